Background: an optimization exercise with open tools, aiming at small area and a short achievable clock period. Do not read the settings as production practice.
In this exercise RTL edits were held to simulation tests only and were not proved equivalent to the original.
Order is by start time. A run may have started before the one above it ended, and the first run may already hold edits.
Not every run is shown, and edits may drop behaviour that the tests do not exercise.
No activity file was given, so power comes from the tool's default toggle rates.

==> flow/design.v <==
module proc(DIN, Resetn, Clock, Run, Done, BusWires);
	input [15:0] DIN;
	input Resetn, Clock, Run;
	output Done;
	output [15:0] BusWires;
	parameter T0 = 2'b00, T1 = 2'b01, T2 = 2'b10, T3 = 2'b11;
	reg [15:0] BusWires;
	reg [0:7] Rin, Rout;
	reg [15:0] Sum;
	reg IRin, Done, DINout, Ain, Gin, Gout, AddSub, ADDRin,incr_pc,W_D;
	reg [1:0] Tstep_Q, Tstep_D;
	wire [2:0] I;
	wire [0:7] Xreg, Yreg;
	wire [15:0] R0, R1, R2, R3, R4, R5, R6, R7, A, G;
	wire [1:9] IR;
	wire [1:10] Sel; 
	assign I = IR[1:3];
	dec3to8 decX (IR[4:6], 1'b1, Xreg);
	dec3to8 decY (IR[7:9], 1'b1, Yreg);
	always @(Tstep_Q, Run, Done)
	begin
		case (Tstep_Q)
			T0:
				if (~Run) Tstep_D = T0;
				else Tstep_D = T1;
	 		T1:
				if (Done) Tstep_D = T0;
				else Tstep_D = T2;
			T2: 
 				Tstep_D = T3;
			T3: 
 				Tstep_D = T0;
		endcase
	end
  	parameter mv = 4'b0000, mvi = 4'b0001, add = 4'b0010, sub = 4'b0011, storex=4'b0100,loadex=4'b0101,mvnzex=4'b0110,shftex=4'b0111,orex=4'b1000,andex=4'b1001;
	always @(*)
	begin
		Done = 1'b0; Ain = 1'b0; Gin = 1'b0; Gout = 1'b0; AddSub = 1'b0;
		IRin = 1'b0; DINout = 1'b0; Rin = 8'b0; Rout = 8'b0;ADDRin = 1'b0;
		incr_pc = 1'b0;W_D = 1'b0;
		case (Tstep_Q)
			T0: 
				begin
					IRin = 1'b1;
				end
			T1:   
				case (I)
					mv: 
					begin
						Rout = Yreg;
						Rin = Xreg;
						Done = 1'b1;
					end
					mvi: 
					begin
						DINout = 1'b1;
						Rin = Xreg; 
						Done = 1'b1;
					end
					add, sub: 
					begin
						Rout = Xreg;
						Ain = 1'b1;
					end
					loadex:  
					begin
						Rout = Yreg;
						ADDRin = 1'b1;
					end
					storex:  
					begin
						Rout = Xreg;
					end
					mvnzex:  
					begin
						if (G != 0) begin
						Rout = Yreg;
						Rin = Xreg;
					end
					Done = 1'b1;
					end		
				endcase
			T2:   
				case (I)
					add: 
					begin
						Rout = Yreg;
						Gin = 1'b1;
					end
					sub: 
					begin
						Rout = Yreg;
						AddSub = 1'b1;
						Gin = 1'b1;
					end
					loadex:  
					begin
						DINout = 1'b1;
						Rin = Xreg;
						Done = 1'b1;
					end
					storex:  
					begin
						Rout = Yreg;
						ADDRin = 1'b1;
						W_D = 1'b1;
					end
					andex:
					begin
						Rout = Yreg;
						AddSub = 1'b1;
						Gin = 1'b1;
					end
					orex:
					begin
						Rout = Yreg;
						Gin = 1'b1;
					end
					shftex:
					begin
						Rout = Yreg;
						Rin = Xreg;
						Done = 1'b1;
					end
				endcase
			T3:  
				case (I)
					add, sub: 
					begin
						Gout = 1'b1;
						Rin = Xreg;
						Done = 1'b1;
					end
				endcase
		endcase
	end	
	always @(posedge Clock, negedge Resetn)
		if (!Resetn)
			Tstep_Q <= T0;
		else
			Tstep_Q <= Tstep_D;
	regn reg_0 (BusWires, Rin[0], Clock, R0);
	regn reg_1 (BusWires, Rin[1], Clock, R1);
	regn reg_2 (BusWires, Rin[2], Clock, R2);
	regn reg_3 (BusWires, Rin[3], Clock, R3);
	regn reg_4 (BusWires, Rin[4], Clock, R4);
	regn reg_5 (BusWires, Rin[5], Clock, R5);
	regn reg_6 (BusWires, Rin[6], Clock, R6);
	regn reg_7 (BusWires, Rin[7], Clock, R7);
	regn reg_A (BusWires, Ain, Clock, A);
	regn #(.n(9)) reg_IR (DIN[15:7], IRin, Clock, IR);
	always @(AddSub or A or BusWires)
		begin
		if (!AddSub)
			Sum = A + BusWires;
	    else
			Sum = A - BusWires;
		end
	regn reg_G (Sum, Gin, Clock, G);
	assign Sel = {Rout, Gout, DINout};
	always @(*)
	begin
		if (Sel == 10'b1000000000)
			BusWires = R0;
   	else if (Sel == 10'b0100000000)
			BusWires = R1;
		else if (Sel == 10'b0010000000)
			BusWires = R2;
		else if (Sel == 10'b0001000000)
			BusWires = R3;
		else if (Sel == 10'b0000100000)
			BusWires = R4;
		else if (Sel == 10'b0000010000)
			BusWires = R5;
		else if (Sel == 10'b0000001000)
			BusWires = R6;
		else if (Sel == 10'b0000000100)
			BusWires = R7;
		else if (Sel == 10'b0000000010)
			BusWires = G;
   	else BusWires = DIN;
	end	
endmodule
module dec3to8(W, En, Y);
	input [2:0] W;
	input En;
	output [0:7] Y;
	reg [0:7] Y;
	always @(W or En)
	begin
		if (En == 1)
			case (W)
				3'b000: Y = 8'b10000000;
	   	   3'b001: Y = 8'b01000000;
				3'b010: Y = 8'b00100000;
				3'b011: Y = 8'b00010000;
				3'b100: Y = 8'b00001000;
				3'b101: Y = 8'b00000100;
				3'b110: Y = 8'b00000010;
				3'b111: Y = 8'b00000001;
			endcase
		else 
			Y = 8'b00000000;
	end
endmodule
module regn(R, Rin, Clock, Q);
	parameter n = 16;
	input [n-1:0] R;
	input Rin, Clock;
	output [n-1:0] Q;
	reg [n-1:0] Q;
	always @(posedge Clock)
	 	if (Rin)
			Q <= R;
endmodule
==> flow/run.sh <==
#!/bin/bash
# synth_recipe.tcl (not shown) runs the flow's synth.tcl, then flattens the netlist and writes it again
# the make line also repeats each setting of config.mk as NAME=value (left out here)
make -C /OpenROAD-flow-scripts/flow DESIGN_CONFIG=/design/flow/config.mk WORK_HOME=/design/flow/orfs CLKGATE_MAP_FILE= SYNTH_SCRIPT=/design/flow/synth_recipe.tcl finish
==> flow/config.mk <==
export PLATFORM = sky130hd
export DESIGN_NAME = proc
export DESIGN_NICKNAME = proc
export VERILOG_FILES = /design/flow/design.v
export SDC_FILE = /design/flow/constraint.sdc
export NUM_CORES = 4
export LEC_CHECK = 0
export CAP_MARGIN = 20
export CORE_MARGIN = 2
export CORE_UTILIZATION = 40
export PLACE_DENSITY = 0.6
export SLEW_MARGIN = 20
==> flow/constraint.sdc <==
create_clock -name core_clock -period 8.0 [get_ports {Clock}]
set_input_delay 1.6000 -clock core_clock [delete_from_list [all_inputs] [get_ports {Clock}]]
set_output_delay 1.6000 -clock core_clock [all_outputs]
set_load 0.01 [all_outputs]
==> run_results.csv, run 1 <==
group,metric,value,unit
sta,fmax,138,MHz
sta,finClkSkew,0.0178,ns
detailed_routing,first_pass_iters,5,
critical_path,crit_required,8.19,ns
logic_synthesis,synth_seq_area_share,59.6,%
clock_network,cts_resized,0,
clock_network,clockRootBuffer,"clkbuf_16",
global_routing,grt_pass1_wl,37500,µm
clock_network,clock_path_buffers,2,
critical_path,cpPeakStageDelay,0.78,ns
logic_synthesis,synth_area_leaders,"edfxtp_1, dfxtp_1, nor2_1, ha_1, a21oi_1",
min_path,min_path_type,"flop to flop",
clock_network,numCtsBuffers,17,
detailed_routing,post-route-drc-count,0,
critical_path,critPathSlowestCell,"nor3_2",
floorplan,io_pins,36,
floorplan,start_util,40.6,%
logic_synthesis,synth-edff-count,169,
layout,area_growth,15.7,%
logic_synthesis,synth_top_area_share,55.5,%
sta,fin_tns_setup,0,ns
floorplan,dieWidth,155,µm
floorplan,coreArea,0.0225,mm²
logic_synthesis,async_reset_ff_share,1.07,%
clock_network,worstSkewPairLatency,0.44,ns
logic_synthesis,synth-seq-cells,187,
critical_path,cp-start-kind,"flop",
sta,min_period,7.26,ns
detailed_routing,vias_per_cell,6.00,
sta,setup_viol,0,
floorplan,rows,55,
place,hpwl,17400,µm
critical_path,path_cells,"nor4_2 -> nand4_2 -> a211o_2 -> a32o_1 -> nor3_2 -> a221o_1 -> o211ai_1 -> nand3_1 -> inv_1 -> ha_1 -> mux2i_1 -> ha_1 -> nor2b_1 -> o21ai_0 -> a21boi_0 -> o211ai_1 -> a21oi_1 -> a2111oi_0 -> o41ai_1 -> a31o_2 -> or3_1 -> o311ai_0 -> nor3_1",
layout,fin_cells,1065,
sta,hold_viol,0,
floorplan,die_h,155,µm
sta,fin_crit_sh,90.7,%
logic_synthesis,synth_cell_types,96,
layout,diodes,0,
global_routing,grt_pass1_vias,6285,
logic_synthesis,postSynthAreaPerCell,13.0,µm²
place,portBuffers,35,
global_routing,grt_max_degree,30,
floorplan,die_area,0.0241,mm²
layout,fillers,1966,
detailed_routing,drt-wirelength-per-cell,23.0,µm
detailed_routing,num_vias,6391,
detailed_routing,drt_wl_total,24500,µm
logic_synthesis,syn-num-nets,738,
layout,nNetsFinal,803,
critical_path,path_max_fanout,16,
layout,drive_above_1_share,15.0,%
pwr,p_leak,3.62,nW
clock_network,cts.sinks,187,
sta,worst_slack,0.744,ns
run_status,status,"finished clean",
flow_run,cap_violations,0,
place,place_worst_setup_slack,0.730,ns
sta,rsz0062_at_grt,"false",
sta,slew_viol_final,0,
critical_path,cp.arrival,7.45,ns
detailed_routing,first_iter_violations,577,
critical_path,critPathKind,"flop to flop",
clock_network,htree_levels,4,
logic_synthesis,synth_area,0.00914,mm²
place,globalplace.congestion,0.880,
logic_synthesis,synth_top_flop_cell,"edfxtp_1",
sta,worst_pin_slew,0.974,ns
global_routing,track_usage,20.8,%
place,dp_cells,1033,
detailed_routing,ant_nets,0,
clock_network,cts_setup_buffers,0,
sta,max_slew_margin,34.6,%
global_routing,antenna_found_initial,0,
pwr,power_density,499,mW/mm²
pwr,peakVddDrop,0.262,mV
logic_synthesis,synthesis.instances,702,
critical_path,end_kind,"flop",
logic_synthesis,synth_warnings,4,
clock_network,cts_tree,"done",
logic_synthesis,synth_top_cell_by_area,"edfxtp_1",
global_routing,grt_overflow,0,
clock_network,clk_pin_slew,0.08,ns
layout,stdcell_area,0.0106,mm²
clock_network,ctsHoldBuffers,0,
place,placed_area,0.00997,mm²
## final timing paths
path | slack [ns] | startpoint | depth (start not counted) | end
max | 0.74 | reg_G.Q[3]$_DFFE_PP_ | 23 | reg_G.Q[15]$_DFFE_PP_
min | 0.61 | reg_IR.Q[3]$_DFFE_PP_ | 2 | Xreg[5]$_SDFF_PN0_
max reg2reg | 0.74 | reg_G.Q[3]$_DFFE_PP_ | 23 | reg_G.Q[15]$_DFFE_PP_
min reg2reg | 0.61 | reg_IR.Q[3]$_DFFE_PP_ | 2 | Xreg[5]$_SDFF_PN0_
max in group asynchronous | 6.56 | Resetn | 1 | asynchronous set/reset pin
min in group asynchronous | 1.32 | Resetn | 1 | Tstep_Q[0]$_DFF_PN0_
## synthesized netlist by cell type (5+ instances only)
| library cell | number |
|---|---|
| buf_2 | 5 |
| dfxtp_1 | 16 |
| edfxtp_1 | 169 |
| ha_1 | 16 |
| clkbuf_1 | 8 |
| nor3b_1 | 5 |
| o22ai_1 | 13 |
| mux2_2 | 12 |
| a222oi_1 | 8 |
| inv_1 | 17 |
| a31oi_1 | 13 |
| o22a_1 | 5 |
| nor3_1 | 15 |
| nor2_1 | 63 |
| o21ai_0 | 17 |
| nor4_2 | 7 |
| mux2i_1 | 11 |
| nor2b_1 | 13 |
| nand2_1 | 30 |
| nand2b_1 | 6 |
| a22oi_1 | 5 |
| xor2_1 | 12 |
| o311a_1 | 5 |
| nor4_1 | 7 |
| o211ai_1 | 7 |
| a21oi_1 | 27 |
| xnor2_1 | 14 |
| a21o_1 | 7 |
| a32o_1 | 5 |
| o21bai_1 | 5 |
| a211oi_1 | 10 |
| nand3_1 | 15 |
| o21ai_1 | 11 |
| nand4_1 | 7 |
| and3_1 | 5 |
| or3_1 | 12 |
## logic make-up (layout without fill, tap and decap cells)
logic type	count (synthesis)	count (layout)	share of synthesized area, %
and+or+nand+nor	213	213	13.4
xor gates and xnor gates	27	27	2.67
AOI/OAI and AO/OA	196	196	17.1
adders and majority gates	17	17	2.41
buffers and inverters	38	116	2.04
muxes	24	24	2.85
DFF	187	187	59.6
## layout make-up
cell class | count | area, µm² | area share (%)
timing repair buffer | 67 | 591 | 5.59
inverter | 17 | 63.8 | 0.604
clock buffer | 17 | 425 | 4.02
clock inverter | 15 | 164 | 1.55
tap | 285 | 357 | 3.37
multi-input combinational | 477 | 3520 | 33.3
sequential | 187 | 5450 | 51.5
## cells in the final DEF (no fill, tap or decap), drive strengths merged, types with 9 or more instances in the layout
master         count
mux2i             11
xnor2             15
nand4              9
nand2             30
a31oi             13
mux2              13
nor4              15
nor3              19
or3               12
edfxtp           169
clkdlybuf4s50     35
clkbuf            17
ha                16
a211oi            11
dfxtp             16
xor2              12
o22ai             13
inv               26
nor2              64
buf               32
nor2b             13
a21oi             28
o21ai             28
nand3             17
## stage by stage
step | hold WS, ns | utilization [%] | total power, mW
after floorplan | 0.550 | - | 3.45
after global placement | 0.586 | 44.3 | 4.41
after detailed placement | 0.600 | 44.3 | 4.44
after CTS | 0.613 | 46.9 | 5.29
after global routing | 0.657 | 47.0 | 5.61
final | 0.606 | 47.0 | 5.28
## per-layer routing
layer / global-route usage [%] / up-vias / share of wire, %
met4: 7.19 / 0 / 2.4
met1: 27.2 / 3199 / 43
met2: 35.3 / 201 / 50
met5: 0 / - / 0
li1: - / 2950 / -
met3: 3.15 / 41 / 5.1
## power by group
| group | internal [mW] | switching [mW] | total [mW] |
|---|---|---|---|
| clock | 0.421 | 0.418 | 0.840 |
| sequential | 1.58 | 0.140 | 1.72 |
| combinational | 1.06 | 1.67 | 2.72 |
| total | 3.06 | 2.22 | 5.28 |
## sequential cells by signal, indices dropped and copies added (netlist names), 9 cells and up, named ones only
| name | flops |
|---|---|
| reg_G.Q | 16 |
| reg_7.Q | 16 |
| reg_2.Q | 16 |
| reg_A.Q | 16 |
| reg_1.Q | 16 |
| reg_IR.Q | 9 |
| reg_4.Q | 16 |
| reg_5.Q | 16 |
| reg_0.Q | 16 |
| reg_3.Q | 16 |
| reg_6.Q | 16 |
## critical path: cells and delay by family (launching register included)
kind                     cells  cell delay (ns)
AND/OR/NAND/NOR              7             2.20
adder cells (fa/ha/maj)      2             0.56
multiplexers                 1             0.25
AO/OA/AOI/OAI               12             3.51
buffers and inverters        1             0.05
flip-flops                   1             0.42
==> run 2, diff against run 1 <==
==> flow/design.v (replaced) <==
module proc(DIN, Resetn, Clock, Run, Done, BusWires);
	input [15:0] DIN;
	input Resetn, Clock, Run;
	output Done;
	output [15:0] BusWires;
	reg [1:0] T;
	reg [8:0] IR;
	reg [15:0] acc;
	reg accg, gnz;
	reg [7:0] rs;
	reg racc, rdin;
	reg [15:0] R0, R1, R2, R3, R4, R5, R6, R7;
	wire [2:0] I = IR[8:6];
	wire [2:0] X = IR[5:3];
	wire [2:0] Y = IR[2:0];
	wire t0 = (T == 2'd0);
	wire t1 = (T == 2'd1);
	wire t2 = (T == 2'd2);
	wire t3 = (T == 2'd3);
	wire op_mv   = (I == 3'b000);
	wire op_mvi  = (I == 3'b001);
	wire op_as   = (I[2:1] == 2'b01);
	wire op_sub  = (I == 3'b011);
	wire op_st   = (I == 3'b100);
	wire op_ld   = (I == 3'b101);
	wire op_mvnz = (I == 3'b110);
	wire op_sh   = (I == 3'b111);
	wire gnz_now = accg ? (|acc) : gnz;
	wire wr = (t1 & (op_mv | op_mvi | (op_mvnz & gnz_now))) | (t2 & (op_ld | op_sh)) | (t3 & op_as);
	assign Done = (t1 & (op_mv | op_mvi | op_mvnz)) | (t2 & (op_ld | op_sh)) | (t3 & op_as);
	wire [15:0] rsel = ({16{rs[0]}} & R0) | ({16{rs[1]}} & R1) | ({16{rs[2]}} & R2) | ({16{rs[3]}} & R3)
	                 | ({16{rs[4]}} & R4) | ({16{rs[5]}} & R5) | ({16{rs[6]}} & R6) | ({16{rs[7]}} & R7);
	assign BusWires = ({16{rdin}} & DIN) | ({16{racc}} & acc) | rsel;
	wire [2:0] dop = DIN[15:13];
	wire d_rdx = (dop == 3'b010) | (dop == 3'b011) | (dop == 3'b100);
	wire d_rdy = (dop == 3'b000) | (dop == 3'b101) | ((dop == 3'b110) & gnz_now);
	reg [7:0] rs_n;
	reg racc_n;
	always @(*) begin
		rs_n = 8'd0; racc_n = 1'b0;
		case (T)
			2'd0: rs_n = ({8{Run & d_rdx}} & (8'd1 << DIN[12:10])) | ({8{Run & d_rdy}} & (8'd1 << DIN[9:7]));
			2'd1: rs_n = {8{op_as | op_st | op_sh}} & (8'd1 << Y);
			2'd2: racc_n = op_as;
			default: ;
		endcase
	end
	wire [15:0] opa = t2 ? acc : 16'd0;
	wire sub = t2 & op_sub;
	wire [15:0] sum = opa + (rsel ^ {16{sub}}) + {15'd0, sub};
	always @(posedge Clock, negedge Resetn)
		if (!Resetn) begin
			T <= 2'd0;
			rs <= 8'd0;
			racc <= 1'b0;
			rdin <= 1'b1;
		end else begin
			case (T)
				2'd0: T <= Run ? 2'd1 : 2'd0;
				2'd1: T <= Done ? 2'd0 : 2'd2;
				2'd2: T <= 2'd3;
				2'd3: T <= 2'd0;
			endcase
			rs <= rs_n;
			racc <= racc_n;
			rdin <= ~(|rs_n | racc_n);
		end
	always @(posedge Clock)
		if (t0)
			IR <= DIN[15:7];
	always @(posedge Clock)
		if ((t1 | t2) & op_as)
			acc <= sum;
	always @(posedge Clock)
		if (t2 & op_as)
			accg <= 1'b1;
		else if (t1 & op_as)
			accg <= 1'b0;
	always @(posedge Clock)
		if (accg)
			gnz <= |acc;
	wire [7:0] we = {8{wr}} & (8'd1 << X);
	always @(posedge Clock) begin
		if (we[0]) R0 <= BusWires;
		if (we[1]) R1 <= BusWires;
		if (we[2]) R2 <= BusWires;
		if (we[3]) R3 <= BusWires;
		if (we[4]) R4 <= BusWires;
		if (we[5]) R5 <= BusWires;
		if (we[6]) R6 <= BusWires;
		if (we[7]) R7 <= BusWires;
	end
endmodule
==> flow/flow/run.sh (new file) <==
#!/bin/bash
# Standard layout, with plain buf_2 cells as the port buffers and the resizer
# free to pick any cell footprint. Output of the ORFS run goes to flow_make.log;
# each ORFS step also keeps its own log under orfs/logs/.
set -euo pipefail
bash standard.sh MATCH_CELL_FOOTPRINT=0 "BUFFER_PORTS_ARGS=-buffer_cell sky130_fd_sc_hd__buf_2" finish > flow_make.log 2>&1
==> flow/standard.sh (new file) <==
#!/bin/bash
# synth_recipe.tcl (not shown) runs the flow's synth.tcl, then flattens the netlist and writes it again
# the make line also repeats each setting of config.mk as NAME=value (left out here)
make -C /OpenROAD-flow-scripts/flow DESIGN_CONFIG=/design/flow/config.mk WORK_HOME=/design/flow/orfs CLKGATE_MAP_FILE= SYNTH_SCRIPT=/design/flow/synth_recipe.tcl "${@:-finish}"
--- a/flow/config.mk
+++ b/flow/config.mk
@@ -8,5 +8,7 @@
 export CAP_MARGIN = 20
 export CORE_MARGIN = 2
 export CORE_UTILIZATION = 40
+export CTS_BUF_LIST = sky130_fd_sc_hd__clkbuf_4 sky130_fd_sc_hd__clkbuf_8
 export PLACE_DENSITY = 0.6
+export SETUP_SLACK_MARGIN = 4.2
 export SLEW_MARGIN = 20
removed: flow/run.sh
==> run 2 against run 1 <==
Still clean. Total power shrank 43%. Sequential share of layout area up 5.1 points. Design area is 17% lower. Global-route usage fell by 1.2 points. Via count decreased by 25%. Clock power decreased by 21%. Final cell count is 23% lower. Clock-buffer cell count rose by 1. Critical path type is now primary input to primary output. Largest cell class unchanged. Largest power group is now sequential cells.
==> run_results.csv, run 2 <==
group,metric,value,unit
clock_network,numCtsBuffers,17,
logic_synthesis,synth-seq-cells,167,
sta,slew_viol_final,0,
clock_network,clock_path_buffers,2,
clock_network,clockRootBuffer,"clkbuf_8",
critical_path,crit_family,"compound AO/OA/AOI/OAI gates",
sta,fin_crit_sh,48.2,%
layout,drive_above_1_share,25.1,%
global_routing,antenna_found_initial,0,
detailed_routing,num_vias,4776,
layout,fillers,1514,
min_path,hp-start,"accg$_SDFFE_PP1P_",
min_path,hold_end,"accg$_SDFFE_PP1P_",
critical_path,crit_required,6.40,ns
detailed_routing,drt_wl_total,18800,µm
layout,area_growth,18.5,%
layout,stdcell_area,0.00877,mm²
sta,setup_viol,0,
pwr,p_leak,3.10,nW
critical_path,reg2reg_from,"T[0]$_DFF_PN0_",
clock_network,htree_levels,4,
flow_run,cap_violations,0,
logic_synthesis,synth_top_area_share,62.0,%
floorplan,io_pins,36,
sta,max_slew_margin,38.9,%
floorplan,rows,49,
logic_synthesis,synth_area_leaders,"edfxtp_1, a22oi_1, dfrtp_1, ha_1, xnor2_1",
logic_synthesis,synth_top_flop_cell,"edfxtp_1",
critical_path,cpPeakStageDelay,0.42,ns
critical_path,path_buf_inv,2,
floorplan,coreArea,0.0181,mm²
pwr,power_density,342,mW/mm²
detailed_routing,ant_nets,0,
sta,min_period,3.86,ns
pwr,peakVddDrop,0.121,mV
critical_path,critPathSlowestCell,"a221o_2",
logic_synthesis,synth-edff-count,153,
critical_path,path_max_fanout,7,
global_routing,grt_pass1_vias,4688,
clock_network,ctsHoldBuffers,0,
detailed_routing,drt-wirelength-per-cell,23.0,µm
logic_synthesis,syn-num-nets,543,
floorplan,dieWidth,140,µm
logic_synthesis,postSynthAreaPerCell,14.7,µm²
critical_path,r2r-end,"acc[12]$_DFFE_PP_",
sta,hold_viol,0,
critical_path,critPathKind,"primary input to primary output",
layout,fin_cells,815,
place,hpwl,12000,µm
global_routing,grt_pass1_wl,28100,µm
run_status,status,"finished clean",
floorplan,die_h,140,µm
critical_path,reg2reg_depth,12,
clock_network,cts_tree,"done",
detailed_routing,first_iter_violations,543,
critical_path,r2r_slack,4.51,ns
logic_synthesis,synth.most_common_cell,"edfxtp_1",
global_routing,grt_max_degree,22,
clock_network,worstSkewPairLatency,0.47,ns
place,globalplace.congestion,0.885,
sta,rsz0062_at_grt,"true",
logic_synthesis,synth_area,0.00740,mm²
clock_network,cts.sinks,167,
place,placed_area,0.00780,mm²
detailed_routing,first_pass_iters,18,
global_routing,track_usage,19.5,%
clock_network,clk_pin_slew,0.09,ns
layout,diodes,0,
critical_path,cp-start-kind,"primary input",
layout,final_cell_mix,"edfxtp_1, a22oi_1, buf_4",
sta,finClkSkew,0.0147,ns
logic_synthesis,synth_seq_area_share,66.7,%
global_routing,grt_overflow,0,
critical_path,cpMostUsedCell,"buf_6",
floorplan,die_area,0.0196,mm²
min_path,min_path_type,"flop to flop",
logic_synthesis,synthesis.instances,504,
min_path,hold_depth,2,
logic_synthesis,synth_warnings,1,
sta,fin_tns_setup,0,ns
critical_path,end_kind,"primary output",
layout,final_common_cell,"edfxtp_1",
place,portBuffers,35,
sta,worst_pin_slew,0.913,ns
detailed_routing,vias_per_cell,5.86,
sta,fmax,259,MHz
logic_synthesis,async_reset_ff_share,7.19,%
logic_synthesis,synth.top_cells.by_count,"edfxtp_1, a22oi_1, xnor2_1",
floorplan,start_util,40.9,%
critical_path,path_cells,"buf_6 -> a221o_2 -> buf_6",
logic_synthesis,synth_cell_types,62,
place,dp_cells,753,
pwr,report.power.total,3.00,mW
layout,post-route-util,48.5,%
logic_synthesis,synth_top_cell_by_area,"edfxtp_1",
critical_path,cp.arrival,2.26,ns
detailed_routing,post-route-drc-count,0,
layout,nNetsFinal,613,
[run 2: cell types whose count changed after synthesis, sizes merged, moves of 13 or more]
cell / change
a21oi: -16
dfxtp: -14
nand3: -13
a22oi: +60
edfxtp: -16
o21ai: -21
a221o: +15
nor2: -45
mux2: -13
[run 2: worst max-delay path by stage]
| stage | from | end | slack, ns | depth (start not counted) |
|---|---|---|---|---|
| finish | DIN[6] | BusWires[6] | 4.14 | 3 |
| global route | DIN[6] | BusWires[6] | 4.11 | 3 |
| CTS | DIN[8] | BusWires[8] | 4.01 | 3 |
| detailed placement | DIN[14] | BusWires[14] | 3.97 | 3 |
| global placement | DIN[14] | BusWires[14] | 4.00 | 3 |
| floorplan | DIN[10] | BusWires[10] | 4.40 | 1 |
[run 2: timing repair]
| action | 4_1_cts | 5_1_grt |
|---|---|---|
| buffers inserted | 23 | 8 |
| endpoints found under the setup margin | 22 | 20 |
| pin swaps | 14 | 20 |
| resized for setup | 75 | 16 |
| hold endpoints to repair | 0 | 0 |
[run 2: final cells by class]
class	instances	area (µm²)	share of cell area, %
tap	229	287	3.27
clock buffer	18	241	2.75
timing repair buffer	74	699	7.97
clock inverter	13	194	2.21
multi-input combinational	301	2340	26.7
inverter	13	48.8	0.556
sequential	167	4960	56.6
[run 2: tightest hold or removal path, cell delays in order (launching register included)]
cell and delay (ns):
dfxtp_1 0.36, nand2_1 0.07, nand2_1 0.04
[run 2: stage by stage]
step / hold slack [ns] / setup WS (ns)
3_5_place_dp: 0.487 / 3.97
2_1_floorplan: 0.458 / 4.40
4_1_cts: 0.502 / 4.01
3_3_place_gp: 0.480 / 4.00
5_1_grt: 0.539 / 4.11
6_report: 0.509 / 4.14
[run 2: power breakdown]
part | internal (mW) | switching, mW | leakage (nW)
Combinational | 0.432 | 0.567 | 1.33
Clock | 0.347 | 0.317 | 0.212
Sequential | 1.22 | 0.122 | 1.56
Total | 1.99 | 1.01 | 3.10
[run 2: kinds of logic (layout without fill, tap and decap cells)]
group	after synthesis	in the layout	synth area share (%)
adder cells (fa/ha/maj)	20	20	3.48
AND/OR/NAND/NOR	116	116	8.87
buffers and inverters	36	118	2.43
multiplexers	1	1	0.304
flip-flops	167	167	66.7
XOR/XNOR	32	32	3.79
AO/OA/AOI/OAI	132	132	14.5
[run 2: metal layers]
metal | GRT usage, % | up-vias | share of wire [%]
met3 | 3.59 | 35 | 5.4
met1 | 24.8 | 2409 | 42
met2 | 33.9 | 186 | 50
li1 | - | 2146 | -
met4 | 6.70 | 0 | 2.5
met5 | 0 | - | 0
==> run 3, diff against run 2 <==
==> flow/design.v (replaced) <==
module proc(DIN, Resetn, Clock, Run, Done, BusWires);
	input [15:0] DIN;
	input Resetn, Clock, Run;
	output Done;
	output [15:0] BusWires;
	reg [1:0] T;
	reg [8:0] IR;
	reg [15:0] acc;
	reg accg, gnz;
	reg [7:0] rs;
	reg racc, rdin;
	reg acc_en, add_en, sub_en;
	reg [15:0] R0, R1, R2, R3, R4, R5, R6, R7;
	wire [2:0] I = IR[8:6];
	wire [2:0] X = IR[5:3];
	wire [2:0] Y = IR[2:0];
	wire t0 = (T == 2'd0);
	wire t1 = (T == 2'd1);
	wire t2 = (T == 2'd2);
	wire t3 = (T == 2'd3);
	wire op_mv   = (I == 3'b000);
	wire op_mvi  = (I == 3'b001);
	wire op_as   = (I[2:1] == 2'b01);
	wire op_sub  = (I == 3'b011);
	wire op_st   = (I == 3'b100);
	wire op_ld   = (I == 3'b101);
	wire op_mvnz = (I == 3'b110);
	wire op_sh   = (I == 3'b111);
	wire gnz_now = accg ? (|acc) : gnz;
	wire wr = (t1 & (op_mv | op_mvi | (op_mvnz & gnz_now))) | (t2 & (op_ld | op_sh)) | (t3 & op_as);
	assign Done = (t1 & (op_mv | op_mvi | op_mvnz)) | (t2 & (op_ld | op_sh)) | (t3 & op_as);
	wire [15:0] rbus, wbus;
	genvar i;
	generate for (i = 0; i < 16; i = i + 1) begin : bus
		wire x0, x1, x2, u, v;
		g_aoi222 m0(.a1(R0[i]), .a2(rs[0]), .b1(R1[i]), .b2(rs[1]), .c1(R2[i]), .c2(rs[2]), .y(x0));
		g_aoi222 m1(.a1(R3[i]), .a2(rs[3]), .b1(R4[i]), .b2(rs[4]), .c1(R5[i]), .c2(rs[5]), .y(x1));
		g_aoi222 m2(.a1(R6[i]), .a2(rs[6]), .b1(R7[i]), .b2(rs[7]), .c1(acc[i]), .c2(racc), .y(x2));
		g_nand3 m3(.a(x0), .b(x1), .c(x2), .y(rbus[i]));
		g_and3 m4(.a(x0), .b(x1), .c(x2), .y(v));
		g_nand2 m5(.a(DIN[i]), .b(rdin), .y(u));
		g_nand2 m6(.a(u), .b(v), .y(BusWires[i]));
		g_nand2 m7(.a(u), .b(v), .y(wbus[i]));
	end endgenerate
	wire [2:0] dop = DIN[15:13];
	wire d_as  = (dop[2:1] == 2'b01);
	wire d_rdx = d_as | (dop == 3'b100);
	wire d_rdy = (dop == 3'b000) | (dop == 3'b101) | ((dop == 3'b110) & gnz_now);
	reg [7:0] rs_n;
	reg racc_n, acc_en_n, add_en_n, sub_en_n;
	always @(*) begin
		rs_n = 8'd0; racc_n = 1'b0; acc_en_n = 1'b0; add_en_n = 1'b0; sub_en_n = 1'b0;
		case (T)
			2'd0: begin
				rs_n = ({8{Run & d_rdx}} & (8'd1 << DIN[12:10])) | ({8{Run & d_rdy}} & (8'd1 << DIN[9:7]));
				acc_en_n = Run & d_as;
				sub_en_n = (dop == 3'b011);
			end
			2'd1: begin
				rs_n = {8{op_as | op_st | op_sh}} & (8'd1 << Y);
				acc_en_n = op_as;
				add_en_n = op_as;
				sub_en_n = op_sub;
			end
			2'd2: racc_n = op_as;
			default: ;
		endcase
	end
	wire [15:0] opa = acc & {16{add_en}};
	wire [15:0] sum = (opa + rbus) ^ {16{sub_en}};
	always @(posedge Clock, negedge Resetn)
		if (!Resetn) begin
			T <= 2'd0;
			rs <= 8'd0;
			racc <= 1'b0;
			rdin <= 1'b1;
			acc_en <= 1'b0;
		end else begin
			case (T)
				2'd0: T <= Run ? 2'd1 : 2'd0;
				2'd1: T <= Done ? 2'd0 : 2'd2;
				2'd2: T <= 2'd3;
				2'd3: T <= 2'd0;
			endcase
			rs <= rs_n;
			racc <= racc_n;
			rdin <= ~(|rs_n | racc_n);
			acc_en <= acc_en_n;
		end
	always @(posedge Clock) begin
		add_en <= add_en_n;
		sub_en <= sub_en_n;
	end
	always @(posedge Clock)
		if (t0)
			IR <= DIN[15:7];
	always @(posedge Clock)
		if (acc_en)
			acc <= sum;
	always @(posedge Clock)
		if (t2 & op_as)
			accg <= 1'b1;
		else if (t1 & op_as)
			accg <= 1'b0;
	always @(posedge Clock)
		if (accg)
			gnz <= |acc;
	wire [7:0] we = {8{wr}} & (8'd1 << X);
	always @(posedge Clock) begin
		if (we[0]) R0 <= wbus;
		if (we[1]) R1 <= wbus;
		if (we[2]) R2 <= wbus;
		if (we[3]) R3 <= wbus;
		if (we[4]) R4 <= wbus;
		if (we[5]) R5 <= wbus;
		if (we[6]) R6 <= wbus;
		if (we[7]) R7 <= wbus;
	end
endmodule
module g_aoi222(a1, a2, b1, b2, c1, c2, y);
	input a1, a2, b1, b2, c1, c2;
	output y;
	assign y = ~((a1 & a2) | (b1 & b2) | (c1 & c2));
endmodule
module g_nand2(a, b, y);
	input a, b;
	output y;
	assign y = ~(a & b);
endmodule
module g_nand3(a, b, c, y);
	input a, b, c;
	output y;
	assign y = ~(a & b & c);
endmodule
module g_and3(a, b, c, y);
	input a, b, c;
	output y;
	assign y = a & b & c;
endmodule
--- a/flow/config.mk
+++ b/flow/config.mk
@@ -12,3 +12,4 @@
 export PLACE_DENSITY = 0.6
 export SETUP_SLACK_MARGIN = 4.2
 export SLEW_MARGIN = 20
+export SYNTH_HIERARCHICAL = 1
==> run 3 against run 2 <==
Clock-buffer cell count rose by 2. Flip-flop and latch count grew 3. Sequential power is essentially flat. Critical path depth grew 1. Clock skew about the same. Synthesized cell count up 6.3%. Register-to-register slack got worse by 0.17 ns. Clock power fell by 18%. Core utilization down 2.6 points. Design area down 5.1%. Global-route usage rose by 0.22 points. Non-clock buffer count down 30. Critical path type unchanged.
==> run_results.csv, run 3 <==
group,metric,value,unit
run_status,status,"finished clean",
logic_synthesis,synth-edff-count,153,
sta,fin_tns_setup,0,ns
layout,nNetsFinal,625,
global_routing,grt_max_degree,17,
layout,diodes,0,
critical_path,end_kind,"primary output",
clock_network,worstSkewPairLatency,0.47,ns
detailed_routing,vias_per_cell,5.95,
floorplan,dieWidth,141,µm
layout,area_growth,11.4,%
critical_path,cp-start-kind,"primary input",
clock_network,cts_tree,"done",
critical_path,r2r_slack,4.34,ns
clock_network,clockRootBuffer,"clkbuf_8",
min_path,hold_end,"gnz$_DFF_P_",
logic_synthesis,synth_cell_types,57,
logic_synthesis,synth-seq-cells,170,
critical_path,cp.arrival,2.15,ns
layout,drive_above_1_share,16.3,%
logic_synthesis,synth.most_common_cell,"edfxtp_1",
floorplan,io_pins,36,
global_routing,grt_overflow,0,
logic_synthesis,synthesis.instances,536,
detailed_routing,drt_wl_total,19100,µm
floorplan,die_area,0.0198,mm²
layout,seq_area,0.00501,mm²
min_path,hold_depth,2,
layout,final_cell_mix,"edfxtp_1, nand2_1, a222oi_1",
detailed_routing,first_iter_violations,629,
min_path,hp-start,"gnz$_DFF_P_",
clock_network,clock_path_buffers,2,
global_routing,antenna_found_initial,0,
layout,fillers,1599,
critical_path,reg2reg_depth,9,
logic_synthesis,synth_warnings,7,
sta,slew_viol_final,0,
detailed_routing,ant_nets,0,
clock_network,numCtsBuffers,17,
place,globalplace.congestion,0.839,
clock_network,clk_pin_slew,0.08,ns
critical_path,r2r-end,"acc[14]$_DFFE_PP_",
floorplan,start_util,41.2,%
critical_path,path_max_fanout,7,
sta,max_slew_margin,31.9,%
global_routing,grt_pass1_vias,4848,
sta,finClkSkew,0.0142,ns
detailed_routing,drt-wirelength-per-cell,23.0,µm
clock_network,ctsHoldBuffers,0,
place,portBuffers,35,
global_routing,track_usage,19.8,%
logic_synthesis,synth_top_flop_cell,"edfxtp_1",
logic_synthesis,synth_area,0.00747,mm²
sta,worst_pin_slew,1.02,ns
layout,post-route-util,45.9,%
sta,fin_crit_sh,46.9,%
logic_synthesis,synth.top_cells.by_count,"edfxtp_1, nand2_1, a222oi_1",
flow_run,cap_violations,0,
layout,multi_input_area,0.00241,mm²
logic_synthesis,synth_top_area_share,61.5,%
critical_path,critPathKind,"primary input to primary output",
detailed_routing,post-route-drc-count,0,
critical_path,reg2reg_from,"racc$_DFF_PN0_",
logic_synthesis,synth_top_cell_by_area,"edfxtp_1",
sta,min_period,3.75,ns
sta,hold_viol,0,
pwr,power_density,313,mW/mm²
clock_network,cts.sinks,170,
layout,final_common_cell,"edfxtp_1",
sta,fmax,266,MHz
floorplan,die_h,141,µm
critical_path,crit_required,6.40,ns
sta,rsz0062_at_grt,"true",
floorplan,rows,49,
logic_synthesis,synth_area_leaders,"edfxtp_1, a222oi_1, dfrtp_1, nand2_1, xnor2_1",
detailed_routing,num_vias,4945,
pwr,p_leak,3.11,nW
sta,setup_viol,0,
logic_synthesis,synth_seq_area_share,66.9,%
pwr,peakVddDrop,0.142,mV
min_path,min_path_type,"flop to flop",
logic_synthesis,async_reset_ff_share,7.65,%
detailed_routing,first_pass_iters,6,
place,hpwl,12200,µm
clock_network,htree_levels,4,
logic_synthesis,syn-num-nets,571,
floorplan,coreArea,0.0181,mm²
global_routing,grt_pass1_wl,28500,µm
logic_synthesis,postSynthAreaPerCell,13.9,µm²
[run 3: changes by cell type in the layout (fill, tap and decap cells not counted), sizes merged, moves of 7 or more]
cell / previous run / this run
and3: 1 / 16
inv: 18 / 9
nand3: 4 / 22
a22oi: 65 / 2
o21ai: 7 / 17
nor2: 19 / 31
a222oi: 0 / 48
buf: 74 / 43
nand2: 24 / 59
nand4: 17 / 5
clkinv: 1 / 8
a221o: 16 / 0
[run 3: per-module statistics from Yosys (local to each module, per instance)]
module,cells inside,copies in the design
g_nand3,1,16
g_nand2,1,48
proc,408,1
g_aoi222,1,48
g_and3,1,16
[run 3: worst max-delay path by stage]
stage | start | to | cells after the start
after floorplan | DIN[0] | BusWires[0] | 2
after detailed placement | DIN[7] | BusWires[7] | 4
after global placement | DIN[7] | BusWires[7] | 4
after CTS | rs[2]$_DFF_PN0_ | BusWires[12] | 4
after global routing | racc$_DFF_PN0_ | acc[14]$_DFFE_PP_ | 9
final | DIN[7] | BusWires[7] | 4
[run 3: metrics by stage]
stage	area (µm²)	std cells	power [mW]	worst slack (ns)	hold WS (ns)
2_1_floorplan	7470	536	1.80	4.64	0.479
3_3_place_gp	7960	799	2.05	4.20	0.504
3_5_place_dp	7960	799	2.07	4.20	0.506
4_1_cts	8310	830	2.61	4.20	0.526
5_1_grt	8320	831	2.74	4.16	0.571
6_report	8320	831	2.60	4.25	0.533
[run 3: cells by family (layout without fill, tap and decap cells)]
group,Yosys count,in the layout,share of synthesized area [%]
buffers and inverters,18,84,0.971
xor gates and xnor gates,33,33,3.87
adders and majority gates,16,16,2.78
AOI/OAI and AO/OA,119,119,13.5
DFF,170,170,66.9
and+or+nand+nor,180,180,11.9
[run 3: per-layer routing]
layer  track usage (%)  vias to the layer above  wire (µm)
li1                  -                     2270          -
met1              25.8                     2411       7800
met2              32.6                      235       9320
met3              3.09                       29       1440
met4              9.26                        0        554
met5                 0                        -          0
[run 3: critical path, stage by stage]
cell and delay, ns:
clkbuf_4 0.18, nand2_1 0.12, nand2_1 0.12, buf_2 0.13
[run 3: power by group]
group	switching, mW	internal [mW]
combinational	0.453	0.260
clock	0.295	0.248
sequential	0.143	1.20
total	0.891	1.71
[run 3: final cells by class]
cell class              instances  share of cell area [%]
clock buffers                  20                    3.08
clock inverters                11                   0.977
repair buffers                 44                    2.95
inverters                       9                   0.406
well taps                     229                    3.44
flip-flops and latches        170                    60.2
multi-input cells             348                    29.0
[run 3: what timing repair did]
item,CTS,global route
setup buffers,0,1
endpoints found under the setup margin,3,14
resized for setup,3,6
pin swaps,0,1
==> run 4, diff against run 3 <==
==> flow/design.v (replaced) <==
module proc(DIN, Resetn, Clock, Run, Done, BusWires);
	input [15:0] DIN;
	input Resetn, Clock, Run;
	output Done;
	output [15:0] BusWires;
	reg [1:0] T;
	reg [8:0] IR;
	reg [15:0] acc;
	reg accg, gnz;
	reg [7:0] rs;
	reg racc, rdin;
	reg acc_en, add_en, sub_en;
	reg [15:0] R0, R1, R2, R3, R4, R5, R6, R7;
	wire [2:0] I = IR[8:6];
	wire [2:0] X = IR[5:3];
	wire [2:0] Y = IR[2:0];
	wire t0 = (T == 2'd0);
	wire t1 = (T == 2'd1);
	wire t2 = (T == 2'd2);
	wire t3 = (T == 2'd3);
	wire op_mv   = (I == 3'b000);
	wire op_mvi  = (I == 3'b001);
	wire op_as   = (I[2:1] == 2'b01);
	wire op_sub  = (I == 3'b011);
	wire op_st   = (I == 3'b100);
	wire op_ld   = (I == 3'b101);
	wire op_mvnz = (I == 3'b110);
	wire op_sh   = (I == 3'b111);
	wire gnz_now = accg ? (|acc) : gnz;
	wire wr = (t1 & (op_mv | op_mvi | (op_mvnz & gnz_now))) | (t2 & (op_ld | op_sh)) | (t3 & op_as);
	assign Done = (t1 & (op_mv | op_mvi | op_mvnz)) | (t2 & (op_ld | op_sh)) | (t3 & op_as);
	wire [15:0] nrbus, wbus;
	genvar i;
	generate for (i = 0; i < 16; i = i + 1) begin : bus
		wire x0, x1, x2, u, v;
		g_aoi222 m0(.a1(R0[i]), .a2(rs[0]), .b1(R1[i]), .b2(rs[1]), .c1(R2[i]), .c2(rs[2]), .y(x0));
		g_aoi222 m1(.a1(R3[i]), .a2(rs[3]), .b1(R4[i]), .b2(rs[4]), .c1(R5[i]), .c2(rs[5]), .y(x1));
		g_aoi222 m2(.a1(R6[i]), .a2(rs[6]), .b1(R7[i]), .b2(rs[7]), .c1(acc[i]), .c2(racc), .y(x2));
		g_and3 m4(.a(x0), .b(x1), .c(x2), .y(v));
		assign nrbus[i] = v;
		g_nand2 m5(.a(DIN[i]), .b(rdin), .y(u));
		g_nand2 m6(.a(u), .b(v), .y(BusWires[i]));
		g_nand2 m7(.a(u), .b(v), .y(wbus[i]));
	end endgenerate
	wire [2:0] dop = DIN[15:13];
	wire d_as  = (dop[2:1] == 2'b01);
	wire d_rdx = d_as | (dop == 3'b100);
	wire d_rdy = (dop == 3'b000) | (dop == 3'b101) | ((dop == 3'b110) & gnz_now);
	wire [2:0] sidx_n = t0 ? (d_rdx ? DIN[12:10] : DIN[9:7]) : Y;
	wire rd_n = t0 ? (Run & (d_rdx | d_rdy)) : (t1 & (op_as | op_st | op_sh));
	wire [7:0] rs_n = {8{rd_n}} & (8'd1 << sidx_n);
	wire racc_n = t2 & op_as;
	wire acc_en_n = (t0 & Run & d_as) | (t1 & op_as);
	wire add_en_n = t1 & op_as;
	wire sub_en_n = t0 ? (dop == 3'b011) : op_sub;
	wire [15:0] sum;
	g_addsub alu(.a(acc), .nb(nrbus), .en(add_en), .inv(sub_en), .y(sum));
	always @(posedge Clock, negedge Resetn)
		if (!Resetn) begin
			T <= 2'd0;
			rs <= 8'd0;
			racc <= 1'b0;
			rdin <= 1'b1;
			acc_en <= 1'b0;
		end else begin
			case (T)
				2'd0: T <= Run ? 2'd1 : 2'd0;
				2'd1: T <= Done ? 2'd0 : 2'd2;
				2'd2: T <= 2'd3;
				2'd3: T <= 2'd0;
			endcase
			rs <= rs_n;
			racc <= racc_n;
			rdin <= ~(|rs_n | racc_n);
			acc_en <= acc_en_n;
		end
	always @(posedge Clock) begin
		add_en <= add_en_n;
		sub_en <= sub_en_n;
	end
	wire [8:0] IR_n;
	wire [15:0] acc_n;
	g_hold9 hir(.en(t0), .d(DIN[15:7]), .q(IR), .y(IR_n));
	g_hold16 hacc(.en(acc_en), .d(sum), .q(acc), .y(acc_n));
	always @(posedge Clock) begin
		IR <= IR_n;
		acc <= acc_n;
	end
	always @(posedge Clock)
		if (t2 & op_as)
			accg <= 1'b1;
		else if (t1 & op_as)
			accg <= 1'b0;
	always @(posedge Clock)
		if (accg)
			gnz <= |acc;
	wire [7:0] we = {8{wr}} & (8'd1 << X);
	wire [15:0] R0_n, R1_n, R2_n, R3_n, R4_n, R5_n, R6_n, R7_n;
	g_hold16 h0(.en(we[0]), .d(wbus), .q(R0), .y(R0_n));
	g_hold16 h1(.en(we[1]), .d(wbus), .q(R1), .y(R1_n));
	g_hold16 h2(.en(we[2]), .d(wbus), .q(R2), .y(R2_n));
	g_hold16 h3(.en(we[3]), .d(wbus), .q(R3), .y(R3_n));
	g_hold16 h4(.en(we[4]), .d(wbus), .q(R4), .y(R4_n));
	g_hold16 h5(.en(we[5]), .d(wbus), .q(R5), .y(R5_n));
	g_hold16 h6(.en(we[6]), .d(wbus), .q(R6), .y(R6_n));
	g_hold16 h7(.en(we[7]), .d(wbus), .q(R7), .y(R7_n));
	always @(posedge Clock) begin
		R0 <= R0_n;
		R1 <= R1_n;
		R2 <= R2_n;
		R3 <= R3_n;
		R4 <= R4_n;
		R5 <= R5_n;
		R6 <= R6_n;
		R7 <= R7_n;
	end
endmodule
module g_aoi222(a1, a2, b1, b2, c1, c2, y);
	input a1, a2, b1, b2, c1, c2;
	output y;
	assign y = ~((a1 & a2) | (b1 & b2) | (c1 & c2));
endmodule
module g_nand2(a, b, y);
	input a, b;
	output y;
	assign y = ~(a & b);
endmodule
module g_and3(a, b, c, y);
	input a, b, c;
	output y;
	assign y = a & b & c;
endmodule
module g_hold16(en, d, q, y);
	input en;
	input [15:0] d, q;
	output [15:0] y;
	wire nen = ~en;
	genvar i;
	generate for (i = 0; i < 16; i = i + 1) begin : b
		g_ao22 m(.a1(en), .a2(d[i]), .b1(nen), .b2(q[i]), .y(y[i]));
	end endgenerate
endmodule
module g_hold9(en, d, q, y);
	input en;
	input [8:0] d, q;
	output [8:0] y;
	wire nen = ~en;
	genvar i;
	generate for (i = 0; i < 9; i = i + 1) begin : b
		g_ao22 m(.a1(en), .a2(d[i]), .b1(nen), .b2(q[i]), .y(y[i]));
	end endgenerate
endmodule
module g_ao22(a1, a2, b1, b2, y);
	input a1, a2, b1, b2;
	output y;
	assign y = (a1 & a2) | (b1 & b2);
endmodule
module g_addsub(a, nb, en, inv, y);
	input [15:0] a, nb;
	wire [15:0] b = ~nb;
	input en, inv;
	output [15:0] y;
	wire [15:0] aa = a & {16{en}};
	wire [15:0] p = aa ^ b;
	wire [15:0] g = aa & b;
	wire gg0 = g[1] | (p[1] & g[0]);
	wire gg1 = g[3] | (p[3] & g[2]);
	wire pp1 = p[3] & p[2];
	wire gg2 = g[5] | (p[5] & g[4]);
	wire pp2 = p[5] & p[4];
	wire gg3 = g[7] | (p[7] & g[6]);
	wire pp3 = p[7] & p[6];
	wire gg4 = g[9] | (p[9] & g[8]);
	wire pp4 = p[9] & p[8];
	wire gg5 = g[11] | (p[11] & g[10]);
	wire pp5 = p[11] & p[10];
	wire gg6 = g[13] | (p[13] & g[12]);
	wire pp6 = p[13] & p[12];
	wire gg7 = g[15] | (p[15] & g[14]);
	wire pp7 = p[15] & p[14];
	wire gg8 = gg1 | (pp1 & gg0);
	wire gg9 = gg3 | (pp3 & gg2);
	wire pp9 = pp3 & pp2;
	wire gg10 = gg5 | (pp5 & gg4);
	wire pp10 = pp5 & pp4;
	wire gg11 = gg7 | (pp7 & gg6);
	wire pp11 = pp7 & pp6;
	wire gg12 = gg9 | (pp9 & gg8);
	wire gg13 = gg11 | (pp11 & gg10);
	wire pp13 = pp11 & pp10;
	wire gg14 = gg13 | (pp13 & gg12);
	wire gg15 = gg10 | (pp10 & gg12);
	wire gg16 = gg2 | (pp2 & gg8);
	wire gg17 = gg4 | (pp4 & gg12);
	wire gg18 = gg6 | (pp6 & gg15);
	wire gg19 = g[2] | (p[2] & gg0);
	wire gg20 = g[4] | (p[4] & gg8);
	wire gg21 = g[6] | (p[6] & gg16);
	wire gg22 = g[8] | (p[8] & gg12);
	wire gg23 = g[10] | (p[10] & gg17);
	wire gg24 = g[12] | (p[12] & gg15);
	wire gg25 = g[14] | (p[14] & gg18);
	wire [15:0] c = {gg25, gg18, gg24, gg15, gg23, gg17, gg22, gg12, gg21, gg16, gg20, gg8, gg19, gg0, g[0], 1'b0};
	assign y = p ^ c ^ {16{inv}};
endmodule
==> flow/flow/run.sh (replaced) <==
#!/bin/bash
# Standard layout (standard.sh) with these changes:
#  - plain buf_2 cells as the port buffers, and the resizer free to pick any
#    cell footprint;
#  - clock tree synthesis without dummy load cells.
# The ORFS run's output goes to flow_make.log; each ORFS step also keeps its
# own log under orfs/logs/.
set -euo pipefail
bash standard.sh \
  MATCH_CELL_FOOTPRINT=0 \
  "BUFFER_PORTS_ARGS=-buffer_cell sky130_fd_sc_hd__buf_2" \
  "CTS_ARGS=-sink_clustering_enable -repair_clock_nets -dont_use_dummy_load -buf_list {sky130_fd_sc_hd__clkbuf_4 sky130_fd_sc_hd__clkbuf_8}" \
  finish > flow_make.log 2>&1
==> run 4 against run 3 <==
Global-route usage rose by 1.8 points. Synthesized area down 5.2%. Flip-flop and latch count unchanged. Sequential share of layout area decreased by 16 points. Design area down 4.3%. Total power grew 24%. Highest routed layer unchanged.
==> run_results.csv, run 4 <==
group,metric,value,unit
logic_synthesis,postSynthAreaPerCell,11.2,µm²
clock_network,cts.sinks,170,
logic_synthesis,synth-seq-cells,170,
clock_network,numCtsBuffers,17,
pwr,seqPwrFrac,48.8,%
detailed_routing,drt-wirelength-per-cell,21.2,µm
sta,hold_viol,0,
detailed_routing,first_pass_iters,8,
logic_synthesis,synth-edff-count,0,
pwr,p_switching,1.25,mW
clock_network,worstSkewPairLatency,0.45,ns
floorplan,io_pins,36,
logic_synthesis,synthesis.instances,634,
critical_path,cp.arrival,4.12,ns
logic_synthesis,syn-num-nets,674,
floorplan,die_h,137,µm
pwr,clkPwrFrac,14.0,%
clock_network,htree_levels,4,
logic_synthesis,synth_seq_area_share,49.0,%
critical_path,cp-start-kind,"flop",
layout,seq_area,0.00348,mm²
layout,diodes,0,
sta,max_slew_margin,35.8,%
logic_synthesis,synth_top_area_share,44.4,%
flow_run,cap_violations,0,
critical_path,r2r_slack,4.21,ns
detailed_routing,num_vias,5715,
critical_path,crit_required,8.33,ns
global_routing,grt_pass1_wl,31300,µm
pwr,p_sw_share,38.7,%
sta,fin_tns_setup,0,ns
pwr,report.power.total,3.23,mW
floorplan,rows,48,
place,portBuffers,35,
sta,worst_slack,4.21,ns
critical_path,critPathKind,"flop to flop",
pwr,power_density,406,mW/mm²
layout,nNetsFinal,744,
detailed_routing,post-route-drc-count,0,
logic_synthesis,synth_area_leaders,"dfxtp_1, a22o_1, a222oi_1, dfrtp_1, nand2_1",
logic_synthesis,async_reset_ff_share,7.65,%
sta,finClkSkew,0.0246,ns
detailed_routing,ant_nets,0,
clock_network,clockRootBuffer,"clkbuf_8",
layout,multi_input_area,0.00353,mm²
layout,final_cell_mix,"dfxtp_1, a22o_1, nand2_1",
floorplan,die_area,0.0188,mm²
clock_network,ctsHoldBuffers,0,
layout,drive_above_1_share,16.0,%
place,hpwl,13500,µm
pwr,peakVddDrop,0.206,mV
layout,fin_cells,927,
floorplan,start_util,40.9,%
critical_path,end_kind,"flop",
pwr,p_int,1.98,mW
logic_synthesis,synth_cell_types,58,
sta,timing.hold.ws,0.472,ns
global_routing,track_usage,21.6,%
detailed_routing,first_iter_violations,716,
logic_synthesis,synth_warnings,7,
place,placed_area,0.00760,mm²
clock_network,clk_pin_slew,0.07,ns
layout,post-route-util,46.1,%
sta,fin_crit_sh,47.3,%
min_path,min_path_type,"flop to flop",
run_status,status,"finished clean",
sta,min_period,3.79,ns
logic_synthesis,synth.top_cells.by_count,"dfxtp_1, a22o_1, nand2_1",
layout,stdcell_area,0.00797,mm²
pwr,p_comb_share,37.3,%
floorplan,coreArea,0.0173,mm²
clock_network,clock_path_buffers,2,
global_routing,grt_pass1_vias,5735,
global_routing,grt_max_degree,18,
sta,slew_viol_final,0,
layout,fillers,1616,
logic_synthesis,synth_top_cell_by_area,"dfxtp_1",
global_routing,antenna_found_initial,0,
sta,rsz0062_at_grt,"true",
place,place_worst_setup_slack,4.19,ns
pwr,p_leak,3.57,nW
layout,area_growth,12.6,%
critical_path,path_max_fanout,14,
place,dp_cells,897,
logic_synthesis,synth.most_common_cell,"dfxtp_1",
layout,final_common_cell,"dfxtp_1",
detailed_routing,drt_wl_total,19600,µm
sta,worst_pin_slew,0.961,ns
floorplan,dieWidth,137,µm
global_routing,grt_overflow,0,
logic_synthesis,synth_top_flop_cell,"dfxtp_1",
detailed_routing,vias_per_cell,6.17,
sta,fmax,264,MHz
clock_network,cts_tree,"done",
sta,setup_viol,0,
logic_synthesis,synth_area,0.00708,mm²
place,globalplace.congestion,0.851,
run 4: layer usage:
layer,track usage [%],vias up,share of wire (%)
met5,0,-,0
met4,7.33,0,2.6
met3,4.26,33,6.5
met2,34.3,245,47
met1,29.4,2798,44
li1,-,2639,-
run 4: final timing paths:
path                               endpoint  cells after the start            start
max                         acc[14]$_DFF_P_                     12  rs[2]$_DFF_PN0_
min                           R2[8]$_DFF_P_                      1    R2[8]$_DFF_P_
max reg2reg                 acc[14]$_DFF_P_                     12  rs[2]$_DFF_PN0_
min reg2reg                   R2[8]$_DFF_P_                      1    R2[8]$_DFF_P_
max in group asynchronous    rdin$_DFF_PN1_                      1           Resetn
min in group asynchronous  acc_en$_DFF_PN0_                      1           Resetn
run 4: area by class of cell:
class | count | area share (%)
Clock buffer | 17 | 2.94
Tap cell | 225 | 3.53
Sequential cell | 170 | 43.7
Multi-Input combinational cell | 430 | 44.3
Inverter | 29 | 1.37
Timing Repair Buffer | 56 | 4.22
run 4: Yosys stat by module, one instance, submodules excluded:
module    cells  flops+latches  times used
proc        257            170           1
g_addsub    102              0           1
g_aoi222      1              0          48
g_ao22        1              0         153
g_and3        1              0          16
g_hold16      1              0           9
g_hold9       1              0           1
g_nand2       1              0          48
run 4: critical path, cell delays in order (launching register included):
cell and delay (ns):
dfrtp_2 0.52, buf_4 0.18, a222oi_1 0.50, and3_1 0.32, inv_1 0.10, ha_1 0.33, a211oi_2 0.33, o21ai_4 0.12
o2111ai_2 0.22, a32oi_1 0.14, fa_1 0.47, xor2_1 0.18, a22o_1 0.25
run 4: cell families after synthesis:
group / count (synthesis) / share of synthesized area (%)
compound gates: 233 / 29.8
simple gates: 146 / 10.8
buf+inv: 34 / 2.00
fa+ha+maj: 21 / 4.56
xor+xnor: 25 / 3.09
mux: 5 / 0.742
flops: 170 / 49.0
run 4: timing repair:
item / CTS / global route
endpoints found under the setup margin: 2 / 13
hold endpoints to repair: 0 / 0
resized for setup: 3 / 15
pin swaps: 0 / 5
setup buffers: 0 / 13
run 4: power groups by stage:
stage | registers (mW) | clock network [mW] | logic, mW
after floorplan | 1.46 | 0 | 0.883
after global placement | 1.57 | 0 | 1.13
after detailed placement | 1.58 | 0 | 1.16
after CTS | 1.57 | 0.458 | 1.17
after global routing | 1.63 | 0.495 | 1.32
final | 1.58 | 0.452 | 1.20
==> run 5, diff against run 4 <==
--- a/flow/design.v
+++ b/flow/design.v
@@ -32,21 +32,23 @@
 	wire [15:0] nrbus, wbus;
 	genvar i;
 	generate for (i = 0; i < 16; i = i + 1) begin : bus
-		wire x0, x1, x2, u, v;
-		g_aoi222 m0(.a1(R0[i]), .a2(rs[0]), .b1(R1[i]), .b2(rs[1]), .c1(R2[i]), .c2(rs[2]), .y(x0));
-		g_aoi222 m1(.a1(R3[i]), .a2(rs[3]), .b1(R4[i]), .b2(rs[4]), .c1(R5[i]), .c2(rs[5]), .y(x1));
-		g_aoi222 m2(.a1(R6[i]), .a2(rs[6]), .b1(R7[i]), .b2(rs[7]), .c1(acc[i]), .c2(racc), .y(x2));
-		g_and3 m4(.a(x0), .b(x1), .c(x2), .y(v));
+		wire x0, x1, x2, x3, v, ya, u;
+		g_aoi22 m0(.a1(R0[i]), .a2(rs[0]), .b1(R1[i]), .b2(rs[1]), .y(x0));
+		g_aoi22 m1(.a1(R2[i]), .a2(rs[2]), .b1(R3[i]), .b2(rs[3]), .y(x1));
+		g_aoi22 m2(.a1(R4[i]), .a2(rs[4]), .b1(R5[i]), .b2(rs[5]), .y(x2));
+		g_aoi22 m3(.a1(R6[i]), .a2(rs[6]), .b1(R7[i]), .b2(rs[7]), .y(x3));
+		g_and4 m4(.a(x0), .b(x1), .c(x2), .d(x3), .y(v));
+		g_nand2 m5(.a(acc[i]), .b(racc), .y(ya));
+		g_nand2 m6(.a(DIN[i]), .b(rdin), .y(u));
+		g_nand3 m7(.a(v), .b(ya), .c(u), .y(BusWires[i]));
+		g_nand3 m8(.a(v), .b(ya), .c(u), .y(wbus[i]));
 		assign nrbus[i] = v;
-		g_nand2 m5(.a(DIN[i]), .b(rdin), .y(u));
-		g_nand2 m6(.a(u), .b(v), .y(BusWires[i]));
-		g_nand2 m7(.a(u), .b(v), .y(wbus[i]));
 	end endgenerate
-	wire [2:0] dop = DIN[15:13];
+	wire [2:0] dop = wbus[15:13];
 	wire d_as  = (dop[2:1] == 2'b01);
 	wire d_rdx = d_as | (dop == 3'b100);
 	wire d_rdy = (dop == 3'b000) | (dop == 3'b101) | ((dop == 3'b110) & gnz_now);
-	wire [2:0] sidx_n = t0 ? (d_rdx ? DIN[12:10] : DIN[9:7]) : Y;
+	wire [2:0] sidx_n = t0 ? (d_rdx ? wbus[12:10] : wbus[9:7]) : Y;
 	wire rd_n = t0 ? (Run & (d_rdx | d_rdy)) : (t1 & (op_as | op_st | op_sh));
 	wire [7:0] rs_n = {8{rd_n}} & (8'd1 << sidx_n);
 	wire racc_n = t2 & op_as;
@@ -80,7 +82,7 @@
 	end
 	wire [8:0] IR_n;
 	wire [15:0] acc_n;
-	g_hold9 hir(.en(t0), .d(DIN[15:7]), .q(IR), .y(IR_n));
+	g_hold9 hir(.en(t0), .d(wbus[15:7]), .q(IR), .y(IR_n));
 	g_hold16 hacc(.en(acc_en), .d(sum), .q(acc), .y(acc_n));
 	always @(posedge Clock) begin
 		IR <= IR_n;
@@ -115,20 +117,25 @@
 		R7 <= R7_n;
 	end
 endmodule
-module g_aoi222(a1, a2, b1, b2, c1, c2, y);
-	input a1, a2, b1, b2, c1, c2;
-	output y;
-	assign y = ~((a1 & a2) | (b1 & b2) | (c1 & c2));
+module g_aoi22(a1, a2, b1, b2, y);
+	input a1, a2, b1, b2;
+	output y;
+	assign y = ~((a1 & a2) | (b1 & b2));
 endmodule
 module g_nand2(a, b, y);
 	input a, b;
 	output y;
 	assign y = ~(a & b);
 endmodule
-module g_and3(a, b, c, y);
+module g_nand3(a, b, c, y);
 	input a, b, c;
 	output y;
-	assign y = a & b & c;
+	assign y = ~(a & b & c);
+endmodule
+module g_and4(a, b, c, d, y);
+	input a, b, c, d;
+	output y;
+	assign y = a & b & c & d;
 endmodule
 module g_hold16(en, d, q, y);
 	input en;
--- a/flow/flow/run.sh
+++ b/flow/flow/run.sh
@@ -1,5 +1,7 @@
 #!/bin/bash
 # Standard layout (standard.sh) with these changes:
+#  - ABC maps for a 3 fF load per gate instead of 5 fF, which keeps the
+#    one-gate modules of the bus multiplexer at their smallest size;
 #  - plain buf_2 cells as the port buffers, and the resizer free to pick any
 #    cell footprint;
 #  - clock tree synthesis without dummy load cells.
@@ -7,6 +9,7 @@
 # own log under orfs/logs/.
 set -euo pipefail
 bash standard.sh \
+  ABC_LOAD_IN_FF=3 \
   MATCH_CELL_FOOTPRINT=0 \
   "BUFFER_PORTS_ARGS=-buffer_cell sky130_fd_sc_hd__buf_2" \
   "CTS_ARGS=-sink_clustering_enable -repair_clock_nets -dont_use_dummy_load -buf_list {sky130_fd_sc_hd__clkbuf_4 sky130_fd_sc_hd__clkbuf_8}" \
==> run 5 against run 4 <==
Synthesized area increased by 2.1%. Still clean on timing, DRC and antenna. Combinational power grew 8%. Flip-flop and latch count did not move. Die area increased by 2.1%. Final cell count rose by 2.7%.
==> run_results.csv, run 5 <==
group,metric,value,unit
run_status,status,"finished clean",
critical_path,crit_family,"buffers and inverters",
sta,min_period,3.68,ns
logic_synthesis,async_reset_ff_share,7.65,%
floorplan,io_pins,36,
floorplan,dieWidth,138,µm
sta,max_slew_margin,33.4,%
layout,nNetsFinal,765,
sta,setup_viol,0,
global_routing,grt_overflow,0,
global_routing,grt_max_degree,18,
clock_network,numCtsBuffers,17,
min_path,min_path_type,"flop to flop",
layout,fillers,1686,
logic_synthesis,synth.most_common_cell,"dfxtp_1",
global_routing,grt_pass1_vias,5836,
detailed_routing,first_iter_violations,474,
logic_synthesis,synth-edff-count,0,
critical_path,cpMostUsedCell,"buf_2",
critical_path,path_cells,"buf_2 -> nand2_1 -> nand3_1 -> buf_2",
critical_path,crit_required,6.40,ns
pwr,power_density,406,mW/mm²
layout,diodes,0,
layout,final_cell_mix,"dfxtp_1, a22o_1, a22oi_1",
pwr,p_leak,3.48,nW
detailed_routing,drt_wl_total,21800,µm
critical_path,cp-start-kind,"primary input",
sta,fmax,272,MHz
detailed_routing,drt-wirelength-per-cell,22.9,µm
logic_synthesis,synth_area,0.00723,mm²
place,globalplace.congestion,0.825,
sta,rsz0062_at_grt,"false",
logic_synthesis,synth_warnings,7,
clock_network,cts_tree,"done",
logic_synthesis,synth.top_cells.by_count,"dfxtp_1, a22o_1, a22oi_1",
detailed_routing,first_pass_iters,5,
clock_network,worstSkewPairLatency,0.45,ns
critical_path,path_max_fanout,2,
clock_network,htree_levels,4,
logic_synthesis,syn-num-nets,706,
clock_network,clk_pin_slew,0.06,ns
critical_path,critPathKind,"primary input to primary output",
logic_synthesis,synth_cell_types,58,
clock_network,clock_path_buffers,2,
floorplan,coreArea,0.0178,mm²
place,portBuffers,35,
critical_path,path_buf_inv,2,
sta,timing.hold.ws,0.472,ns
global_routing,antenna_found_initial,0,
logic_synthesis,synth_area_leaders,"dfxtp_1, a22o_1, a22oi_1, dfrtp_1, nand3_1",
global_routing,track_usage,22.8,%
detailed_routing,vias_per_cell,6.16,
floorplan,die_h,138,µm
flow_run,cap_violations,0,
detailed_routing,post-route-drc-count,0,
global_routing,grt_pass1_wl,33900,µm
sta,worst_pin_slew,0.997,ns
layout,drive_above_1_share,13.0,%
sta,hold_viol,0,
layout,multi_input_area,0.00366,mm²
floorplan,start_util,40.5,%
detailed_routing,ant_nets,0,
clock_network,clockRootBuffer,"clkbuf_8",
place,hpwl,13800,µm
sta,fin_crit_sh,46.0,%
logic_synthesis,synth-seq-cells,170,
clock_network,cts.sinks,170,
sta,finClkSkew,0.0206,ns
logic_synthesis,synth_seq_area_share,48.0,%
layout,area_growth,10.9,%
sta,fin_tns_setup,0,ns
floorplan,rows,49,
clock_network,cts_setup_buffers,0,
critical_path,critPathSlowestCell,"buf_2",
layout,final_common_cell,"dfxtp_1",
sta,slew_viol_final,0,
logic_synthesis,synth_top_flop_cell,"dfxtp_1",
critical_path,cp.arrival,2.08,ns
critical_path,end_kind,"primary output",
logic_synthesis,postSynthAreaPerCell,10.9,µm²
logic_synthesis,synthesis.instances,666,
pwr,peakVddDrop,0.153,mV
critical_path,cpPeakStageDelay,0.16,ns
layout,seq_area,0.00348,mm²
logic_synthesis,synth_top_cell_by_area,"dfxtp_1",
detailed_routing,num_vias,5865,
floorplan,die_area,0.0192,mm²
logic_synthesis,synth_top_area_share,43.5,%
-- run 5: cell count changes after synthesis, sizes merged --
cell,previous run,this run
and4,0,16
a22oi,0,64
a222oi,48,0
nand2,58,42
and3,17,1
nand3,3,35
inv,28,29
clkinv,1,0
-- run 5: path summary, 6_finish.rpt --
path	from	endpoint	slack (ns)	cells after the start
setup / recovery	DIN[0]	BusWires[0]	4.32	4
hold / removal	R3[14]$_DFF_P_	R3[14]$_DFF_P_	0.47	1
setup reg to reg	rs[6]$_DFF_PN0_	acc[14]$_DFF_P_	4.40	12
hold reg to reg	R3[14]$_DFF_P_	R3[14]$_DFF_P_	0.47	1
max in group asynchronous	Resetn	rdin$_DFF_PN1_	6.69	1
min in group asynchronous	Resetn	T[0]$_DFF_PN0_	1.02	1
-- run 5: timing repair --
| item | in CTS | in global routing |
|---|---|---|
| gates resized for setup | 0 | 7 |
| hold buffers | 0 | 0 |
| setup endpoints to repair | 0 | 10 |
-- run 5: cells by family after synthesis --
logic type | share of synthesized area [%]
AND/OR/NAND/NOR | 12.6
multiplexers | 0.727
XOR/XNOR | 3.03
adder cells (fa/ha/maj) | 4.46
buffers and inverters | 1.99
flip-flops | 48.0
AO/OA/AOI/OAI | 29.2
-- run 5: stage by stage --
step / util, % / area [µm²] / power, mW / std cells / setup WS, ns
after floorplan: - / 7230 / 2.35 / 666 / 4.43
after global placement: 43.6 / 7780 / 2.75 / 935 / 4.31
after detailed placement: 43.6 / 7780 / 2.79 / 935 / 4.28
after CTS: 44.9 / 8010 / 3.25 / 952 / 4.28
after global routing: 45.0 / 8020 / 3.45 / 952 / 4.21
final: 45.0 / 8020 / 3.25 / 952 / 4.32
-- run 5: report_power, final --
group          total [mW]  leakage, nW  switching [mW]  internal [mW]
clock network       0.455        0.122           0.267          0.188
logic                1.29         1.90           0.725          0.565
registers            1.51         1.46           0.328           1.18
-- run 5: per-layer routing --
metal,vias up,global-route usage (%),wire [µm]
met2,190,35.7,10100
met1,2926,30.6,9780
met5,-,0,0
met4,0,9.56,753
met3,46,5.20,1220
li1,2703,-,-
-- run 5: Yosys stat by module (local to each module, per instance) --
| module | cells inside | cell area [µm²] | flops+latches |
|---|---|---|---|
| proc | 257 | 4100 | 170 |
| g_nand3 | 1 | 5.00 | 0 |
| g_hold16 | 1 | 3.75 | 0 |
| g_and4 | 1 | 8.76 | 0 |
| g_nand2 | 1 | 3.75 | 0 |
| g_aoi22 | 1 | 7.51 | 0 |
| g_hold9 | 1 | 3.75 | 0 |
| g_addsub | 102 | 857 | 0 |
| g_ao22 | 1 | 8.76 | 0 |
-- run 5: area by class of cell --
class | count | area share, %
multi-input combinational | 462 | 45.7
sequential | 170 | 43.4
tap | 229 | 3.57
timing repair buffer | 45 | 3.12
clock buffer | 17 | 2.92
inverter | 29 | 1.36
-- run 5: worst reg2reg max path, delay by kind of cell, from the launching register on --
family	cells	cell delay, ns
buf+inv	1	0.07
simple gates	1	0.31
compound gates	6	1.24
flops	1	0.60
fa+ha+maj	3	1.10
xor+xnor	1	0.17
==> run 6, diff against run 5 <==
--- a/flow/design.v
+++ b/flow/design.v
@@ -9,7 +9,7 @@
 	reg accg, gnz;
 	reg [7:0] rs;
 	reg racc, rdin;
-	reg acc_en, add_en, sub_en;
+	reg acc_en, sub_en;
 	reg [15:0] R0, R1, R2, R3, R4, R5, R6, R7;
 	wire [2:0] I = IR[8:6];
 	wire [2:0] X = IR[5:3];
@@ -53,10 +53,9 @@
 	wire [7:0] rs_n = {8{rd_n}} & (8'd1 << sidx_n);
 	wire racc_n = t2 & op_as;
 	wire acc_en_n = (t0 & Run & d_as) | (t1 & op_as);
-	wire add_en_n = t1 & op_as;
 	wire sub_en_n = t0 ? (dop == 3'b011) : op_sub;
 	wire [15:0] sum;
-	g_addsub alu(.a(acc), .nb(nrbus), .en(add_en), .inv(sub_en), .y(sum));
+	g_addsub alu(.a(acc), .nb(nrbus), .inv(sub_en), .y(sum));
 	always @(posedge Clock, negedge Resetn)
 		if (!Resetn) begin
 			T <= 2'd0;
@@ -76,23 +75,15 @@
 			rdin <= ~(|rs_n | racc_n);
 			acc_en <= acc_en_n;
 		end
-	always @(posedge Clock) begin
-		add_en <= add_en_n;
+	always @(posedge Clock)
 		sub_en <= sub_en_n;
-	end
 	wire [8:0] IR_n;
-	wire [15:0] acc_n;
 	g_hold9 hir(.en(t0), .d(wbus[15:7]), .q(IR), .y(IR_n));
-	g_hold16 hacc(.en(acc_en), .d(sum), .q(acc), .y(acc_n));
 	always @(posedge Clock) begin
 		IR <= IR_n;
-		acc <= acc_n;
+		acc <= {16{acc_en}} & sum;
+		accg <= t2 & op_as;
 	end
-	always @(posedge Clock)
-		if (t2 & op_as)
-			accg <= 1'b1;
-		else if (t1 & op_as)
-			accg <= 1'b0;
 	always @(posedge Clock)
 		if (accg)
 			gnz <= |acc;
@@ -162,12 +153,12 @@
 	output y;
 	assign y = (a1 & a2) | (b1 & b2);
 endmodule
-module g_addsub(a, nb, en, inv, y);
+module g_addsub(a, nb, inv, y);
 	input [15:0] a, nb;
 	wire [15:0] b = ~nb;
-	input en, inv;
+	input inv;
 	output [15:0] y;
-	wire [15:0] aa = a & {16{en}};
+	wire [15:0] aa = a;
 	wire [15:0] p = aa ^ b;
 	wire [15:0] g = aa & b;
 	wire gg0 = g[1] | (p[1] & g[0]);
==> run 6 against run 5 <==
Clock skew rose by 0.013 ns. Design area fell by 1.9%. Flip-flop and latch count fell by 1. Global-route usage rose by 0.56 points. Clock-buffer cell count did not move. Sequential power fell by 5%. Via count fell by 2.6%. Synthesized cell count fell by 2.9%. Combinational power barely moved. Largest cell class unchanged.
==> run_results.csv, run 6 <==
group,metric,value,unit
pwr,clkPwrFrac,14.4,%
clock_network,worstSkewPairLatency,0.47,ns
detailed_routing,post-route-drc-count,0,
critical_path,crit_required,6.40,ns
logic_synthesis,synth_top_cell_by_area,"dfxtp_1",
clock_network,clockRootBuffer,"clkbuf_8",
logic_synthesis,async_reset_ff_share,7.69,%
detailed_routing,ant_nets,0,
logic_synthesis,postSynthAreaPerCell,10.9,µm²
sta,timing.hold.ws,0.469,ns
detailed_routing,drt-wirelength-per-cell,22.5,µm
logic_synthesis,synth-edff-count,0,
logic_synthesis,synth.top_cells.by_count,"dfxtp_1, a22o_1, a22oi_1",
clock_network,clk_pin_slew,0.06,ns
clock_network,numCtsBuffers,17,
min_path,min_path_type,"flop to flop",
logic_synthesis,synth.most_common_cell,"dfxtp_1",
logic_synthesis,synth_seq_area_share,48.9,%
global_routing,gr-usage-met2,36.3,%
floorplan,rows,48,
sta,hold_viol,0,
clock_network,cts_tree,"done",
sta,rsz0062_at_grt,"false",
floorplan,io_pins,36,
min_path,hp-start,"R1[10]$_DFF_P_",
pwr,p_comb_share,39.9,%
detailed_routing,first_pass_iters,5,
clock_network,clock_path_buffers,2,
floorplan,die_h,137,µm
sta,min_period,3.64,ns
layout,fin_cells,933,
global_routing,grt_pass1_vias,5740,
floorplan,dieWidth,137,µm
logic_synthesis,synth_area,0.00705,mm²
detailed_routing,vias_per_cell,6.13,
run_status,status,"finished clean",
detailed_routing,drt_wl_total,21000,µm
global_routing,grt_use_met3,6.04,%
layout,diodes,0,
layout,final_cell_mix,"dfxtp_1, a22o_1, a22oi_1",
pwr,p_int,1.92,mW
critical_path,crit_start,"DIN[7]",
pwr,report.power.total,3.16,mW
layout,nNetsFinal,750,
sta,worst_pin_slew,0.826,ns
layout,area_growth,11.6,%
place,globalplace.congestion,0.794,
sta,fin_crit_sh,45.5,%
critical_path,path_max_fanout,2,
logic_synthesis,synth_top_area_share,44.3,%
place,dp_cells,916,
layout,fillers,1601,
sta,slew_viol_final,0,
pwr,power_density,401,mW/mm²
pwr,p_sw_share,39.2,%
pwr,p_leak,3.42,nW
pwr,p_switching,1.24,mW
global_routing,antenna_found_initial,0,
detailed_routing,first_iter_violations,516,
critical_path,critPathKind,"primary input to primary output",
layout,stdcell_area,0.00787,mm²
sta,fin_tns_setup,0,ns
critical_path,reg2reg_from,"rs[4]$_DFF_PN0_",
layout,drive_above_1_share,13.4,%
logic_synthesis,synthesis.instances,647,
floorplan,coreArea,0.0172,mm²
detailed_routing,num_vias,5715,
place,hpwl,13200,µm
clock_network,cts.sinks,169,
place,portBuffers,35,
clock_network,htree_levels,4,
sta,finClkSkew,0.0336,ns
logic_synthesis,synth_top_flop_cell,"dfxtp_1",
sta,max_slew_margin,44.9,%
floorplan,start_util,40.9,%
global_routing,grt_pass1_wl,32500,µm
critical_path,cp.arrival,2.04,ns
logic_synthesis,synth_area_leaders,"dfxtp_1, a22o_1, a22oi_1, dfrtp_1, nand3_1",
pwr,seqPwrFrac,45.7,%
global_routing,track_usage,23.4,%
floorplan,die_area,0.0187,mm²
critical_path,r2r_slack,4.50,ns
global_routing,grt.busiest_layer,"met2",
sta,fmax,275,MHz
critical_path,end_kind,"primary output",
global_routing,use_met1,30.5,%
layout,final_common_cell,"dfxtp_1",
flow_run,cap_violations,0,
critical_path,cp-start-kind,"primary input",
logic_synthesis,synth_cell_types,57,
sta,setup_viol,0,
pwr,peakVddDrop,0.142,mV
global_routing,grt_max_degree,18,
logic_synthesis,syn-num-nets,687,
logic_synthesis,synth_warnings,7,
place,placed_area,0.00762,mm²
logic_synthesis,synth-seq-cells,169,
global_routing,grt_overflow,0,
run 6: per-layer routing:
layer / part of all wire (%) / vias to the layer above / routed length [µm]
li1: - / 2637 / -
met1: 44 / 2803 / 9150
met2: 46 / 231 / 9710
met3: 7.3 / 44 / 1530
met4: 2.9 / 0 / 602
met5: 0 / - / 0
run 6: kinds of logic after synthesis:
group,Yosys count,share of synthesized area [%]
xor+xnor,25,3.11
fa+ha+maj,21,4.58
compound gates,232,27.5
buf+inv,32,2.13
simple gates,163,13.0
mux,5,0.799
flops,169,48.9
run 6: area by class of cell:
| cell class | count | area (µm²) | area share, % |
|---|---|---|---|
| Clock buffer | 17 | 234 | 2.97 |
| Inverter | 26 | 103 | 1.30 |
| Multi-Input combinational cell | 446 | 3510 | 44.6 |
| Sequential cell | 169 | 3450 | 43.9 |
| Tap cell | 225 | 282 | 3.58 |
| Timing Repair Buffer | 50 | 288 | 3.66 |
run 6: final timing paths:
check / endpoint / cells past startpoint
worst min register to register: R1[10]$_DFF_P_ / 1
worst min-delay path: R1[10]$_DFF_P_ / 1
worst max register to register: acc[15]$_DFF_P_ / 13
max in group asynchronous: rdin$_DFF_PN1_ / 1
min in group asynchronous: asynchronous set/reset pin / 1
worst max-delay path: BusWires[7] / 4
run 6: power by group through the flow:
| stage | combinational, mW | clock (mW) | sequential (mW) |
|---|---|---|---|
| floorplan | 0.901 | 0 | 1.38 |
| global placement | 1.21 | 0 | 1.44 |
| detailed placement | 1.24 | 0 | 1.45 |
| CTS | 1.25 | 0.458 | 1.44 |
| global route | 1.37 | 0.496 | 1.49 |
| finish | 1.26 | 0.454 | 1.44 |
run 6: worst max-delay path: stages:
cell	delay (ns)
buf_2	0.09
nand2_1	0.09
nand3_1	0.10
buf_2	0.15
run 6: Yosys stat by module (local to each module, per instance):
module / area, µm² / times used / cells inside
g_hold16: 3.75 / 8 / 1
g_hold9: 3.75 / 1 / 1
proc: 4180 / 1 / 272
g_addsub: 738 / 1 / 85
g_aoi22: 7.51 / 64 / 1
g_nand3: 5.00 / 32 / 1
g_and4: 8.76 / 16 / 1
g_nand2: 3.75 / 32 / 1
g_ao22: 8.76 / 137 / 1
run 6: per-stage QoR:
step,setup WS (ns),utilization [%]
2_1_floorplan,4.44,-
6_report,4.36,45.6
3_5_place_dp,4.25,44.2
4_1_cts,4.26,45.6
5_1_grt,4.26,45.6
3_3_place_gp,4.32,44.2
run 6: repair_timing:
item,in CTS,in global routing
hold buffers,0,0
buffers inserted,0,0
resized for setup,0,5
endpoints found under the setup margin,0,3
==> run 7, diff against run 6 <==
--- a/flow/design.v
+++ b/flow/design.v
@@ -50,7 +50,8 @@
 	wire d_rdy = (dop == 3'b000) | (dop == 3'b101) | ((dop == 3'b110) & gnz_now);
 	wire [2:0] sidx_n = t0 ? (d_rdx ? wbus[12:10] : wbus[9:7]) : Y;
 	wire rd_n = t0 ? (Run & (d_rdx | d_rdy)) : (t1 & (op_as | op_st | op_sh));
-	wire [7:0] rs_n = {8{rd_n}} & (8'd1 << sidx_n);
+	wire [7:0] rs_n;
+	g_dec8 drs(.en(rd_n), .s(sidx_n), .y(rs_n));
 	wire racc_n = t2 & op_as;
 	wire acc_en_n = (t0 & Run & d_as) | (t1 & op_as);
 	wire sub_en_n = t0 ? (dop == 3'b011) : op_sub;
@@ -72,7 +73,7 @@
 			endcase
 			rs <= rs_n;
 			racc <= racc_n;
-			rdin <= ~(|rs_n | racc_n);
+			rdin <= ~(rd_n | racc_n);
 			acc_en <= acc_en_n;
 		end
 	always @(posedge Clock)
@@ -87,7 +88,8 @@
 	always @(posedge Clock)
 		if (accg)
 			gnz <= |acc;
-	wire [7:0] we = {8{wr}} & (8'd1 << X);
+	wire [7:0] we;
+	g_dec8 dwe(.en(wr), .s(X), .y(we));
 	wire [15:0] R0_n, R1_n, R2_n, R3_n, R4_n, R5_n, R6_n, R7_n;
 	g_hold16 h0(.en(we[0]), .d(wbus), .q(R0), .y(R0_n));
 	g_hold16 h1(.en(we[1]), .d(wbus), .q(R1), .y(R1_n));
@@ -201,3 +203,19 @@
 	wire [15:0] c = {gg25, gg18, gg24, gg15, gg23, gg17, gg22, gg12, gg21, gg16, gg20, gg8, gg19, gg0, g[0], 1'b0};
 	assign y = p ^ c ^ {16{inv}};
 endmodule
+module g_dec8(en, s, y);
+	input en;
+	input [2:0] s;
+	output [7:0] y;
+	wire nen = ~en;
+	wire [2:0] ns = ~s;
+	genvar k;
+	generate for (k = 0; k < 8; k = k + 1) begin : d
+		g_nor4 m(.a(nen), .b(k[2] ? ns[2] : s[2]), .c(k[1] ? ns[1] : s[1]), .d(k[0] ? ns[0] : s[0]), .y(y[k]));
+	end endgenerate
+endmodule
+module g_nor4(a, b, c, d, y);
+	input a, b, c, d;
+	output y;
+	assign y = ~(a | b | c | d);
+endmodule
==> run 7 against run 6 <==
Still clean on timing, DRC and antenna. Fmax is 1.2% lower. Flip-flop and latch count unchanged. Synthesized cell count down 0.15%. Clock-buffer cell count is the same. Sequential power is essentially flat. Synthesized area down 1.8%. First-iteration DRC count fell by 2.1%. Routed wire length is 0.21% higher.
==> run_results.csv, run 7 <==
group,metric,value,unit
critical_path,end_kind,"primary output",
place,portBuffers,35,
clock_network,cts_setup_buffers,0,
global_routing,grt_pass1_wl,32800,µm
pwr,peakVddDrop,0.174,mV
global_routing,grt_pass1_vias,5803,
place,hpwl,13300,µm
min_path,hold_end,"R7[10]$_DFF_P_",
run_status,status,"finished clean",
global_routing,grt_max_degree,19,
flow_run,cap_violations,0,
clock_network,clockRootBuffer,"clkbuf_8",
logic_synthesis,synth_cell_types,43,
clock_network,clock_path_buffers,2,
sta,fmax,271,MHz
clock_network,clk_pin_slew,0.06,ns
critical_path,cp-start-kind,"primary input",
global_routing,grt_use_met3,4.49,%
pwr,p_comb_share,38.9,%
detailed_routing,drt_wl_total,21000,µm
detailed_routing,first_pass_iters,6,
clock_network,worstSkewPairLatency,0.45,ns
critical_path,reg2reg_depth,13,
logic_synthesis,synth_warnings,7,
sta,slew_viol_final,0,
sta,min_period,3.69,ns
sta,finClkSkew,0.0263,ns
pwr,seqPwrFrac,46.6,%
layout,final_cell_mix,"dfxtp_1, a22o_1, a22oi_1",
global_routing,grt_overflow,0,
detailed_routing,ant_nets,0,
sta,hold_viol,0,
min_path,hp-start,"R7[10]$_DFF_P_",
detailed_routing,post-route-drc-count,0,
sta,fin_tns_setup,0,ns
floorplan,dieWidth,136,µm
logic_synthesis,synth_seq_area_share,49.8,%
logic_synthesis,synthesis.instances,646,
pwr,power_density,407,mW/mm²
min_path,hold_depth,1,
floorplan,coreArea,0.0171,mm²
logic_synthesis,synth-edff-count,0,
detailed_routing,first_iter_violations,505,
global_routing,grt.busiest_layer,"met2",
logic_synthesis,synth_top_area_share,45.1,%
floorplan,die_area,0.0184,mm²
min_path,min_path_type,"flop to flop",
place,globalplace.congestion,0.830,
critical_path,path_max_fanout,2,
floorplan,rows,48,
sta,fin_crit_sh,46.1,%
logic_synthesis,async_reset_ff_share,7.69,%
floorplan,io_pins,36,
sta,max_slew_margin,34.6,%
sta,worst_slack,4.31,ns
pwr,p_int,1.89,mW
layout,nNetsFinal,747,
logic_synthesis,syn-num-nets,686,
pwr,p_switching,1.26,mW
logic_synthesis,synth.top_cells.by_count,"dfxtp_1, a22o_1, a22oi_1",
logic_synthesis,synth-seq-cells,169,
global_routing,antenna_found_initial,0,
clock_network,htree_levels,4,
logic_synthesis,synth.most_common_cell,"dfxtp_1",
layout,drive_above_1_share,11.6,%
layout,final_common_cell,"dfxtp_1",
logic_synthesis,postSynthAreaPerCell,10.7,µm²
sta,rsz0062_at_grt,"false",
logic_synthesis,synth_top_cell_by_area,"dfxtp_1",
global_routing,track_usage,23.6,%
clock_network,numCtsBuffers,17,
layout,post-route-util,45.2,%
critical_path,r2r-end,"acc[15]$_DFF_P_",
logic_synthesis,synth_area,0.00692,mm²
layout,diodes,0,
layout,area_growth,11.8,%
critical_path,crit_required,6.40,ns
global_routing,use_met1,32.6,%
critical_path,critPathKind,"primary input to primary output",
logic_synthesis,synth_area_leaders,"dfxtp_1, a22o_1, a22oi_1, dfrtp_1, nand3_1",
global_routing,gr-usage-met2,36.8,%
clock_network,ctsHoldBuffers,0,
pwr,clkPwrFrac,14.5,%
pwr,p_leak,3.37,nW
sta,setup_viol,0,
place,place_worst_setup_slack,4.05,ns
critical_path,reg2reg_from,"rs[2]$_DFF_PN0_",
critical_path,cp.arrival,2.09,ns
sta,worst_pin_slew,0.980,ns
clock_network,cts_tree,"done",
layout,fillers,1629,
logic_synthesis,synth_top_flop_cell,"dfxtp_1",
detailed_routing,drt-wirelength-per-cell,22.6,µm
detailed_routing,num_vias,5789,
clock_network,cts.sinks,169,
detailed_routing,vias_per_cell,6.22,
floorplan,start_util,40.4,%
floorplan,die_h,136,µm
pwr,p_sw_share,40.1,%
critical_path,r2r_slack,4.45,ns
run 7: per-stage QoR:
stage                     total power, mW  cells  instance area (µm²)  hold WS (ns)
final                                3.15    930                 7730         0.470
after global routing                 3.35    930                 7730         0.485
after CTS                            3.14    930                 7720         0.474
after detailed placement             2.68    913                 7480         0.453
after global placement               2.63    913                 7480         0.453
after floorplan                      2.25    646                 6920         0.440
run 7: layout make-up:
class / count / area [µm²] / area share [%]
Tap cell: 225 / 282 / 3.64
Clock buffer: 17 / 234 / 3.03
Inverter: 35 / 131 / 1.70
Timing Repair Buffer: 47 / 265 / 3.43
Sequential cell: 169 / 3460 / 44.7
Multi-Input combinational cell: 437 / 3360 / 43.5
run 7: how the worst max path moves through the flow:
stage / startpoint / endpoint / slack [ns] / cells after the start
detailed placement: DIN[14] / rs[5]$_DFF_PN0_ / 4.05 / 9
global route: rs[0]$_DFF_PN0_ / acc[15]$_DFF_P_ / 4.21 / 13
global placement: DIN[14] / rs[1]$_DFF_PN0_ / 4.18 / 9
CTS: rs[0]$_DFF_PN0_ / acc[15]$_DFF_P_ / 4.27 / 13
floorplan: T[0]$_DFF_PN0_ / R4[0]$_DFF_P_ / 4.50 / 8
finish: DIN[0] / BusWires[0] / 4.31 / 4
run 7: layer usage:
layer,vias to the layer above,wire (µm)
met5,-,0
met4,0,626
met1,2909,9560
met3,48,1210
li1,2609,-
met2,223,9650
run 7: what timing repair did:
action	in CTS	in global routing
gates resized for setup	0	6
endpoints found under the hold margin	0	0
endpoints found under the setup margin	0	10
run 7: per-module statistics from Yosys, one instance, submodules excluded, excerpt:
| module | cell area (µm²) | flops+latches | cells | times used |
|---|---|---|---|---|
| g_nor4 | 6.26 | 0 | 1 | 16 |
| g_hold16 | 3.75 | 0 | 1 | 8 |
| g_nand2 | 3.75 | 0 | 1 | 32 |
| g_nand3 | 5.00 | 0 | 1 | 32 |
| g_dec8 | 15.0 | 0 | 4 | 2 |
| g_hold9 | 3.75 | 0 | 1 | 1 |
run 7: cells by family after synthesis:
logic type | after synthesis | share of synthesized area [%]
DFF | 169 | 49.8
buffers and inverters | 40 | 2.37
muxes | 3 | 0.434
and+or+nand+nor | 157 | 12.4
xor gates and xnor gates | 25 | 3.16
AOI/OAI and AO/OA | 231 | 27.1
adders and majority gates | 21 | 4.66
run 7: worst max-delay path, cell delays in order:
cell and delay, ns:
buf_2 0.10, nand2_1 0.10, nand3_1 0.12, buf_2 0.17
run 7: power groups by stage:
| stage | registers [mW] | logic (mW) | clock network [mW] |
|---|---|---|---|
| 5_1_grt | 1.51 | 1.34 | 0.496 |
| 3_5_place_dp | 1.47 | 1.21 | 0 |
| 3_3_place_gp | 1.46 | 1.17 | 0 |
| 6_report | 1.47 | 1.23 | 0.455 |
| 2_1_floorplan | 1.38 | 0.871 | 0 |
| 4_1_cts | 1.46 | 1.22 | 0.462 |
==> run 8, diff against run 7 <==
--- a/flow/design.v
+++ b/flow/design.v
@@ -30,6 +30,7 @@
 	wire wr = (t1 & (op_mv | op_mvi | (op_mvnz & gnz_now))) | (t2 & (op_ld | op_sh)) | (t3 & op_as);
 	assign Done = (t1 & (op_mv | op_mvi | op_mvnz)) | (t2 & (op_ld | op_sh)) | (t3 & op_as);
 	wire [15:0] nrbus, wbus;
+	wire [15:7] dbus;
 	genvar i;
 	generate for (i = 0; i < 16; i = i + 1) begin : bus
 		wire x0, x1, x2, x3, v, ya, u;
@@ -42,13 +43,16 @@
 		g_nand2 m6(.a(DIN[i]), .b(rdin), .y(u));
 		g_nand3 m7(.a(v), .b(ya), .c(u), .y(BusWires[i]));
 		g_nand3 m8(.a(v), .b(ya), .c(u), .y(wbus[i]));
+		if (i >= 7) begin : d
+			g_nand3 m9(.a(v), .b(ya), .c(u), .y(dbus[i]));
+		end
 		assign nrbus[i] = v;
 	end endgenerate
-	wire [2:0] dop = wbus[15:13];
+	wire [2:0] dop = dbus[15:13];
 	wire d_as  = (dop[2:1] == 2'b01);
 	wire d_rdx = d_as | (dop == 3'b100);
 	wire d_rdy = (dop == 3'b000) | (dop == 3'b101) | ((dop == 3'b110) & gnz_now);
-	wire [2:0] sidx_n = t0 ? (d_rdx ? wbus[12:10] : wbus[9:7]) : Y;
+	wire [2:0] sidx_n = t0 ? (d_rdx ? dbus[12:10] : dbus[9:7]) : Y;
 	wire rd_n = t0 ? (Run & (d_rdx | d_rdy)) : (t1 & (op_as | op_st | op_sh));
 	wire [7:0] rs_n;
 	g_dec8 drs(.en(rd_n), .s(sidx_n), .y(rs_n));
@@ -79,7 +83,7 @@
 	always @(posedge Clock)
 		sub_en <= sub_en_n;
 	wire [8:0] IR_n;
-	g_hold9 hir(.en(t0), .d(wbus[15:7]), .q(IR), .y(IR_n));
+	g_hold9 hir(.en(t0), .d(dbus[15:7]), .q(IR), .y(IR_n));
 	always @(posedge Clock) begin
 		IR <= IR_n;
 		acc <= {16{acc_en}} & sum;
==> run 8 against run 7 <==
Via count shrank 0.79%. Flip-flop and latch count unchanged. Fmax increased by 0.29%. Clock-buffer cell count unchanged. Core utilization is 0.18 points higher. Sequential share of layout area decreased by 0.42 points. Synthesized cell count is 1.4% higher. Hold slack better by 0.00053 ns. Largest cell class unchanged. Still clean on timing, DRC and antenna. Highest routed layer unchanged. Die area up 0.63%.
==> run_results.csv, run 8 <==
group,metric,value,unit
critical_path,crit_family,"buffers and inverters",
place,placed_area,0.00755,mm²
clock_network,cts_resized,0,
logic_synthesis,synthesis.instances,655,
global_routing,grt_pass1_vias,5919,
critical_path,critPathSlowestCell,"buf_2",
detailed_routing,post-route-drc-count,0,
floorplan,io_pins,36,
pwr,p_leak,3.43,nW
sta,hold_viol,0,
global_routing,antenna_found_initial,0,
sta,setup_viol,0,
detailed_routing,ant_nets,0,
floorplan,rows,48,
pwr,p_switching,1.26,mW
sta,slew_viol_final,0,
layout,final_cell_mix,"dfxtp_1, a22o_1, a22oi_1",
layout,area_growth,11.9,%
logic_synthesis,synth_warnings,7,
logic_synthesis,synth_cell_types,43,
global_routing,grt_overflow,0,
logic_synthesis,postSynthAreaPerCell,10.6,µm²
layout,stdcell_area,0.00779,mm²
floorplan,coreArea,0.0172,mm²
sta,fin_crit_sh,45.9,%
sta,fmax,272,MHz
clock_network,cts_tree,"done",
logic_synthesis,synth_top_cell_by_area,"dfxtp_1",
logic_synthesis,synth-edff-count,0,
pwr,p_sw_share,40.0,%
clock_network,numCtsBuffers,17,
detailed_routing,drt_wl_total,20600,µm
critical_path,cp.arrival,2.08,ns
sta,worst_pin_slew,1.02,ns
sta,rsz0062_at_grt,"false",
clock_network,clk_pin_slew,0.06,ns
min_path,min_path_type,"flop to flop",
detailed_routing,vias_per_cell,6.10,
logic_synthesis,synth_top_flop_cell,"dfxtp_1",
clock_network,ctsHoldBuffers,0,
logic_synthesis,synth.top_cells.by_count,"dfxtp_1, a22o_1, a22oi_1",
detailed_routing,num_vias,5743,
critical_path,path_buf_inv,2,
place,portBuffers,35,
clock_network,clockRootBuffer,"clkbuf_8",
detailed_routing,drt-wirelength-per-cell,21.9,µm
floorplan,die_h,136,µm
critical_path,critPathKind,"primary input to primary output",
logic_synthesis,synth_area_leaders,"dfxtp_1, a22o_1, a22oi_1, dfrtp_1, nand3_1",
pwr,power_density,406,mW/mm²
logic_synthesis,synth_seq_area_share,49.5,%
logic_synthesis,synth_area,0.00697,mm²
layout,fillers,1629,
pwr,clkPwrFrac,14.4,%
layout,diodes,0,
layout,drive_above_1_share,11.3,%
floorplan,start_util,40.6,%
layout,nNetsFinal,759,
sta,fin_tns_setup,0,ns
critical_path,path_cells,"buf_2 -> nand2_1 -> nand3_1 -> buf_2",
clock_network,cts.sinks,169,
sta,finClkSkew,0.0216,ns
floorplan,dieWidth,136,µm
sta,min_period,3.68,ns
clock_network,htree_levels,4,
critical_path,cpMostUsedCell,"buf_2",
critical_path,cpPeakStageDelay,0.16,ns
run_status,status,"finished clean",
place,globalplace.congestion,0.898,
logic_synthesis,syn-num-nets,695,
place,hpwl,13600,µm
clock_network,clock_path_buffers,2,
critical_path,end_kind,"primary output",
pwr,seqPwrFrac,45.6,%
critical_path,crit_required,6.40,ns
logic_synthesis,synth_top_area_share,44.8,%
pwr,peakVddDrop,0.157,mV
logic_synthesis,synth.most_common_cell,"dfxtp_1",
detailed_routing,first_iter_violations,360,
pwr,p_int,1.90,mW
flow_run,cap_violations,0,
logic_synthesis,async_reset_ff_share,7.69,%
global_routing,track_usage,23.2,%
layout,final_common_cell,"dfxtp_1",
pwr,p_comb_share,40.0,%
clock_network,cts_setup_buffers,0,
logic_synthesis,synth-seq-cells,169,
global_routing,grt_pass1_wl,32600,µm
critical_path,cp-start-kind,"primary input",
clock_network,worstSkewPairLatency,0.46,ns
global_routing,grt_max_degree,19,
sta,max_slew_margin,31.9,%
floorplan,die_area,0.0185,mm²
detailed_routing,first_pass_iters,5,
critical_path,path_max_fanout,3,
## run 8: cell types whose count changed after synthesis
| cell | delta |
|---|---|
| nand3_1 | +9 |
## run 8: cells by family (layout without fill, tap and decap cells)
family                   after synthesis  in the layout  share of synthesized area (%)
buffers and inverters                 40            102                           2.35
AO/OA/AOI/OAI                        231            231                           26.9
multiplexers                           3              3                          0.431
adder cells (fa/ha/maj)               21             21                           4.63
XOR/XNOR                              25             25                           3.14
AND/OR/NAND/NOR                      166            166                           13.0
flip-flops                           169            169                           49.5
## run 8: final timing paths
| path | from | endpoint | slack [ns] | cells past startpoint |
|---|---|---|---|---|
| max in group asynchronous | Resetn | rdin$_DFF_PN1_ | 6.68 | 1 |
| min in group asynchronous | Resetn | acc_en$_DFF_PN0_ | 1.02 | 1 |
| min | R7[9]$_DFF_P_ | R7[9]$_DFF_P_ | 0.47 | 1 |
| max | DIN[10] | BusWires[10] | 4.32 | 4 |
| max reg2reg | rs[0]$_DFF_PN0_ | acc[15]$_DFF_P_ | 4.54 | 14 |
| min reg2reg | R7[9]$_DFF_P_ | R7[9]$_DFF_P_ | 0.47 | 1 |
## run 8: through the flow
stage	total power, mW	hold WS (ns)	std cells	worst slack (ns)	util (%)
finish	3.16	0.471	942	4.32	45.4
global route	3.36	0.489	942	4.26	45.4
global placement	2.64	0.452	925	4.34	44.0
CTS	3.15	0.475	942	4.33	45.3
detailed placement	2.70	0.453	925	4.26	44.0
floorplan	2.26	0.440	655	4.50	-
## run 8: power by group through the flow
stage	logic (mW)	registers (mW)	clock network, mW
floorplan	0.886	1.38	0
global placement	1.20	1.43	0
detailed placement	1.25	1.45	0
CTS	1.26	1.44	0.462
global route	1.38	1.48	0.496
finish	1.27	1.44	0.454
## run 8: layer usage
layer	up-vias	track usage, %	wire length (µm)
met1	2840	28.4	8870
met2	203	38.8	9890
li1	2652	-	-
met3	48	5.56	1170
met4	0	10.5	669
met5	-	0	0
## run 8: worst reg2reg max path, stage by stage, from the launching register on
cell and delay [ns]:
dfrtp_1 0.36, buf_4 0.21, a22oi_1 0.21, and4_1 0.26, inv_1 0.06, ha_1 0.19, fa_1 0.44, a211oi_2 0.27
o21ai_2 0.11, o2111ai_1 0.25, a32oi_1 0.16, fa_1 0.40, xnor2_1 0.15, xnor2_1 0.15, and2_1 0.15
## run 8: cell type report
cell class,instances,area (µm²),area share (%)
Sequential cell,169,3450,44.3
Multi-Input combinational cell,446,3410,43.7
Timing Repair Buffer,50,288,3.69
Tap cell,225,282,3.61
Clock buffer,17,234,3.00
Inverter,35,131,1.69
## run 8: per-module statistics from Yosys, one instance, submodules excluded, excerpt
module	copies in the design	flip-flops and latches	cell area, µm²	cells inside
g_nor4	16	0	6.26	1
g_hold16	8	0	3.75	1
g_hold9	1	0	3.75	1
proc	1	169	3910	247
g_nand2	32	0	3.75	1
g_ao22	137	0	8.76	1

## static timing again, ports no longer ideal
Ports are ideal in the flow. The routed layouts listed here were re-timed in OpenROAD.
Step 1, drivers: a clkbuf_16 drives Clock and a buf_2 each remaining input, both assumed.
Step 2, shift: input delay + t, output delay - t, t = (earliest + latest rising clock arrival at the registers) / 2. This alone moves slack from input paths to output paths.
Three values: ideal ports, drivers, drivers and shift; two values: the first two.
| run | t, ns | setup WS [ns] | worst setup path after step 2 | clock arrival spread, ns | worst data-port slew with drivers (ns) |
|---|---|---|---|---|---|
| run 1 | 0.477 | 0.744 / 0.744 / 0.744 | register to register | 0.018 / 0.018 | 0.04 |
| run 2 | 0.500 | 4.140 / 4.104 / 4.104 | input to output | 0.015 / 0.015 | 0.06 |
| run 3 | 0.501 | 4.247 / 4.224 / 4.224 | input to output | 0.014 / 0.014 | 0.03 |
| run 4 | 0.470 | 4.213 / 4.207 / 4.213 | register to register | 0.025 / 0.025 | 0.03 |
| run 5 | 0.482 | 4.317 / 4.296 / 4.259 | input to register | 0.025 / 0.025 | 0.03 |
| run 6 | 0.495 | 4.358 / 4.338 / 4.207 | input to register | 0.033 / 0.034 | 0.03 |
| run 7 | 0.475 | 4.314 / 4.275 / 3.946 | input to register | 0.030 / 0.030 | 0.05 |
| run 8 | 0.487 | 4.325 / 4.306 / 4.220 | input to register | 0.023 / 0.024 | 0.04 |
After both steps setup and hold are still met in every run listed. The setup slack of run 7, which loses most, moves by -0.039 ns with the drivers and by -0.368 ns with both steps.
